Source: an optimization exercise on an open RTL-to-GDS flow (aim: small area, a short achievable clock period and few clock cycles per item). Production flows keep margins and buffers that such runs may drop. Where RTL was checked, it was by simulation tests only, not by an equivalence proof against the original. Order is by start time. A run may have started before the one above it ended, and the first run may already hold edits. The series may have gaps, and a smaller design here may also do less where the tests do not look. The RTL of runs 2 and 3 was laid out without a check of its function. Power and IR drop assume default switching activity.

[flow/design.v]
typedef enum logic[3:0] {
    ADD     = 4'b0000,
    SLL     = 4'b0001, 
    SLT     = 4'b0010, 
    SLTU    = 4'b0011, 
    XOR     = 4'b0100, 
    SRL     = 4'b0101,
    OR      = 4'b0110, 
    AND     = 4'b0111, 
    SRA     = 4'b1101,
    NOP     = 4'b1000,
    SUB     = 4'b1001
} alu_op_t;
typedef struct packed {
    logic LOAD;
    logic LOAD_FP;
    logic MISC_MEM;
    logic OP_IMM;
    logic AUIPC;
    logic OP_IMM_32;
    logic STORE;
    logic STORE_FP;
    logic AMO;
    logic OP;
    logic LUI;
    logic OP_32;
    logic MADD;
    logic MSUB;
    logic NMSUB;
    logic NMADD;
    logic OP_FP;
    logic BRANCH;
    logic JALR;
    logic JAL;
    logic SYSTEM;
} opcode_map;
typedef struct packed {
    logic [6:0] funct7;
    logic [2:0] funct3;
    logic [4:0] rs2;
    logic [4:0] rs1;
    logic [4:0] rd;
    logic [6:0] opcode;
    logic [11:0] imm_i;
    logic [11:0] imm_s;
    logic [11:0] imm_b;
    logic [19:0] imm_u;
    logic [19:0] imm_j;
} instr_field;
typedef struct packed {
    logic [31:0] rs1_val;
    logic [31:0] rs2_val;
} regval_t;
typedef struct packed {  
    logic ADDI;
    logic SLTI;
    logic SLTIU;
    logic XORI;
    logic ORI;
    logic ANDI;
    logic SLLI;
    logic SRLI;
    logic SRAI;
    logic LUI;
    logic AUIPC;
    logic JAL;
    logic JALR;
    logic ADD;
    logic SUB;
    logic SLL;
    logic SLT;
    logic SLTU;
    logic XOR;
    logic SRL;
    logic SRA;
    logic OR;
    logic AND;
    logic BEQ;
    logic BNE;
    logic BLT;
    logic BGE;
    logic BLTU;
    logic BGEU;
    logic LB;
    logic LH;
    logic LW;
    logic LBU;
    logic LHU;
    logic SB;
    logic SH;
    logic SW;
} instruction_decode_t;
module alu (
    input logic [32-1:0] a,
    input logic [32-1:0] b,
    input alu_op_t op,
    output logic [32-1:0] result,
    output logic EQ,
    output logic NE,
    output logic LT,
    output logic LTU,
    output logic GE,
    output logic GEU
);
    logic [32-2:0] zeros;
    logic cmp_EQ, cmp_NE, cmp_LT, cmp_LTU, cmp_GE, cmp_GEU;  
    assign zeros = 0;
    always_comb begin : result_mux
        case (op)
            AND : result = a & b;
            OR  : result = a | b;
            XOR : result = a ^ b;
            SLT : result = {zeros, cmp_LT};
            SLTU : result = {zeros, cmp_LTU};
            SLL : result = a << b[4:0]; 
            SRA : result = $signed(a) >>> b[4:0];
            SRL : result = a >> b[4:0];
            ADD : result = a + b;
            SUB : result = a - b;
            NOP: result = 0; 
            default : result = 0;
        endcase
    end
    always_comb begin : compare
        cmp_EQ = a == b;
        cmp_NE = ~cmp_EQ;
        cmp_LT = $signed(a) < $signed(b);
        cmp_LTU = a < b;
        cmp_GE = ~cmp_LT;
        cmp_GEU = ~cmp_LTU;
    end
    assign EQ = cmp_EQ;
    assign NE = cmp_NE;
    assign LT = cmp_LT;
    assign LTU = cmp_LTU;
    assign GE = cmp_GE;
    assign GEU = cmp_GEU;
endmodule
module decoder
(
    input logic [31:0] i,  
    output instr_field i_field_pkt,
    output opcode_map op_decode_pkt,
    output instruction_decode_t instruction_decode_pkt,
    output logic illegal_instruction 
);
    logic _0_0_x;
    logic _0_1_x;
    logic _1_0_x;
    logic _1_1_x;
    logic x_0_0_0;
    logic x_0_0_1;
    logic x_0_1_0;
    logic x_0_1_1;
    logic x_1_0_0;
    logic x_1_0_1;
    logic x_1_1_0;
    logic x_1_1_1;
    assign i_field_pkt.funct7 = i[31:25];
    assign i_field_pkt.funct3 = i[14:12];
    assign i_field_pkt.rs2 = i[24:20];
    assign i_field_pkt.rs1 = i[19:15];
    assign i_field_pkt.rd = i[11:7];
    assign i_field_pkt.opcode = i[6:0];
    assign i_field_pkt.imm_i = i[31:20];
    assign i_field_pkt.imm_s = { i[31:25], i[11:7]};
    assign i_field_pkt.imm_b = { i[31], i[7], i[30:25], i[11:8]};
    assign i_field_pkt.imm_u = i[31:12];
    assign i_field_pkt.imm_j = {i[31], i[19:12], i[20], i[30:21]};
    assign _0_0_x = !i[6] & !i[5];
    assign _0_1_x = !i[6] & i[5];
    assign _1_0_x = i[6] & !i[5];
    assign _1_1_x = i[6] & i[5];
    assign x_0_0_0 = !i[4] & !i[3] & !i[2];
    assign x_0_0_1 = !i[4] & !i[3] & i[2];
    assign x_0_1_0 = !i[4] & i[3] & !i[2];
    assign x_0_1_1 = !i[4] & i[3] & i[2];
    assign x_1_0_0 = i[4] & !i[3] & !i[2];
    assign x_1_0_1 = i[4] & !i[3] & i[2];
    assign x_1_1_0 = i[4] & i[3] & !i[2];
    assign x_1_1_1 = i[4] & i[3] & i[2];
    assign op_decode_pkt.LOAD = _0_0_x & x_0_0_0;
    assign op_decode_pkt.STORE = _0_1_x & x_0_0_0;
    assign op_decode_pkt.MADD = _1_0_x & x_0_0_0;
    assign op_decode_pkt.BRANCH = _1_1_x & x_0_0_0;
    assign op_decode_pkt.LOAD_FP = _0_0_x & x_0_0_1;
    assign op_decode_pkt.STORE_FP = _0_1_x & x_0_0_1;
    assign op_decode_pkt.MSUB = _1_0_x & x_0_0_1;
    assign op_decode_pkt.JALR = _1_1_x & x_0_0_1;
    assign op_decode_pkt.NMSUB = _1_0_x & x_0_1_0;
    assign op_decode_pkt.MISC_MEM = _0_0_x & x_0_1_1;
    assign op_decode_pkt.AMO = _0_1_x & x_0_1_1;
    assign op_decode_pkt.NMADD = _1_0_x & x_0_1_1;
    assign op_decode_pkt.JAL = _1_1_x & x_0_1_1;
    assign op_decode_pkt.OP_IMM = _0_0_x & x_1_0_0;
    assign op_decode_pkt.OP = _0_1_x & x_1_0_0;
    assign op_decode_pkt.OP_FP = _1_0_x & x_1_0_0;
    assign op_decode_pkt.SYSTEM = _1_1_x & x_1_0_0;
    assign op_decode_pkt.AUIPC = _0_0_x & x_1_0_1;
    assign op_decode_pkt.LUI = _0_1_x & x_1_0_1;
    assign op_decode_pkt.OP_IMM_32 = _0_0_x & x_1_1_1;
    assign op_decode_pkt.OP_32 = _0_1_x & x_1_1_1;
    assign instruction_decode_pkt.ADDI = op_decode_pkt.OP_IMM & (i_field_pkt.funct3 == 3'b000);
    assign instruction_decode_pkt.SLTI = op_decode_pkt.OP_IMM & (i_field_pkt.funct3 == 3'b010);
    assign instruction_decode_pkt.SLTIU = op_decode_pkt.OP_IMM & (i_field_pkt.funct3 == 3'b011);
    assign instruction_decode_pkt.XORI = op_decode_pkt.OP_IMM & (i_field_pkt.funct3 == 3'b100);
    assign instruction_decode_pkt.ORI = op_decode_pkt.OP_IMM & (i_field_pkt.funct3 == 3'b110);
    assign instruction_decode_pkt.ANDI = op_decode_pkt.OP_IMM & (i_field_pkt.funct3 == 3'b111);
    assign instruction_decode_pkt.SLLI = op_decode_pkt.OP_IMM & (i_field_pkt.funct3 == 3'b001) & i_field_pkt.imm_i[11:5] == 7'b0000000;
    assign instruction_decode_pkt.SRLI = op_decode_pkt.OP_IMM & (i_field_pkt.funct3 == 3'b101) & i_field_pkt.imm_i[11:5] == 7'b0000000;
    assign instruction_decode_pkt.SRAI = op_decode_pkt.OP_IMM & (i_field_pkt.funct3 == 3'b101) & i_field_pkt.imm_i[11:5] == 7'b0100000;
    assign instruction_decode_pkt.LUI = op_decode_pkt.LUI;
    assign instruction_decode_pkt.AUIPC = op_decode_pkt.AUIPC;
    assign instruction_decode_pkt.JAL = op_decode_pkt.JAL;
    assign instruction_decode_pkt.JALR = op_decode_pkt.JALR;
    assign instruction_decode_pkt.ADD = op_decode_pkt.OP & (i_field_pkt.funct3 == 3'b000) & (i_field_pkt.funct7 == 7'b0000000);
    assign instruction_decode_pkt.SUB = op_decode_pkt.OP & (i_field_pkt.funct3 == 3'b000) & (i_field_pkt.funct7 == 7'b0100000);
    assign instruction_decode_pkt.SLL = op_decode_pkt.OP & (i_field_pkt.funct3 == 3'b001) & (i_field_pkt.funct7 == 7'b0000000);
    assign instruction_decode_pkt.SLT = op_decode_pkt.OP & (i_field_pkt.funct3 == 3'b010) & (i_field_pkt.funct7 == 7'b0000000);
    assign instruction_decode_pkt.SLTU = op_decode_pkt.OP & (i_field_pkt.funct3 == 3'b011) & (i_field_pkt.funct7 == 7'b0000000);
    assign instruction_decode_pkt.XOR = op_decode_pkt.OP & (i_field_pkt.funct3 == 3'b100) & (i_field_pkt.funct7 == 7'b0000000);
    assign instruction_decode_pkt.SRL = op_decode_pkt.OP & (i_field_pkt.funct3 == 3'b101) & (i_field_pkt.funct7 == 7'b0000000);
    assign instruction_decode_pkt.SRA = op_decode_pkt.OP & (i_field_pkt.funct3 == 3'b101) & (i_field_pkt.funct7 == 7'b0100000);
    assign instruction_decode_pkt.OR = op_decode_pkt.OP & (i_field_pkt.funct3 == 3'b110) & (i_field_pkt.funct7 == 7'b0000000);
    assign instruction_decode_pkt.AND = op_decode_pkt.OP & (i_field_pkt.funct3 == 3'b111) & (i_field_pkt.funct7 == 7'b0000000);
    assign instruction_decode_pkt.BEQ = op_decode_pkt.BRANCH & (i_field_pkt.funct3 == 3'b000);
    assign instruction_decode_pkt.BNE = op_decode_pkt.BRANCH & (i_field_pkt.funct3 == 3'b001);
    assign instruction_decode_pkt.BLT = op_decode_pkt.BRANCH & (i_field_pkt.funct3 == 3'b100);
    assign instruction_decode_pkt.BGE = op_decode_pkt.BRANCH & (i_field_pkt.funct3 == 3'b101);
    assign instruction_decode_pkt.BLTU = op_decode_pkt.BRANCH & (i_field_pkt.funct3 == 3'b110);
    assign instruction_decode_pkt.BGEU = op_decode_pkt.BRANCH & (i_field_pkt.funct3 == 3'b111);
    assign instruction_decode_pkt.LB = op_decode_pkt.LOAD & (i_field_pkt.funct3 == 3'b000);
    assign instruction_decode_pkt.LH = op_decode_pkt.LOAD & (i_field_pkt.funct3 == 3'b001);
    assign instruction_decode_pkt.LW = op_decode_pkt.LOAD & (i_field_pkt.funct3 == 3'b010);
    assign instruction_decode_pkt.LBU = op_decode_pkt.LOAD & (i_field_pkt.funct3 == 3'b100);
    assign instruction_decode_pkt.LHU = op_decode_pkt.LOAD & (i_field_pkt.funct3 == 3'b101);
    assign instruction_decode_pkt.SB = op_decode_pkt.STORE & (i_field_pkt.funct3 == 3'b000);
    assign instruction_decode_pkt.SH = op_decode_pkt.STORE & (i_field_pkt.funct3 == 3'b001);
    assign instruction_decode_pkt.SW = op_decode_pkt.STORE & (i_field_pkt.funct3 == 3'b010);
    assign illegal_instruction = instruction_decode_pkt == 0;
endmodule
module regfile_32b(
    input logic [4:0] r0addr,
    input logic [4:0] r1addr,
    output logic [31:0] r0data,
    output logic [31:0] r1data,
    input logic [4:0] waddr,
    input logic [31:0] wdata,
    input logic wren,
    input logic clk
);
    logic [31:0]regs[1:31];
    assign r0data = (r0addr == 0) ? 0 : regs[r0addr];
    assign r1data = (r1addr == 0) ? 0 : regs[r1addr];
    always_ff @(posedge clk) begin
            if (wren && (waddr != 0)) begin
                regs[waddr] <= wdata;
            end
    end
endmodule
module core
(
    input logic clk,
    input logic cpu_rstn,
    output logic [32-1:0] instr_rd_addr,
    output logic [32-1:0] instr_wr_addr,
    output logic [32-1:0] instr_wr_data,
    input logic [32-1:0] instr_rd_data,
    output logic [3:0] instr_wr_strobe,
    output logic [32-1:0] data_rd_addr,
    output logic [32-1:0] data_wr_addr,
    output logic [32-1:0] data_wr_data,
    input logic [32-1:0] data_rd_data,
    output logic [3:0] data_wr_strobe
);
    logic [32-1:0] fetch_addr;
    logic fetch_addr_misaligned;
    logic next_pc_sel;
    logic [32-1:0] current_pc;
    logic [32-1:0] next_pc;
    logic [32-1:0] pc_plus_4;
    logic [32-1:0] instruction;
    logic [32-1:0] target_address;
    instr_field i_field_pkt;
    opcode_map op_decode_pkt;
    instruction_decode_t instruction_decode_pkt;
    logic is_illegal_instruction;
    logic [$bits(i_field_pkt.imm_i)-1:0] offset_i;
    logic [$bits(i_field_pkt.imm_j)-1:0] offset_j;
    logic [$bits(i_field_pkt.imm_s)-1:0] offset_s;
    logic [$bits(i_field_pkt.imm_b)-1:0] offset_b;
    logic [32-1:0] regfile_wr_data;
    logic [32-1:0] alu_a;
    logic [32-1:0] alu_b;
    logic [32-1:0] alu_result;
    alu_op_t alu_op;
    regval_t regval;
    logic alu_eq;
    logic alu_ne;
    logic alu_lt;
    logic alu_ltu;
    logic alu_ge;
    logic alu_geu;
    logic [32-1:0] return_address;
    logic [32-1:0] address_generate;
    logic [32-1:0] link_address;
    logic [32-1:0] load_val_mux_out;
    localparam offset_i_nbits = $bits(offset_i);
    localparam offset_j_nbits = $bits(offset_j);
    localparam offset_s_nbits = $bits(offset_s);
    localparam offset_b_nbits = $bits(offset_b);
    localparam sign_extend_i_nbits = $bits(alu_b) - offset_i_nbits;
    localparam sign_extend_j_nbits = $bits(alu_b) - offset_j_nbits;
    localparam sign_extend_s_nbits = $bits(alu_b) - offset_s_nbits;
    localparam sign_extend_b_nbits = $bits(alu_b) - offset_b_nbits;
    logic alu_b_use_imm_i;
    logic alu_b_use_imm_s;
    logic next_pc_jump; 
    logic regfile_use_imm_u;
    logic regfile_use_link_address;
    logic regfile_use_alu_result;
    logic regfile_use_load_val;
    logic use_aligned_address_generate;
    logic use_raw_address_generate;
    logic adder_use_imm_u;
    logic adder_use_offset_j;
    logic adder_use_offset_i;
    logic adder_use_offset_b;
    logic regfile_wr_en;
    logic dmem_write_req;
    logic target_address_sel;
    assign target_address_sel = use_aligned_address_generate;
    assign target_address = target_address_sel ? (alu_result & 32'hFFFF_FFFE) : address_generate;
    always_comb begin : address_gen
        logic [3:0] address_generate_sel;
        address_generate_sel = {adder_use_imm_u, adder_use_offset_b, adder_use_offset_i, adder_use_offset_j};       
        case (address_generate_sel)
            4'b1000: address_generate = current_pc + {i_field_pkt.imm_u, 12'h000};
            4'b0100: address_generate = current_pc + {{(sign_extend_b_nbits-1){offset_b[offset_b_nbits-1]}}, offset_b, 1'b0};
            4'b0010: address_generate = current_pc + {{sign_extend_i_nbits{offset_i[offset_i_nbits-1]}}, offset_i};
            4'b0001: address_generate = current_pc + {{(sign_extend_j_nbits-1){offset_j[offset_j_nbits-1]}}, offset_j, 1'b0};
            default : address_generate = current_pc + {i_field_pkt.imm_u, 12'h000};
        endcase
    end
    assign pc_plus_4 = current_pc + 4; 
    assign fetch_addr = current_pc;
    assign next_pc = next_pc_sel ? target_address : pc_plus_4;
    assign fetch_addr_misaligned = fetch_addr[0] | fetch_addr[1];
    assign next_pc_sel = next_pc_jump;
    assign instr_rd_addr = current_pc[31:2];
    assign instr_wr_addr = 0;
    assign instr_wr_data = 0; 
    assign instr_wr_strobe = 0; 
    assign instruction = instr_rd_data;
  always_ff @(posedge (clk) or negedge (cpu_rstn)) begin                           
    if (!cpu_rstn) begin                                                             
      current_pc <= (0);                                                        
    end else begin                                                                   
      current_pc <= (next_pc);                                                                  
    end                                                                              
  end;
    assign offset_i = i_field_pkt.imm_i;
    assign offset_j = i_field_pkt.imm_j;
    assign offset_s = i_field_pkt.imm_s;
    assign offset_b = i_field_pkt.imm_b;
    assign alu_a = regval.rs1_val;
    always_comb begin: controls
        alu_b_use_imm_i = instruction_decode_pkt.ADDI
                            | instruction_decode_pkt.SLTI
                            | instruction_decode_pkt.SLTIU
                            | instruction_decode_pkt.XORI
                            | instruction_decode_pkt.ORI
                            | instruction_decode_pkt.ANDI
                            | instruction_decode_pkt.SLLI
                            | instruction_decode_pkt.SRLI
                            | instruction_decode_pkt.SRAI
                            | instruction_decode_pkt.LB
                            | instruction_decode_pkt.LH
                            | instruction_decode_pkt.LW
                            | instruction_decode_pkt.LBU
                            | instruction_decode_pkt.LHU
                            | instruction_decode_pkt.JALR;
        alu_b_use_imm_s = instruction_decode_pkt.SB
                        | instruction_decode_pkt.SH
                        | instruction_decode_pkt.SW;
        next_pc_jump = instruction_decode_pkt.JAL | instruction_decode_pkt.JALR 
                            | (instruction_decode_pkt.BEQ & alu_eq)
                            | (instruction_decode_pkt.BNE & alu_ne)
                            | (instruction_decode_pkt.BLT & alu_lt)
                            | (instruction_decode_pkt.BGE & alu_ge)
                            | (instruction_decode_pkt.BLTU & alu_ltu)
                            | (instruction_decode_pkt.BGEU & alu_geu);
        regfile_use_imm_u = instruction_decode_pkt.LUI;
        regfile_use_link_address = instruction_decode_pkt.JAL 
                                | instruction_decode_pkt.JALR ;
        regfile_use_alu_result = op_decode_pkt.OP | op_decode_pkt.OP_IMM;
        regfile_use_load_val = instruction_decode_pkt.LB
                                | instruction_decode_pkt.LH
                                | instruction_decode_pkt.LW
                                | instruction_decode_pkt.LBU
                                | instruction_decode_pkt.LHU;
        use_aligned_address_generate = instruction_decode_pkt.JALR;
        use_raw_address_generate = ~use_aligned_address_generate;
        adder_use_imm_u = instruction_decode_pkt.AUIPC;
        adder_use_offset_j = instruction_decode_pkt.JAL;
        adder_use_offset_i = instruction_decode_pkt.JALR;
        adder_use_offset_b = op_decode_pkt.BRANCH;
        regfile_wr_en = ~is_illegal_instruction 
                        & (instruction_decode_pkt.LUI 
                        | instruction_decode_pkt.AUIPC 
                        | instruction_decode_pkt.JAL 
                        | instruction_decode_pkt.JALR
                        | op_decode_pkt.LOAD
                        | op_decode_pkt.OP
                        | op_decode_pkt.OP_IMM);
        dmem_write_req = ~is_illegal_instruction & op_decode_pkt.STORE;
    end
    always_comb begin: alu_rs2_sel_mux
        if (alu_b_use_imm_i) alu_b = {{sign_extend_i_nbits{offset_i[offset_i_nbits-1]}}, offset_i};
        else if (alu_b_use_imm_s) alu_b = {{sign_extend_s_nbits{offset_s[offset_s_nbits-1]}}, offset_s};
        else alu_b = regval.rs2_val;
    end
    always_comb begin : alu_op_decode
        logic alu_use_qualifier;
        logic alu_op_and;
        logic alu_op_or;
        logic alu_op_xor;
        logic alu_op_slt;
        logic alu_op_sltu;
        logic alu_op_sll;
        logic alu_op_srl;
        logic alu_op_sra;
        logic alu_op_add;
        logic alu_op_sub;
        alu_use_qualifier = op_decode_pkt.OP | op_decode_pkt.OP_IMM 
                            | op_decode_pkt.LOAD | op_decode_pkt.STORE
                            | op_decode_pkt.JALR;
        alu_op_add = instruction_decode_pkt.ADD | instruction_decode_pkt.ADDI
                   | op_decode_pkt.LOAD | op_decode_pkt.STORE | op_decode_pkt.JALR;
        alu_op_sub = instruction_decode_pkt.SUB;
        alu_op_or = instruction_decode_pkt.OR | instruction_decode_pkt.ORI;
        alu_op_xor = instruction_decode_pkt.XOR | instruction_decode_pkt.XORI;
        alu_op_and = instruction_decode_pkt.AND | instruction_decode_pkt.ANDI;
        alu_op_slt = instruction_decode_pkt.SLT | instruction_decode_pkt.SLTI;
        alu_op_sltu = instruction_decode_pkt.SLTU | instruction_decode_pkt.SLTIU;
        alu_op_sll = instruction_decode_pkt.SLL | instruction_decode_pkt.SLLI;
        alu_op_srl = instruction_decode_pkt.SRL | instruction_decode_pkt.SRLI;
        alu_op_sra = instruction_decode_pkt.SRA | instruction_decode_pkt.SRAI;
        if (alu_use_qualifier) begin
            case (1'b1)
                alu_op_add : alu_op = ADD;
                alu_op_sub : alu_op = SUB;
                alu_op_or : alu_op = OR;
                alu_op_xor : alu_op = XOR;
                alu_op_and : alu_op = AND;
                alu_op_slt : alu_op = SLT;
                alu_op_sltu : alu_op = SLTU;
                alu_op_sll : alu_op = SLL;
                alu_op_srl : alu_op = SRL;
                alu_op_sra : alu_op = SRA;
                default : alu_op = NOP;
            endcase 
        end else begin
            alu_op = NOP;
        end
    end
    always_comb begin : regfile_wr_data_mux
        link_address = pc_plus_4;
        if (regfile_use_imm_u) regfile_wr_data = {i_field_pkt.imm_u, 12'b0};
        else if (regfile_use_link_address) regfile_wr_data = link_address;
        else if (regfile_use_alu_result) regfile_wr_data = alu_result;
        else if (regfile_use_load_val) regfile_wr_data = load_val_mux_out;
        else regfile_wr_data = address_generate;  
    end
    assign data_rd_addr = alu_result[31:2];
    assign data_wr_addr = alu_result[31:2];
    logic data_addr_misaligned;
    logic data_wren;
    assign data_addr_misaligned = data_wren & (alu_result[1] | alu_result[0]); 
    assign data_wren = dmem_write_req;
    always_comb begin : store_wr_strobe_logic
        if (instruction_decode_pkt.SB & data_wren) begin
            data_wr_strobe = 4'b0001 << alu_result[1:0];
            data_wr_data = {4{regval.rs2_val[7:0]}};
        end else if (instruction_decode_pkt.SH & data_wren) begin
            data_wr_strobe = alu_result[1] ? 4'b1100 : 4'b0011;
            data_wr_data = {2{regval.rs2_val[15:0]}};
        end else if (instruction_decode_pkt.SW & data_wren) begin
            data_wr_strobe = 4'b1111;
            data_wr_data = regval.rs2_val;
        end else begin
            data_wr_strobe = '0;
            data_wr_data = regval.rs2_val;
        end
    end
    always_comb begin : load_transform_mux
        logic [32-1:0] load_raw;
        logic [32-1:0] load_val_byte;
        logic [32-1:0] load_val_byte_unsigned;
        logic [32-1:0] load_val_word;
        logic [32-1:0] load_val_halfword;
        logic [32-1:0] load_val_halfword_unsigned;
        load_raw = data_rd_data >> {alu_result[1:0], 3'b000};
        load_val_byte = {{24{load_raw[7]}}, load_raw[7:0]};
        load_val_byte_unsigned = {24'b0, load_raw[7:0]};
        load_val_word = load_raw;
        load_val_halfword = {{16{load_raw[15]}}, load_raw[15:0]};
        load_val_halfword_unsigned = {16'b0, load_raw[15:0]};
        if (instruction_decode_pkt.LB) load_val_mux_out = load_val_byte;
        else if (instruction_decode_pkt.LH) load_val_mux_out = load_val_halfword;
        else if (instruction_decode_pkt.LW) load_val_mux_out = load_val_word;
        else if (instruction_decode_pkt.LBU) load_val_mux_out = load_val_byte_unsigned;
        else if (instruction_decode_pkt.LHU) load_val_mux_out = load_val_halfword_unsigned;
        else load_val_mux_out = '0;
    end
    decoder decode(
        .i(instruction),
        .i_field_pkt(i_field_pkt),
        .op_decode_pkt(op_decode_pkt),
        .instruction_decode_pkt(instruction_decode_pkt),
        .illegal_instruction(is_illegal_instruction)
    );
    alu alu(
        .a(alu_a),
        .b(alu_b),
        .op(alu_op),
        .result(alu_result),
        .EQ(alu_eq),
        .NE(alu_ne),
        .LT(alu_lt),
        .LTU(alu_ltu),
        .GE(alu_ge),
        .GEU(alu_geu)
    );
    regfile_32b regfile(
        .r0addr(i_field_pkt.rs1),
        .r1addr(i_field_pkt.rs2),
        .r0data(regval.rs1_val),
        .r1data(regval.rs2_val),
        .waddr(i_field_pkt.rd),
        .wdata(regfile_wr_data),
        .wren(regfile_wr_en),
        .clk(clk)
    );
endmodule
[flow/constraint.sdc]
create_clock -name core_clock -period 13.0 [get_ports {clk}]
set_input_delay 2.6000 -clock core_clock [delete_from_list [all_inputs] [get_ports {clk}]]
set_output_delay 2.6000 -clock core_clock [all_outputs]
set_load 0.01 [all_outputs]
[flow/run.sh]
#!/bin/bash
# synth_recipe.tcl (not shown) runs the flow's synth.tcl, then flattens the netlist and writes it again
# the make line also repeats each setting of config.mk as NAME=value (left out here)
make -C /OpenROAD-flow-scripts/flow DESIGN_CONFIG=/design/flow/config.mk WORK_HOME=/design/flow/orfs CLKGATE_MAP_FILE= SYNTH_SCRIPT=/design/flow/synth_recipe.tcl finish
[flow/config.mk]
export PLATFORM = sky130hd
export DESIGN_NAME = core
export DESIGN_NICKNAME = core
export VERILOG_FILES = /design/flow/design.v
export SDC_FILE = /design/flow/constraint.sdc
export NUM_CORES = 4
export LEC_CHECK = 0
export CAP_MARGIN = 20
export CORE_MARGIN = 2
export CORE_UTILIZATION = 40
export SLEW_MARGIN = 20
==> impl_metrics.csv, run 1 <==
group,metric,value,unit
power_and_ir_drop,p_leak,25.4,nW
critical_path,startpoint,"instr_rd_data[6]",
cts,clkTransAtPathRegs,0.07,ns
critical_path,critPathMaxFanout,10,
drt,drc,0,
timing,relSlewSlack,0.186,
synth,synth_compound_area_frac,0.133,
critical_path,reg2reg_slack,4.28,ns
grt,grt_use_total,0.309,
drt,wl_per_cell,33.8,µm
synth,ys_types,119,
grt,grt_antenna_before_repair,18,
floorplan,die_h,407,µm
timing,setup_viol,0,
synth,yosysTopAreaCellShare,0.459,
drt,vias_per_cell,6.60,
power_and_ir_drop,ir_worst_vdd,0.111,mV
finish,n_fill_cell,14400,
synth,synth_simple_gate_area_share,0.0960,
finish,nets,5684,
floorplan,ios,266,
floorplan,die_w,407,µm
synth,synth_top_family_by_area,"multiplexers",
worst_hold_path,hp-class,"reg -> reg",
timing,tns,0,ns
timing,maxSlewViolCount,0,
critical_path,critical_path_class,"in -> out",
floorplan,core-area,0.161,mm²
outcome,run_status,"finished clean",
grt,grt_overflow_total,0,
critical_path,crit_required,10.40,ns
grt,grt_max_degree,71,
critical_path,r2r_start,"regfile.regs[3][0]",
finish,seq_area,0.0306,mm²
worst_hold_path,min_to,"current_pc[0]",
cts,cts_setup_buffers,0,
cts,cts_made_buffers,108,
synth,ys.flop_type,"edfxtp_1",
timing,min_period,12.72,ns
drt,num_vias,50900,
synth,yosys.area.top_type,"edfxtp_1",
cts,clockBufferDepth,3,
job,cap_violations,0,
synth,synth.most_common_cell,"edfxtp_1",
timing,finalCritPeriodShare,0.979,
synth,yosysSeqAreaShare,0.471,
grt,grt_pass1_wl,362000,µm
timing,tightest_slew,1.22,ns
floorplan,dieArea,0.166,mm²
synth,ys_ff_latch,1024,
synth,synth-xor-area-share,0.0124,
critical_path,r2r-end,"regfile.regs[21][16]",
timing,skew,0.0786,ns
drt,wl,260000,µm
critical_path,r2r_cells,24,
grt,grt_pass1_vias,48200,
finish,fin_util,0.454,
finish,area_growth,12.5,%
critical_path,critPathArrivalTime,10.12,ns
drt,dr.pass1.iters,7,
cts,insertion_delay,0.77,ns
drt,drt_iter0_drc,7195,
critical_path,setup.worst_path.start_class,"input port",
power_and_ir_drop,p_per_area,163,mW/mm²
worst_hold_path,holdPathStages,2,
finish,multi_input_area,0.0315,mm²
floorplan,rows,147,
synth,syn_area_per_cell,12.2,µm²
synth,synthAdderAreaFrac,0.0326,
finish,drive_above_1_share,0.206,
critical_path,worstSetupEndpointType,"primary output",
cts,cts_tree,"yes",
synth,ys_warn_count,3,
placed_design,dp_hpwl,170000,µm
cts,clock_sinks,1024,
synth,synthMuxAreaShare,0.200,
synth,synth_common_cells,"edfxtp_1 (992), nand2_1 (467), mux4_2 (442)",
cts,hold_buffers,0,
synth,synth_area_leaders,"edfxtp_1 (46%), mux4_2 (15%), mux2i_1 (3.2%)",
timing,hold_viol_final,0,
cts,htreeDepth,3,
floorplan,initial_utilization,0.404,
timing,fmax,0.0786,GHz
placed_design,gp_congestion,1.02,
placed_design,portBuffers,189,
cts,ctsResizeCount,0,
cts,root_buffer,"clkbuf_16",
timing,hold_slack,0.546,ns
synth,synthArstFlopShare,0.0313,
drt,drtAntennaViolNets,0,
worst_hold_path,hp-start,"current_pc[0]",
synth,netlist_area,0.0650,mm²
synth,netlist_instances,5319,
timing,rsz0062_at_grt,"false",
synth,synth_edf_count,992,
[stage by stage]
step / worst slack, ns / cell area, µm² / instances / power [mW]
final: 0.279 / 73100 / 7709 / 11.9
after global routing: 0.182 / 73100 / 7703 / 12.3
after CTS: 0.550 / 73100 / 7702 / 11.8
after detailed placement: 0.556 / 69600 / 7502 / 8.77
after global placement: 0.599 / 69600 / 7502 / 8.72
after floorplan: 0.884 / 65200 / 5392 / 7.07
[layout by cell type, fill, tap and decap left out, types with 19 or more instances in the layout]
| master | n |
|---|---|
| xnor2_1 | 55 |
| nand3_1 | 70 |
| o22ai_1 | 42 |
| nand2_1 | 466 |
| a221oi_1 | 30 |
| o211ai_1 | 49 |
| mux2i_1 | 210 |
| buf_12 | 19 |
| mux4_2 | 442 |
| and2_1 | 48 |
| and3_1 | 23 |
| a221o_1 | 26 |
| ha_1 | 161 |
| or3_1 | 27 |
| edfxtp_1 | 992 |
| conb_1 | 74 |
| dfrtp_1 | 32 |
| o21ai_0 | 242 |
| o2111ai_1 | 23 |
| buf_4 | 270 |
| clkdlybuf4s50_1 | 177 |
| o21bai_1 | 32 |
| clkinv_1 | 26 |
| a22oi_1 | 61 |
| a21o_1 | 59 |
| a21oi_1 | 372 |
| mux2_2 | 79 |
| nor2_4 | 33 |
| inv_1 | 137 |
| nand2b_1 | 30 |
| a31oi_1 | 25 |
| o221ai_1 | 43 |
| xor2_1 | 37 |
| a211oi_1 | 108 |
| clkbuf_16 | 109 |
| nor3_1 | 145 |
| nor2_1 | 339 |
| clkbuf_1 | 26 |
| nor3_2 | 21 |
[layer usage]
| layer | vias up | global-route usage | routed length [µm] |
|---|---|---|---|
| met5 | - | 0 | 71 |
| li1 | 21000 | - | - |
| met3 | 720 | 0.0620 | 28300 |
| met1 | 25800 | 0.401 | 96700 |
| met2 | 3388 | 0.480 | 117000 |
| met4 | 10 | 0.185 | 17900 |
[flip-flops by register name, indices dropped and copies added, names as in the netlist]
| signal | cells |
|---|---|
| regfile.regs | 992 |
| current_pc | 32 |
[kinds of logic after synthesis]
logic type / Yosys count
adders and majority gates: 166
muxes: 734
AOI/OAI and AO/OA: 1303
xor gates and xnor gates: 92
and+or+nand+nor: 1334
other: 1
buffers and inverters: 665
DFF: 1024
[worst max path at each step]
stage | to | slack (ns) | cells after the start
finish | data_wr_strobe[2] | 0.28 | 22
global route | data_wr_strobe[3] | 0.18 | 21
CTS | data_wr_strobe[3] | 0.55 | 21
detailed placement | data_wr_strobe[3] | 0.56 | 21
global placement | data_wr_strobe[3] | 0.60 | 21
floorplan | data_wr_strobe[1] | 0.88 | 29
[critical path: stages]
cell,delay (ns)
clkdlybuf4s50_1,0.72
or4b_1,0.35
nor4_4,0.08
buf_4,0.17
a2111oi_2,0.64
nand2_2,0.30
o211a_4,0.36
fa_1,0.44
a21o_1,0.17
a21o_1,0.21
a21oi_1,0.15
o21bai_1,0.11
a2111o_1,0.49
a311oi_2,0.50
nor2_1,0.13
or4_1,0.48
xnor2_1,0.78
o31ai_1,0.29
nor3_4,0.27
a21oi_1,0.11
o21ai_0,0.18
clkdlybuf4s50_1,0.57
[area by class of cell]
cell class	count	share of cell area
inverters	142	0.00733
flip-flops and latches	1024	0.418
clock buffers	135	0.0386
repair buffers	473	0.0582
clock inverters	65	0.00893
multi-input cells	3703	0.431
well taps	2160	0.0370
diodes	7	0.000240
[where the power goes]
group	total (mW)	internal, mW	leakage [nW]	switching [mW]
sequential	4.50	4.35	9.23	0.149
combinational	4.32	1.42	14.5	2.90
clock	3.07	1.72	1.68	1.35
Testbench counts, summed over its fixed seeds: cycles 132,254, instructions 132,254.
==> run 2: changes to the inputs <==
==> flow/design.v (replaced) <==
module core
(
    input  logic        clk,
    input  logic        cpu_rstn,
    output logic [31:0] instr_rd_addr,
    output logic [31:0] instr_wr_addr,
    output logic [31:0] instr_wr_data,
    input  logic [31:0] instr_rd_data,
    output logic [3:0]  instr_wr_strobe,
    output logic [31:0] data_rd_addr,
    output logic [31:0] data_wr_addr,
    output logic [31:0] data_wr_data,
    input  logic [31:0] data_rd_data,
    output logic [3:0]  data_wr_strobe
);
    logic [29:0] pc_f;           
    logic        v_d;
    logic [31:0] ir_d;
    logic [29:0] pc_d;
    logic        v_x;
    logic [31:0] a_x, b_x, s_x;   
    logic [29:0] alt_x;           
    logic [4:0]  rd_x;
    logic        wen_x, ld_x, st_x, br_x, jalr_x, link_x, pred_x;
    logic [2:0]  f3_x;
    logic        sub_x, sra_x;
    logic [3:0]  sel_x;           
    logic        fa_m_x, fa_w_x, fb_m_x, fb_w_x, fs_m_x, fs_w_x;
    logic        wen_m, ld_m;
    logic [4:0]  rd_m;
    logic [2:0]  f3_m;
    logic [31:0] res_m, sd_m;
    logic [3:0]  stb_m;
    logic        wen_w;
    logic [4:0]  rd_w;
    logic [31:0] res_w;
    logic [31:0] rf [1:31];
    assign instr_rd_addr   = {2'b00, pc_f};
    assign instr_wr_addr   = '0;
    assign instr_wr_data   = '0;
    assign instr_wr_strobe = '0;
    logic [6:0] opc;
    logic [4:0] rs1, rs2, rd;
    logic [2:0] f3;
    assign opc = ir_d[6:0];
    assign rs1 = ir_d[19:15];
    assign rs2 = ir_d[24:20];
    assign rd  = ir_d[11:7];
    assign f3  = ir_d[14:12];
    logic is_lui, is_auipc, is_jal, is_jalr, is_br, is_ld, is_st, is_opi, is_op;
    assign is_lui   = opc[6:2] == 5'b01101;
    assign is_auipc = opc[6:2] == 5'b00101;
    assign is_jal   = opc[6:2] == 5'b11011;
    assign is_jalr  = opc[6:2] == 5'b11001;
    assign is_br    = opc[6:2] == 5'b11000;
    assign is_ld    = opc[6:2] == 5'b00000;
    assign is_st    = opc[6:2] == 5'b01000;
    assign is_opi   = opc[6:2] == 5'b00100;
    assign is_op    = opc[6:2] == 5'b01100;
    logic use_rs1, use_rs2, wen_d;
    assign use_rs1 = is_jalr | is_br | is_ld | is_st | is_opi | is_op;
    assign use_rs2 = is_br | is_st | is_op;
    assign wen_d   = (is_lui | is_auipc | is_jal | is_jalr | is_ld | is_opi | is_op) & (rd != 5'd0);
    logic [31:0] imm_i, imm_s, imm_b, imm_u, imm_j;
    assign imm_i = {{20{ir_d[31]}}, ir_d[31:20]};
    assign imm_s = {{20{ir_d[31]}}, ir_d[31:25], ir_d[11:7]};
    assign imm_b = {{19{ir_d[31]}}, ir_d[31], ir_d[7], ir_d[30:25], ir_d[11:8], 1'b0};
    assign imm_u = {ir_d[31:12], 12'b0};
    assign imm_j = {{11{ir_d[31]}}, ir_d[31], ir_d[19:12], ir_d[20], ir_d[30:21], 1'b0};
    logic [31:0] r1, r2;
    always_comb begin
        if (wen_w && rd_w == rs1) r1 = res_w;
        else if (rs1 == 5'd0)     r1 = '0;
        else                      r1 = rf[rs1];
        if (wen_w && rd_w == rs2) r2 = res_w;
        else if (rs2 == 5'd0)     r2 = '0;
        else                      r2 = rf[rs2];
    end
    logic h1x, h2x, h1m, h2m, stall;
    assign h1x = v_x & wen_x & (rd_x == rs1);
    assign h2x = v_x & wen_x & (rd_x == rs2);
    assign h1m = wen_m & (rd_m == rs1);
    assign h2m = wen_m & (rd_m == rs2);
    assign stall = v_d & ld_x & ((use_rs1 & h1x) | (use_rs2 & h2x));
    logic        pred_d;
    logic [29:0] tgt_d, pc1_d;
    assign pc1_d  = pc_d + 30'd1;
    assign tgt_d  = pc_d + (is_jal ? imm_j[31:2] : imm_b[31:2]);
    assign pred_d = is_jal | (is_br & ir_d[31]);
    logic [31:0] a_d, b_d;
    always_comb begin
        if (is_auipc)    a_d = {pc_d, 2'b00};
        else if (is_lui) a_d = '0;
        else             a_d = r1;
        if (is_op | is_br)           b_d = r2;
        else if (is_st)              b_d = imm_s;
        else if (is_lui | is_auipc)  b_d = imm_u;
        else                         b_d = imm_i;
    end
    logic [3:0] sel_d;
    assign sel_d = (is_op | is_opi) ? {1'b0, f3} : 4'd0;
    logic [31:0] a, b, s;
    assign a = fa_m_x ? res_m : fa_w_x ? res_w : a_x;
    assign b = fb_m_x ? res_m : fb_w_x ? res_w : b_x;
    assign s = fs_m_x ? res_m : fs_w_x ? res_w : s_x;
    logic [31:0] sum;
    assign sum = sub_x ? a - b : a + b;
    logic eq, lt, ltu;
    assign eq  = a == b;
    assign ltu = a < b;
    assign lt  = $signed(a) < $signed(b);
    logic [31:0] sra_r, srl_r;
    assign sra_r = $signed(a) >>> b[4:0];
    assign srl_r = a >> b[4:0];
    logic [31:0] alu;
    always_comb begin
        case (sel_x[2:0])
            3'd0: alu = sum;
            3'd1: alu = a << b[4:0];
            3'd2: alu = {31'b0, lt};
            3'd3: alu = {31'b0, ltu};
            3'd4: alu = a ^ b;
            3'd5: alu = sra_x ? sra_r : srl_r;
            3'd6: alu = a | b;
            default: alu = a & b;
        endcase
    end
    logic taken, redir_x;
    logic [29:0] tgt_x;
    always_comb begin
        case (f3_x)
            3'b000: taken = eq;
            3'b001: taken = ~eq;
            3'b100: taken = lt;
            3'b101: taken = ~lt;
            3'b110: taken = ltu;
            default: taken = ~ltu;
        endcase
    end
    assign redir_x = v_x & (jalr_x | (br_x & (taken ^ pred_x)));
    assign tgt_x   = jalr_x ? sum[31:2] : alt_x;
    logic [3:0]  stb_x;
    logic [31:0] sd_x;
    always_comb begin
        case (f3_x[1:0])
            2'b00:   begin stb_x = 4'b0001 << sum[1:0];           sd_x = {4{s[7:0]}}; end
            2'b01:   begin stb_x = sum[1] ? 4'b1100 : 4'b0011;    sd_x = {2{s[15:0]}}; end
            default: begin stb_x = 4'b1111;                        sd_x = s; end
        endcase
    end
    assign data_rd_addr   = {2'b00, res_m[31:2]};
    assign data_wr_addr   = {2'b00, res_m[31:2]};
    assign data_wr_data   = sd_m;
    assign data_wr_strobe = stb_m;
    logic [31:0] ldw, ldv;
    assign ldw = data_rd_data >> {res_m[1:0], 3'b000};
    always_comb begin
        case (f3_m)
            3'b000:  ldv = {{24{ldw[7]}}, ldw[7:0]};
            3'b001:  ldv = {{16{ldw[15]}}, ldw[15:0]};
            3'b100:  ldv = {24'b0, ldw[7:0]};
            3'b101:  ldv = {16'b0, ldw[15:0]};
            default: ldv = ldw;
        endcase
    end
    logic redir_d;
    assign redir_d = v_d & pred_d & ~stall & ~redir_x;
    always_ff @(posedge clk or negedge cpu_rstn) begin
        if (!cpu_rstn) begin
            pc_f  <= '0;
            v_d   <= 1'b0;
            v_x   <= 1'b0;
            wen_x <= 1'b0;
            ld_x  <= 1'b0;
            st_x  <= 1'b0;
            br_x  <= 1'b0;
            jalr_x <= 1'b0;
            wen_m <= 1'b0;
            stb_m <= '0;
            wen_w <= 1'b0;
        end else begin
            if (redir_x)      pc_f <= tgt_x;
            else if (stall)   pc_f <= pc_f;
            else if (redir_d) pc_f <= tgt_d;
            else              pc_f <= pc_f + 30'd1;
            if (redir_x | redir_d) v_d <= 1'b0;
            else if (!stall)       v_d <= 1'b1;
            if (redir_x | stall | ~v_d) begin
                v_x <= 1'b0; wen_x <= 1'b0; ld_x <= 1'b0; st_x <= 1'b0; br_x <= 1'b0; jalr_x <= 1'b0;
            end else begin
                v_x <= 1'b1; wen_x <= wen_d; ld_x <= is_ld; st_x <= is_st; br_x <= is_br; jalr_x <= is_jalr;
            end
            wen_m <= wen_x;
            stb_m <= (v_x & st_x) ? stb_x : 4'b0000;
            wen_w <= wen_m;
        end
    end
    always_ff @(posedge clk) begin
        if (!stall) begin
            ir_d <= instr_rd_data;
            pc_d <= pc_f;
        end
        a_x    <= a_d;
        b_x    <= b_d;
        s_x    <= r2;
        alt_x  <= (is_br & ~ir_d[31]) ? tgt_d : pc1_d;
        rd_x   <= rd;
        link_x <= is_jal | is_jalr;
        pred_x <= ir_d[31];
        f3_x   <= f3;
        sub_x  <= is_op & ir_d[30] & (f3 == 3'b000);
        sra_x  <= ir_d[30];
        sel_x  <= sel_d;
        fa_m_x <= use_rs1 & h1x;
        fa_w_x <= use_rs1 & h1m;
        fb_m_x <= (is_op | is_br) & h2x;
        fb_w_x <= (is_op | is_br) & h2m;
        fs_m_x <= h2x;
        fs_w_x <= h2m;
        rd_m  <= rd_x;
        ld_m  <= ld_x;
        f3_m  <= f3_x;
        res_m <= link_x ? {alt_x, 2'b00} : alu;
        sd_m  <= sd_x;
        rd_w  <= rd_m;
        res_w <= ld_m ? ldv : res_m;
        if (wen_w) rf[rd_w] <= res_w;
    end
endmodule
==> impl_metrics.csv, run 2 <==
group,metric,value,unit
outcome,run_status,"finished clean",
cts,root_buffer,"clkbuf_16",
grt,grt_use_total,0.283,
placed_design,dp.cells,7988,
cts,clock_sinks,1362,
critical_path,r2r_start,"fb_w_x",
timing,finalCritPeriodShare,0.478,
floorplan,rows,157,
drt,num_vias,52000,
drt,vias_per_cell,6.29,
cts,cts_setup_buffers,0,
finish,layoutNonFillerInstCount,8268,
timing,tightest_slew,1.19,ns
critical_path,cp.depth,16,
critical_path,crit_path_end,"pc_f[29]",
placed_design,gp_congestion,1.01,
grt,grt_antenna_before_repair,17,
grt,grt_pass1_vias,49800,
cts,ctsResizeCount,0,
synth,synth_common_cells,"edfxtp_1 (1052), mux4_2 (553), nor2_1 (478)",
critical_path,critPathTopFamily,"compound AO/OA/AOI/OAI gates",
drt,dr.pass1.iters,6,
synth,ys_types,98,
synth,synthArstFlopShare,0.0316,
timing,skew,0.0732,ns
timing,relSlewSlack,0.184,
placed_design,dp_hpwl,179000,µm
placed_design,place_worst_setup_slack,6.68,ns
critical_path,critPathMaxFanout,32,
cts,clockBufferDepth,3,
timing,post-route-worst-setup-slack,6.79,ns
synth,netlist_instances,5649,
drt,wl,269000,µm
power_and_ir_drop,ir_worst_vdd,0.121,mV
cts,cts_made_buffers,148,
cts,htreeDepth,4,
critical_path,cp_slowest_stage_delay,0.73,ns
grt,grt_max_degree,117,
critical_path,cpMaxStageDelayCell,"clkinv_1",
synth,synth_edf_count,1052,
finish,drive_above_1_share,0.185,
finish,final_cell_mix,"edfxtp_1 (1052), mux4_2 (553), nor2_1 (445), mux2i_1 (421), a21oi_1 (395)",
floorplan,dieArea,0.187,mm²
timing,maxSlewViolCount,0,
synth,synth_area_leaders,"edfxtp_1 (43%), mux4_2 (17%), dfxtp_1 (7.3%)",
critical_path,r2r-end,"pc_f[29]",
synth,syn_area_per_cell,13.0,µm²
finish,final_common_cell,"edfxtp_1",
finish,nets,5871,
power_and_ir_drop,p_per_area,166,mW/mm²
synth,yosys.area.top_type,"edfxtp_1",
worst_hold_path,holdPathStages,0,
floorplan,die_w,433,µm
critical_path,startpoint,"fb_w_x",
finish,largest_register,"rf",
synth,ys_ff_latch,1362,
timing,hold_viol_final,0,
timing,rsz0062_at_grt,"false",
critical_path,path_cells,"buf_4 > mux2i_1 > o21a_2 > clkinv_1 > buf_4 > ha_1 > a21oi_1 > o31a_1 > a21o_1 > o211ai_1 > o211ai_1 > a2111oi_0 > o41a_1 > a222oi_1 > o311ai_0 > mux2_1",
drt,wl_per_cell,32.6,µm
grt,grt_pass1_wl,376000,µm
synth,ys_warn_count,1,
cts,insertion_delay,0.84,ns
synth,yosysTopAreaCellShare,0.429,
timing,tns,0,ns
drt,drt_iter0_drc,7015,
cts,cts_tree,"yes",
job,cap_violations,0,
finish,area_growth,12.3,%
placed_design,portBuffers,189,
cts,clkTransAtPathRegs,0.06,ns
critical_path,critPathArrivalTime,6.90,ns
floorplan,core-area,0.183,mm²
critical_path,cp_num_buf_inv,3,
critical_path,setup.worst_path.start_class,"register",
synth,yosysSeqAreaShare,0.516,
floorplan,ios,266,
critical_path,worstSetupEndpointType,"register",
synth,synth.most_common_cell,"edfxtp_1",
cts,hold_buffers,0,
grt,grt_overflow_total,0,
finish,largest_register_ffs,992,
timing,setup_viol,0,
worst_hold_path,hp-class,"reg -> reg",
timing,fmax,0.161,GHz
floorplan,die_h,433,µm
drt,drtAntennaViolNets,0,
worst_hold_path,hp-start,"rd_m[0]",
critical_path,r2r_cells,16,
synth,netlist_area,0.0736,mm²
critical_path,reg2reg_slack,6.79,ns
power_and_ir_drop,finalPower,13.7,mW
floorplan,initial_utilization,0.402,
drt,drc,0,
power_and_ir_drop,p_leak,28.3,nW
critical_path,critical_path_class,"reg -> reg",
synth,ys.flop_type,"edfxtp_1",
critical_path,crit_required,13.69,ns
timing,min_period,6.21,ns
==> run 2: power by group <==
| part | total (mW) | switching [mW] | internal (mW) |
|---|---|---|---|
| clock network | 4.23 | 1.88 | 2.35 |
| registers | 5.98 | 0.562 | 5.42 |
| logic | 3.53 | 2.25 | 1.28 |
==> run 2: per-layer routing <==
metal / vias to the layer above / routed length, µm / GRT usage
met4: 12 / 16300 / 0.154
met1: 26700 / 105000 / 0.375
met2: 2947 / 122000 / 0.434
met5: - / 83 / 0
li1: 21800 / - / -
met3: 566 / 25400 / 0.0587
==> run 2: worst min-delay path by stage <==
stage and endpoint:
6_report rd_w[0], 5_1_grt rd_m[2], 4_1_cts rd_w[0], 3_5_place_dp rd_w[4], 3_3_place_gp rd_m[4], 2_1_floorplan f3_m[0]
==> run 2: layout make-up <==
class | instances | area, µm²
fill | 16300 | 100000
sequential | 1362 | 38100
multi-input combinational | 3671 | 33000
clock buffer | 191 | 3940
timing repair buffer | 357 | 3200
tap | 2464 | 3080
clock inverter | 81 | 892
inverter | 134 | 504
antenna | 8 | 20.0
==> run 2: cell families after synthesis <==
logic type / Yosys count / synth area share
DFF: 1362 / 0.516
AOI/OAI and AO/OA: 1169 / 0.0986
and+or+nand+nor: 1160 / 0.0716
muxes: 1018 / 0.233
buffers and inverters: 689 / 0.0433
adders and majority gates: 131 / 0.0226
xor gates and xnor gates: 119 / 0.0142
other: 1 / 0.0000510
==> run 2: stage by stage <==
stage / utilization / hold WS [ns] / instance area, µm²
after floorplan: - / 0.329 / 73900
after global placement: 0.425 / 0.391 / 77800
after detailed placement: 0.425 / 0.387 / 77800
after CTS: 0.452 / 0.397 / 82600
after global routing: 0.452 / 0.407 / 82600
final: 0.452 / 0.397 / 82700
==> run 3: changes to the inputs <==
==> flow/flow/run.sh (new file) <==
#!/bin/bash
# Standard ORFS layout, with the resizer asked for extra setup slack so that it
# optimises the paths well below the 13 ns constraint.
set -euo pipefail
bash standard.sh SETUP_SLACK_MARGIN=9 finish > flow_std.log 2>&1
==> flow/standard.sh (new file) <==
#!/bin/bash
# synth_recipe.tcl (not shown) runs the flow's synth.tcl, then flattens the netlist and writes it again
# the make line also repeats each setting of config.mk as NAME=value (left out here)
make -C /OpenROAD-flow-scripts/flow DESIGN_CONFIG=/design/flow/config.mk WORK_HOME=/design/flow/orfs CLKGATE_MAP_FILE= SYNTH_SCRIPT=/design/flow/synth_recipe.tcl "${@:-finish}"
--- a/flow/config.mk
+++ b/flow/config.mk
@@ -6,4 +6,5 @@
 export NUM_CORES = 4
 export LEC_CHECK = 0
+export ABC_CLOCK_PERIOD_IN_PS = 4000
 export CAP_MARGIN = 20
 export CORE_MARGIN = 2
removed: flow/run.sh
==> impl_metrics.csv, run 3 <==
group,metric,value,unit
grt,grt_max_degree,119,
drt,vias_per_cell,6.34,
cts,cts_tree,"yes",
worst_hold_path,holdPathStages,0,
drt,drt_iter0_drc,7479,
power_and_ir_drop,internal_power,9.59,mW
floorplan,dieArea,0.187,mm²
finish,final_cell_mix,"edfxtp_1 (1052), mux4_2 (553), nor2_1 (436), mux2i_1 (397), a21oi_1 (370)",
placed_design,dp.cells,7963,
timing,hold_viol_final,0,
drt,wl_per_cell,33.8,µm
critical_path,path_cells,"buf_16 > buf_4 > mux2i_1 > o21a_1 > inv_1 > ha_1 > a21o_1 > a21oi_1 > o41a_1 > o21bai_1 > a21oi_1 > a2111oi_1 > o41a_1 > buf_4 > a222oi_1 > o311ai_1 > mux2_4",
drt,dr.pass1.iters,7,
critical_path,critPathArrivalTime,5.19,ns
drt,wl,289000,µm
floorplan,ios,266,
critical_path,cpMaxStageDelayCell,"dfxtp_4",
finish,layoutNonFillerInstCount,8560,
drt,num_vias,54200,
critical_path,worstSetupEndpointType,"register",
floorplan,rows,157,
critical_path,critPathTopFamily,"compound AO/OA/AOI/OAI gates",
timing,maxSlewViolCount,0,
synth,yosysSeqAreaShare,0.516,
worst_hold_path,hp-class,"reg -> reg",
synth,netlist_instances,5649,
cts,cts_made_buffers,148,
critical_path,r2r_cells,17,
power_and_ir_drop,swShare,0.348,
floorplan,die_h,433,µm
synth,synth.most_common_cell,"edfxtp_1",
timing,rsz0062_at_grt,"true",
cts,clockBufferDepth,3,
placed_design,portBuffers,189,
finish,n_fill_cell,15900,
power_and_ir_drop,p_per_area,167,mW/mm²
timing,skew,0.0511,ns
timing,hold_slack,0.387,ns
timing,tns,0,ns
finish,largest_register,"rf",
power_and_ir_drop,clockPowerShare,0.283,
worst_hold_path,min_to,"rd_m[1]",
synth,synth_edf_count,1052,
floorplan,core-area,0.183,mm²
synth,synth_area_leaders,"edfxtp_1 (43%), mux4_2 (17%), dfxtp_1 (7.3%)",
drt,drc,0,
finish,largest_register_ffs,992,
timing,tightest_slew,1.25,ns
synth,ys_types,98,
synth,synth_common_cells,"edfxtp_1 (1052), mux4_2 (553), nor2_1 (478)",
synth,synthArstFlopShare,0.0316,
cts,insertion_delay,0.82,ns
synth,yosysTopAreaCellShare,0.429,
critical_path,r2r-end,"pc_f[29]",
grt,grt_antenna_before_repair,14,
placed_design,gp_congestion,1.02,
synth,ys_ff_latch,1362,
power_and_ir_drop,seqPwrFrac,0.410,
cts,clock_sinks,1362,
finish,nets,6168,
synth,netlist_area,0.0736,mm²
finish,drive_above_1_share,0.299,
critical_path,cp_slowest_stage_delay,0.44,ns
timing,finalCritPeriodShare,0.346,
power_and_ir_drop,p_leak,30.7,nW
grt,grt_use_total,0.301,
worst_hold_path,hp-start,"rd_x[1]",
synth,ys.flop_type,"edfxtp_1",
timing,fmax,0.223,GHz
cts,root_buffer,"clkbuf_16",
power_and_ir_drop,combPwrFrac,0.307,
synth,syn_area_per_cell,13.0,µm²
placed_design,placed_area,0.0777,mm²
grt,grt_overflow_total,0,
critical_path,critical_path_class,"reg -> reg",
drt,drtAntennaViolNets,0,
timing,min_period,4.49,ns
critical_path,setup.worst_path.start_class,"register",
finish,final_common_cell,"edfxtp_1",
placed_design,dp_hpwl,180000,µm
cts,clkTransAtPathRegs,0.06,ns
synth,ys_warn_count,1,
timing,setup_viol,0,
synth,yosys.area.top_type,"edfxtp_1",
finish,area_growth,19.6,%
power_and_ir_drop,ir_worst_vdd,0.139,mV
floorplan,die_w,433,µm
critical_path,critPathMaxFanout,7,
cts,htreeDepth,4,
critical_path,r2r_start,"fa_w_x",
outcome,run_status,"finished clean",
power_and_ir_drop,p_sw,5.11,mW
job,cap_violations,0,
grt,grt_pass1_vias,51800,
critical_path,crit_required,13.70,ns
finish,final_area,0.0880,mm²
floorplan,initial_utilization,0.402,
critical_path,reg2reg_slack,8.51,ns
critical_path,cp_num_buf_inv,4,
timing,relSlewSlack,0.145,
grt,grt_pass1_wl,397000,µm
[run 3: cells by family after synthesis]
family	share of synthesized area
multiplexers	0.233
buffers and inverters	0.0433
other	0.0000510
XOR/XNOR	0.0142
flip-flops	0.516
AND/OR/NAND/NOR	0.0716
AO/OA/AOI/OAI	0.0986
adder cells (fa/ha/maj)	0.0226
[run 3: worst max path at each step]
stage,slack [ns],cells after the start,startpoint,to
6_report,8.51,17,fa_w_x,pc_f[29]
5_1_grt,8.49,18,fb_w_x,pc_f[7]
4_1_cts,8.55,16,fa_w_x,pc_f[24]
3_5_place_dp,6.97,20,fb_m_x,pc_f[0]
3_3_place_gp,7.00,16,fa_w_x,pc_f[0]
2_1_floorplan,8.88,18,fa_w_x,pc_f[29]
[run 3: stage by stage]
step	worst slack [ns]	util	power (mW)
after floorplan	8.88	-	7.94
after global placement	7.00	0.425	9.47
after detailed placement	6.97	0.425	9.50
after CTS	8.55	0.471	14.3
after global routing	8.49	0.481	15.1
final	8.51	0.481	14.7
[run 3: timing repair]
item	4_1_cts	5_1_grt
pin swaps	73	131
cloned	17	5
buffers inserted	195	105
setup endpoints to repair	328	154
hold buffers	0	0
resized for setup	948	208
[run 3: layout make-up]
class	instances	area [µm²]	area share
clock inverter	77	763	0.00867
inverter	134	548	0.00623
tap	2464	3080	0.0350
sequential	1362	38300	0.435
antenna	5	12.5	0.000142
clock buffer	193	3980	0.0452
timing repair buffer	653	6550	0.0744
multi-input combinational	3672	34800	0.396
[run 3: power by group through the flow]
stage | combinational, mW | clock [mW] | sequential (mW)
finish | 4.51 | 4.16 | 6.02
global route | 4.69 | 4.38 | 6.03
CTS | 4.07 | 4.20 | 6.02
global placement | 3.24 | 0 | 6.23
detailed placement | 3.26 | 0 | 6.24
floorplan | 1.97 | 0 | 5.97
[run 3: metal layers]
metal	vias up	global-route usage	part of all wire
li1	22400	-	-
met1	27800	0.394	0.39
met4	14	0.162	0.061
met3	700	0.0699	0.10
met5	-	0	0.00036
met2	3312	0.463	0.45
[run 3: worst reg2reg max path: cells and delay by family (launching register included)]
family	cells	cell delay [ns]
buf+inv	4	0.72
mux	2	0.49
fa+ha+maj	1	0.33
flops	1	0.44
compound gates	10	2.43
==> run 4: changes to the inputs <==
--- a/flow/design.v
+++ b/flow/design.v
@@ -15,12 +15,16 @@
 );
     logic [29:0] pc_f;           
+    logic        btb_v;          
+    logic [29:0] btb_pc;         
+    logic [29:0] btb_tgt;
     logic        v_d;
+    logic        bp_d;           
     logic [31:0] ir_d;
     logic [29:0] pc_d;
-    logic        v_x;
     logic [31:0] a_x, b_x, s_x;   
     logic [29:0] alt_x;           
     logic [4:0]  rd_x;
-    logic        wen_x, ld_x, st_x, br_x, jalr_x, link_x, pred_x;
+    logic        wen_x, ld_x, st_x, jalr_x, link_x;
+    logic [5:0]  mc_x;
     logic [2:0]  f3_x;
     logic        sub_x, sra_x;
@@ -78,6 +82,6 @@
     end
     logic h1x, h2x, h1m, h2m, stall;
-    assign h1x = v_x & wen_x & (rd_x == rs1);
-    assign h2x = v_x & wen_x & (rd_x == rs2);
+    assign h1x = wen_x & (rd_x == rs1);
+    assign h2x = wen_x & (rd_x == rs2);
     assign h1m = wen_m & (rd_m == rs1);
     assign h2m = wen_m & (rd_m == rs2);
@@ -98,4 +102,19 @@
         else                         b_d = imm_i;
     end
+    logic [5:0] mc_d;
+    always_comb begin
+        mc_d = '0;
+        if (is_br) begin
+            case (f3)
+                3'b000: mc_d[ir_d[31] ? 1 : 0] = 1'b1;
+                3'b001: mc_d[ir_d[31] ? 0 : 1] = 1'b1;
+                3'b100: mc_d[ir_d[31] ? 3 : 2] = 1'b1;
+                3'b101: mc_d[ir_d[31] ? 2 : 3] = 1'b1;
+                3'b110: mc_d[ir_d[31] ? 5 : 4] = 1'b1;
+                3'b111: mc_d[ir_d[31] ? 4 : 5] = 1'b1;
+                default: ;
+            endcase
+        end
+    end
     logic [3:0] sel_d;
     assign sel_d = (is_op | is_opi) ? {1'b0, f3} : 4'd0;
@@ -104,39 +123,39 @@
     assign b = fb_m_x ? res_m : fb_w_x ? res_w : b_x;
     assign s = fs_m_x ? res_m : fs_w_x ? res_w : s_x;
+    logic [33:0] addo;
     logic [31:0] sum;
-    assign sum = sub_x ? a - b : a + b;
-    logic eq, lt, ltu;
-    assign eq  = a == b;
-    assign ltu = a < b;
-    assign lt  = $signed(a) < $signed(b);
-    logic [31:0] sra_r, srl_r;
-    assign sra_r = $signed(a) >>> b[4:0];
-    assign srl_r = a >> b[4:0];
+    logic        eq, lt, ltu;
+    assign addo = {1'b0, a, 1'b1} + {1'b0, b ^ {32{sub_x}}, sub_x};
+    assign sum  = addo[32:1];
+    assign eq   = a == b;
+    assign ltu  = ~addo[33];
+    assign lt   = (a[31] ^ b[31]) ? a[31] : sum[31];
+    logic [31:0] sh_in, sh_out, sh_rev;
+    logic        sh_fill;
+    always_comb begin
+        for (int k = 0; k < 32; k++) sh_in[k] = sel_x[2] ? a[k] : a[31-k];
+    end
+    assign sh_fill = sra_x & sel_x[2] & a[31];
+    assign sh_out  = $signed({sh_fill, sh_in}) >>> b[4:0];
+    always_comb begin
+        for (int k = 0; k < 32; k++) sh_rev[k] = sh_out[31-k];
+    end
     logic [31:0] alu;
     always_comb begin
         case (sel_x[2:0])
             3'd0: alu = sum;
-            3'd1: alu = a << b[4:0];
+            3'd1: alu = sh_rev;
             3'd2: alu = {31'b0, lt};
             3'd3: alu = {31'b0, ltu};
             3'd4: alu = a ^ b;
-            3'd5: alu = sra_x ? sra_r : srl_r;
+            3'd5: alu = sh_out;
             3'd6: alu = a | b;
             default: alu = a & b;
         endcase
     end
-    logic taken, redir_x;
+    logic redir_x;
     logic [29:0] tgt_x;
-    always_comb begin
-        case (f3_x)
-            3'b000: taken = eq;
-            3'b001: taken = ~eq;
-            3'b100: taken = lt;
-            3'b101: taken = ~lt;
-            3'b110: taken = ltu;
-            default: taken = ~ltu;
-        endcase
-    end
-    assign redir_x = v_x & (jalr_x | (br_x & (taken ^ pred_x)));
+    assign redir_x = jalr_x | (mc_x[0] & eq) | (mc_x[1] & ~eq) | (mc_x[2] & lt)
+                   | (mc_x[3] & ~lt) | (mc_x[4] & ltu) | (mc_x[5] & ~ltu);
     assign tgt_x   = jalr_x ? sum[31:2] : alt_x;
     logic [3:0]  stb_x;
@@ -165,14 +184,16 @@
     end
     logic redir_d;
-    assign redir_d = v_d & pred_d & ~stall & ~redir_x;
+    assign redir_d = v_d & pred_d & ~bp_d & ~stall & ~redir_x;
+    logic hit_f;
+    assign hit_f = btb_v & (pc_f == btb_pc);
     always_ff @(posedge clk or negedge cpu_rstn) begin
         if (!cpu_rstn) begin
             pc_f  <= '0;
+            btb_v <= 1'b0;
             v_d   <= 1'b0;
-            v_x   <= 1'b0;
             wen_x <= 1'b0;
             ld_x  <= 1'b0;
             st_x  <= 1'b0;
-            br_x  <= 1'b0;
+            mc_x  <= '0;
             jalr_x <= 1'b0;
             wen_m <= 1'b0;
@@ -183,14 +204,16 @@
             else if (stall)   pc_f <= pc_f;
             else if (redir_d) pc_f <= tgt_d;
+            else if (hit_f)   pc_f <= btb_tgt;
             else              pc_f <= pc_f + 30'd1;
+            if (redir_d & is_br) btb_v <= 1'b1;
             if (redir_x | redir_d) v_d <= 1'b0;
             else if (!stall)       v_d <= 1'b1;
             if (redir_x | stall | ~v_d) begin
-                v_x <= 1'b0; wen_x <= 1'b0; ld_x <= 1'b0; st_x <= 1'b0; br_x <= 1'b0; jalr_x <= 1'b0;
+                wen_x <= 1'b0; ld_x <= 1'b0; st_x <= 1'b0; mc_x <= '0; jalr_x <= 1'b0;
             end else begin
-                v_x <= 1'b1; wen_x <= wen_d; ld_x <= is_ld; st_x <= is_st; br_x <= is_br; jalr_x <= is_jalr;
+                wen_x <= wen_d; ld_x <= is_ld; st_x <= is_st; mc_x <= mc_d; jalr_x <= is_jalr;
             end
             wen_m <= wen_x;
-            stb_m <= (v_x & st_x) ? stb_x : 4'b0000;
+            stb_m <= st_x ? stb_x : 4'b0000;
             wen_w <= wen_m;
         end
@@ -200,4 +223,9 @@
             ir_d <= instr_rd_data;
             pc_d <= pc_f;
+            bp_d <= hit_f;
+        end
+        if (redir_d & is_br) begin
+            btb_pc  <= pc_d;
+            btb_tgt <= tgt_d;
         end
         a_x    <= a_d;
@@ -207,7 +235,6 @@
         rd_x   <= rd;
         link_x <= is_jal | is_jalr;
-        pred_x <= ir_d[31];
         f3_x   <= f3;
-        sub_x  <= is_op & ir_d[30] & (f3 == 3'b000);
+        sub_x  <= (is_op & ir_d[30] & (f3 == 3'b000)) | ((is_op | is_opi) & (f3[2:1] == 2'b01)) | is_br;
         sra_x  <= ir_d[30];
         sel_x  <= sel_d;
==> impl_metrics.csv, run 4 <==
group,metric,value,unit
floorplan,initial_utilization,0.401,
timing,hold_viol_final,0,
grt,grt_pass1_wl,403000,µm
synth,ys.flop_type,"edfxtp_1",
timing,min_period,4.74,ns
outcome,run_status,"finished clean",
finish,nets,6107,
grt,grt_max_degree,113,
finish,n_fill_cell,16100,
cts,htreeDepth,4,
drt,wl,292000,µm
timing,maxSlewViolCount,0,
finish,largest_register,"rf",
finish,largest_register_ffs,992,
synth,yosys.area.top_type,"edfxtp_1",
cts,clock_sinks,1427,
finish,final_cell_mix,"edfxtp_1 (1113), mux4_2 (573), nor2_1 (390), nand2_1 (330), mux2i_1 (319)",
synth,syn_area_per_cell,13.5,µm²
synth,ys_types,91,
job,cap_violations,0,
timing,hold_slack,0.347,ns
cts,cts_made_buffers,153,
drt,drc,0,
placed_design,dp_hpwl,181000,µm
worst_hold_path,holdPathStages,0,
critical_path,r2r-end,"pc_f[29]",
synth,yosysSeqAreaShare,0.532,
critical_path,crit_required,13.65,ns
floorplan,die_w,437,µm
critical_path,crit_path_end,"pc_f[29]",
drt,vias_per_cell,6.39,
cts,insertion_delay,0.83,ns
synth,ys_ff_latch,1427,
critical_path,startpoint,"fb_w_x",
cts,clkTransAtPathRegs,0.06,ns
timing,relSlewSlack,0.192,
critical_path,critPathMaxFanout,8,
cts,cts_tree,"yes",
power_and_ir_drop,ir_worst_vdd,0.144,mV
grt,grt_antenna_before_repair,13,
drt,wl_per_cell,34.2,µm
synth,netlist_instances,5569,
grt,grt_overflow_total,0,
synth,synth_edf_count,1113,
synth,synth.most_common_cell,"edfxtp_1",
critical_path,reg2reg_slack,8.26,ns
drt,dr.pass1.iters,6,
floorplan,rows,159,
timing,tightest_slew,1.21,ns
cts,root_buffer,"clkbuf_16",
synth,synth_area_leaders,"edfxtp_1 (44%), mux4_2 (17%), dfxtp_1 (7.1%)",
timing,tns,0,ns
synth,yosysTopAreaCellShare,0.445,
critical_path,setup.worst_path.start_class,"register",
floorplan,ios,266,
timing,setup_viol,0,
power_and_ir_drop,p_per_area,175,mW/mm²
floorplan,core-area,0.187,mm²
drt,drt_iter0_drc,7943,
drt,drtAntennaViolNets,0,
grt,grt_pass1_vias,51900,
critical_path,critical_path_class,"reg -> reg",
timing,skew,0.0698,ns
critical_path,r2r_start,"fb_w_x",
finish,area_growth,20.6,%
synth,synth_common_cells,"edfxtp_1 (1113), mux4_2 (573), nor2_1 (435)",
placed_design,gp_congestion,1.00,
placed_design,portBuffers,189,
floorplan,dieArea,0.191,mm²
power_and_ir_drop,p_leak,31.6,nW
synth,synthArstFlopShare,0.0336,
floorplan,die_h,437,µm
finish,drive_above_1_share,0.318,
critical_path,r2r_cells,22,
grt,grt_use_total,0.298,
timing,rsz0062_at_grt,"true",
drt,num_vias,54600,
timing,finalCritPeriodShare,0.365,
worst_hold_path,hp-class,"reg -> reg",
cts,clockBufferDepth,3,
synth,ys_warn_count,1,
timing,fmax,0.211,GHz
cts,hold_buffers,0,
synth,netlist_area,0.0751,mm²
critical_path,critPathArrivalTime,5.39,ns
critical_path,worstSetupEndpointType,"register",
finish,final_common_cell,"edfxtp_1",
## run 4: changes by cell type after synthesis, sizes merged, moves of 17 or more
| cell | previous run | this run |
|---|---|---|
| a211oi | 113 | 133 |
| a21oi | 395 | 335 |
| edfxtp | 1052 | 1113 |
| inv | 128 | 102 |
| mux2i | 422 | 339 |
| mux4 | 553 | 573 |
| nand2 | 312 | 337 |
| nor2 | 478 | 435 |
| o21a | 61 | 35 |
| o21ai | 278 | 237 |
| o22ai | 27 | 10 |
| xnor2 | 56 | 125 |
## run 4: area by class of cell
cell class                 instances  area (µm²)  area share
inverter                         104         408     0.00450
clock buffer                     198        4160      0.0459
tap                             2495        3120      0.0344
sequential                      1427       40200       0.444
multi-input combinational       3571       35000       0.386
timing repair buffer             655        6810      0.0752
antenna                            4        10.0    0.000110
clock inverter                    87         941      0.0104
## run 4: power breakdown
group	leakage (nW)	switching, mW	internal (mW)	total (mW)
Clock	2.48	1.94	2.51	4.45
Combinational	16.1	2.99	1.94	4.93
Sequential	13.0	0.663	5.80	6.47
Total	31.6	5.59	10.3	15.8
## run 4: what timing repair did
action                                  CTS  global route
pin swaps                                82            70
buffers inserted                        228            75
setup endpoints to repair               376           232
cloned                                   27             4
resized for setup                      1065           181
endpoints found under the hold margin     0             0
## run 4: per-layer routing
metal / vias to the layer above / share of wire / global-route usage
li1: 22300 / - / -
met1: 28000 / 0.38 / 0.396
met2: 3578 / 0.45 / 0.452
met3: 768 / 0.10 / 0.0614
met4: 8 / 0.072 / 0.174
met5: - / 0.00020 / 0
## run 4: stage by stage
stage | util | cells | power (mW) | worst slack (ns) | area (µm²)
floorplan | - | 5642 | 8.43 | 7.64 | 75800
global placement | 0.424 | 7918 | 10.2 | 6.26 | 79400
detailed placement | 0.424 | 7918 | 10.3 | 6.20 | 79400
CTS | 0.476 | 8458 | 15.4 | 8.40 | 89100
global route | 0.484 | 8539 | 16.2 | 8.19 | 90600
finish | 0.484 | 8541 | 15.8 | 8.26 | 90600
## run 4: cells by family (layout without fill, tap and decap cells)
kind of cell,after synthesis,after routing,synth area share
flip-flops,1427,1427,0.532
AND/OR/NAND/NOR,1147,1150,0.0697
AO/OA/AOI/OAI,1057,1059,0.0895
multiplexers,955,955,0.224
buffers and inverters,649,1044,0.0400
XOR/XNOR,204,204,0.0238
adder cells (fa/ha/maj),129,129,0.0216
other,1,78,0.0000499
## run 4: worst min path at each step
stage,from,end,slack [ns]
after detailed placement,f3_x[2],f3_m[2],0.33
after floorplan,f3_x[2],f3_m[2],0.31
after global placement,f3_x[2],f3_m[2],0.32
after global routing,f3_x[2],f3_m[2],0.35
final,f3_x[2],f3_m[2],0.35
after CTS,f3_x[2],f3_m[2],0.34
## run 4: worst max-delay path, cell delays in order (launching register included)
cell,delay (ns)
dfxtp_4,0.41
buf_4,0.15
buf_16,0.15
mux2i_2,0.24
nor2_2,0.07
a21oi_4,0.27
xnor2_1,0.11
ha_2,0.43
nand2_2,0.08
nor4_4,0.31
and3_4,0.25
nor2_1,0.04
a31o_2,0.24
a311oi_4,0.33
mux2i_2,0.37
a2111oi_4,0.10
buf_4,0.17
buf_6,0.11
buf_6,0.11
buf_12,0.13
buf_16,0.16
a211oi_4,0.27
a21oi_2,0.06
Testbench counts for the RTL of run 4, summed over its fixed seeds: cycles 149,464, instructions 132,254.
==> run 5: changes to the inputs <==
==> flow/design.v (replaced) <==
module core
(
    input  logic        clk,
    input  logic        cpu_rstn,
    output logic [31:0] instr_rd_addr,
    output logic [31:0] instr_wr_addr,
    output logic [31:0] instr_wr_data,
    input  logic [31:0] instr_rd_data,
    output logic [3:0]  instr_wr_strobe,
    output logic [31:0] data_rd_addr,
    output logic [31:0] data_wr_addr,
    output logic [31:0] data_wr_data,
    input  logic [31:0] data_rd_data,
    output logic [3:0]  data_wr_strobe
);
    logic [29:0] pc_f;            
    logic        v_d;
    logic        fr_d;            
    logic [31:0] ir_d;
    logic [29:0] pc_d;
    logic [31:0] a_x, b_x;        
    logic [29:0] alt_x;           
    logic [4:0]  rd_x;
    logic        wen_x, ld_x, st_x, jalr_x, ar_x;
    logic        kill_x;          
    logic [5:0]  mc_x;            
    logic [2:0]  f3_x;
    logic        sub_x, sra_x;
    logic [2:0]  sel_x;           
    logic        fa_x, fb_x;      
    logic        wen_m, ld_m;
    logic [4:0]  rd_m;
    logic [2:0]  f3_m;
    logic [31:0] res_m, sd_m;
    logic [3:0]  stb_m;
    logic [31:0] rf [1:31];
    assign instr_rd_addr   = {2'b00, pc_f};
    assign instr_wr_addr   = '0;
    assign instr_wr_data   = '0;
    assign instr_wr_strobe = '0;
    assign data_rd_addr   = {2'b00, res_m[31:2]};
    assign data_wr_addr   = {2'b00, res_m[31:2]};
    assign data_wr_data   = sd_m;
    assign data_wr_strobe = stb_m;
    logic [31:0] ldw, ldv, wdata;
    assign ldw = data_rd_data >> {res_m[1:0], 3'b000};
    always_comb begin
        case (f3_m)
            3'b000:  ldv = {{24{ldw[7]}}, ldw[7:0]};
            3'b001:  ldv = {{16{ldw[15]}}, ldw[15:0]};
            3'b100:  ldv = {24'b0, ldw[7:0]};
            3'b101:  ldv = {16'b0, ldw[15:0]};
            default: ldv = ldw;
        endcase
    end
    assign wdata = ld_m ? ldv : res_m;
    localparam int SK = 8;
    logic [31:0] ins, imm_f;
    logic        take_f, near_f;
    logic [SK:0] lo_f;
    assign ins    = instr_rd_data;
    assign take_f = (ins[6:2] == 5'b11011) | ((ins[6:2] == 5'b11000) & ins[31]);
    assign imm_f  = ins[2] ? {{11{ins[31]}}, ins[31], ins[19:12], ins[20], ins[30:21], 1'b0}
                           : {{19{ins[31]}}, ins[31], ins[7], ins[30:25], ins[11:8], 1'b0};
    assign lo_f   = {1'b0, pc_f[SK-1:0]} + {1'b0, imm_f[SK+1:2]};
    assign near_f = (((imm_f[31:SK+2] == '0) & ~lo_f[SK]) | ((imm_f[31:SK+2] == '1) & lo_f[SK]))
                  & ~(&pc_f[SK-1:0]);
    logic [6:0] opc;
    logic [4:0] rs1, rs2, rd;
    logic [2:0] f3;
    assign opc = ir_d[6:0];
    assign rs1 = ir_d[19:15];
    assign rs2 = ir_d[24:20];
    assign rd  = ir_d[11:7];
    assign f3  = ir_d[14:12];
    logic is_lui, is_auipc, is_jal, is_jalr, is_br, is_ld, is_st, is_opi, is_op;
    assign is_lui   = opc[6:2] == 5'b01101;
    assign is_auipc = opc[6:2] == 5'b00101;
    assign is_jal   = opc[6:2] == 5'b11011;
    assign is_jalr  = opc[6:2] == 5'b11001;
    assign is_br    = opc[6:2] == 5'b11000;
    assign is_ld    = opc[6:2] == 5'b00000;
    assign is_st    = opc[6:2] == 5'b01000;
    assign is_opi   = opc[6:2] == 5'b00100;
    assign is_op    = opc[6:2] == 5'b01100;
    logic use_rs1, use_rs2, wen_d;
    assign use_rs1 = is_jalr | is_br | is_ld | is_st | is_opi | is_op;
    assign use_rs2 = is_br | is_st | is_op;
    assign wen_d   = (is_lui | is_auipc | is_jal | is_jalr | is_ld | is_opi | is_op) & (rd != 5'd0);
    logic [31:0] imm_i, imm_s, imm_b, imm_u, imm_j;
    assign imm_j = {{11{ir_d[31]}}, ir_d[31], ir_d[19:12], ir_d[20], ir_d[30:21], 1'b0};
    assign imm_i = {{20{ir_d[31]}}, ir_d[31:20]};
    assign imm_s = {{20{ir_d[31]}}, ir_d[31:25], ir_d[11:7]};
    assign imm_b = {{19{ir_d[31]}}, ir_d[31], ir_d[7], ir_d[30:25], ir_d[11:8], 1'b0};
    assign imm_u = {ir_d[31:12], 12'b0};
    logic [31:1] rs1_oh, rs2_oh;
    logic [31:0] q1, q2, r1, r2;
    always_comb begin
        for (int k = 1; k < 32; k++) begin
            rs1_oh[k] = rs1 == k[4:0];
            rs2_oh[k] = rs2 == k[4:0];
        end
        q1 = '0;
        q2 = '0;
        for (int k = 1; k < 32; k++) begin
            q1 = q1 | (rf[k] & {32{rs1_oh[k]}});
            q2 = q2 | (rf[k] & {32{rs2_oh[k]}});
        end
        if (wen_m && rd_m == rs1) r1 = wdata;
        else                      r1 = q1;
        if (wen_m && rd_m == rs2) r2 = wdata;
        else                      r2 = q2;
    end
    logic h1x, h2x, stall;
    assign h1x   = wen_x & ~kill_x & (rd_x == rs1);
    assign h2x   = wen_x & ~kill_x & (rd_x == rs2);
    assign stall = v_d & ld_x & ((use_rs1 & h1x) | (use_rs2 & h2x));
    logic [29:0] add_d, pc1_d, alt_d;
    logic        redir_d;
    assign pc1_d = pc_d + 30'd1;
    assign add_d = pc_d + (is_br ? imm_b[31:2] : is_jal ? imm_j[31:2] : imm_u[31:2]);
    assign redir_d = v_d & ~fr_d & (is_jal | (is_br & ir_d[31])) & ~stall;
    always_comb begin
        if ((is_br & ~ir_d[31]) | is_auipc) alt_d = add_d;
        else if (is_lui)                    alt_d = imm_u[31:2];
        else if (is_st)                     alt_d = imm_s[29:0];
        else                                alt_d = pc1_d;
    end
    logic [5:0] mc_d;
    always_comb begin
        mc_d = '0;
        if (is_br) begin
            case (f3)
                3'b000: mc_d[ir_d[31] ? 1 : 0] = 1'b1;
                3'b001: mc_d[ir_d[31] ? 0 : 1] = 1'b1;
                3'b100: mc_d[ir_d[31] ? 3 : 2] = 1'b1;
                3'b101: mc_d[ir_d[31] ? 2 : 3] = 1'b1;
                3'b110: mc_d[ir_d[31] ? 5 : 4] = 1'b1;
                3'b111: mc_d[ir_d[31] ? 4 : 5] = 1'b1;
                default: ;
            endcase
        end
    end
    logic [31:0] a, b, bs;
    assign a  = fa_x ? res_m : a_x;
    assign bs = fb_x ? res_m : b_x;                        
    assign b  = st_x ? {{2{alt_x[29]}}, alt_x} : bs;       
    logic [32:0] addo;
    logic [31:0] sum;
    assign addo = {a, 1'b1} + {b ^ {32{sub_x}}, sub_x};
    assign sum  = addo[32:1];
    logic eq, lt, ltu;
    assign eq  = a == bs;
    assign ltu = a < bs;
    assign lt  = (a[31] ^ bs[31]) ? a[31] : ltu;
    logic [31:0] sh_in, sh_out, sh_rev;
    logic        sh_fill;
    always_comb begin
        for (int k = 0; k < 32; k++) sh_in[k] = sel_x[2] ? a[k] : a[31-k];
    end
    assign sh_fill = sra_x & sel_x[2] & a[31];
    assign sh_out  = $signed({sh_fill, sh_in}) >>> b[4:0];
    always_comb begin
        for (int k = 0; k < 32; k++) sh_rev[k] = sh_out[31-k];
    end
    logic [31:0] alu;
    always_comb begin
        case (sel_x)
            3'd0: alu = sum;
            3'd1: alu = sh_rev;
            3'd2: alu = {31'b0, lt};
            3'd3: alu = {31'b0, ltu};
            3'd4: alu = a ^ b;
            3'd5: alu = sh_out;
            3'd6: alu = a | b;
            default: alu = a & b;
        endcase
    end
    logic        redir_x;
    logic [29:0] tgt_x;
    logic [5:0] mc;
    logic       jalr;
    assign mc      = mc_x & {6{~kill_x}};
    assign jalr    = jalr_x & ~kill_x;
    assign redir_x = jalr | (mc[0] & eq) | (mc[1] & ~eq) | (mc[2] & lt)
                   | (mc[3] & ~lt) | (mc[4] & ltu) | (mc[5] & ~ltu);
    assign tgt_x   = jalr ? sum[31:2] : alt_x;
    logic [3:0]  stb_x;
    logic [31:0] sd_x;
    always_comb begin
        case (f3_x[1:0])
            2'b00:   begin stb_x = 4'b0001 << sum[1:0];           sd_x = {4{bs[7:0]}}; end
            2'b01:   begin stb_x = sum[1] ? 4'b1100 : 4'b0011;    sd_x = {2{bs[15:0]}}; end
            default: begin stb_x = 4'b1111;                        sd_x = bs; end
        endcase
    end
    always_ff @(posedge clk or negedge cpu_rstn) begin
        if (!cpu_rstn) begin
            pc_f   <= '0;
            v_d    <= 1'b0;
            wen_x  <= 1'b0;
            ld_x   <= 1'b0;
            st_x   <= 1'b0;
            mc_x   <= '0;
            jalr_x <= 1'b0;
            kill_x <= 1'b0;
            wen_m  <= 1'b0;
            stb_m  <= '0;
        end else begin
            if (redir_x)      pc_f <= tgt_x;
            else if (stall)   pc_f <= pc_f;
            else if (redir_d) pc_f <= add_d;
            else begin
                pc_f[29:SK]   <= pc_f[29:SK] + {{(29-SK){1'b0}}, &pc_f[SK-1:0]};
                pc_f[SK-1:0]  <= (take_f & near_f) ? lo_f[SK-1:0] : pc_f[SK-1:0] + 1'b1;
            end
            if (redir_x | redir_d) v_d <= 1'b0;
            else if (!stall)  v_d <= 1'b1;
            kill_x <= redir_x;
            if (stall | ~v_d) begin
                wen_x <= 1'b0; ld_x <= 1'b0; st_x <= 1'b0; mc_x <= '0; jalr_x <= 1'b0;
            end else begin
                wen_x <= wen_d; ld_x <= is_ld; st_x <= is_st; mc_x <= mc_d; jalr_x <= is_jalr;
            end
            wen_m <= wen_x & ~kill_x;
            stb_m <= (st_x & ~kill_x) ? stb_x : 4'b0000;
        end
    end
    always_ff @(posedge clk) begin
        if (!stall) begin
            ir_d <= instr_rd_data;
            pc_d <= pc_f;
            fr_d <= near_f;
        end
        a_x   <= r1;
        b_x   <= (is_op | is_br | is_st) ? r2 : imm_i;
        alt_x <= alt_d;
        rd_x  <= rd;
        ar_x  <= is_jal | is_jalr | is_lui | is_auipc;
        f3_x  <= f3;
        sub_x <= is_op & ir_d[30] & (f3 == 3'b000);
        sra_x <= ir_d[30];
        sel_x <= (is_op | is_opi) ? f3 : 3'd0;
        fa_x  <= use_rs1 & h1x;
        fb_x  <= use_rs2 & h2x;
        rd_m  <= rd_x;
        ld_m  <= ld_x;
        f3_m  <= f3_x;
        res_m <= ar_x ? {alt_x, 2'b00} : alu;
        sd_m  <= sd_x;
        for (int k = 1; k < 32; k++)
            if (wen_m && rd_m == k[4:0]) rf[k] <= wdata;
    end
endmodule
==> impl_metrics.csv, run 5 <==
group,metric,value,unit
critical_path,crit_required,13.70,ns
floorplan,die_w,408,µm
critical_path,critPathArrivalTime,5.07,ns
cts,insertion_delay,0.84,ns
synth,ys_warn_count,2,
finish,fin_util,0.501,
job,cap_violations,0,
drt,vias_per_cell,7.40,
timing,tightest_slew,1.35,ns
grt,grt_overflow_total,0,
power_and_ir_drop,p_sw,5.13,mW
synth,ys_types,93,
critical_path,worstSetupEndpointType,"register",
critical_path,critPathMaxFanout,4,
floorplan,dieArea,0.167,mm²
timing,rsz0062_at_grt,"true",
timing,min_period,4.37,ns
floorplan,rows,148,
drt,num_vias,61300,
power_and_ir_drop,p_per_area,175,mW/mm²
synth,yosysTopAreaCellShare,0.483,
drt,drtAntennaViolNets,0,
timing,post-route-worst-setup-slack,8.63,ns
timing,setup_viol,0,
synth,ys_ff_latch,1283,
timing,fmax,0.229,GHz
timing,relSlewSlack,0.0933,
timing,skew,0.0741,ns
placed_design,dp_hpwl,199000,µm
power_and_ir_drop,swShare,0.361,
power_and_ir_drop,seqPwrFrac,0.393,
cts,hold_buffers,0,
drt,routed-wl-met3,62200,µm
finish,area_growth,24.6,%
finish,nets,6217,
timing,maxSlewViolCount,0,
critical_path,cpMaxStageDelayCell,"clkdlybuf4s50_1",
finish,largest_register,"rf",
floorplan,core-area,0.163,mm²
timing,tns,0,ns
drt,dr.pass1.iters,13,
synth,ys.flop_type,"edfxtp_1",
floorplan,initial_utilization,0.402,
synth,netlist_instances,5554,
cts,cts_made_buffers,139,
synth,synth_area_leaders,"edfxtp_1 (48%), dfxtp_1 (5.6%), a22oi_1 (4.3%)",
drt,wl_per_cell,42.4,µm
floorplan,die_h,408,µm
critical_path,setup.worst_path.start_class,"input port",
drt,top_layer_used,"met5",
drt,met2_wirelength,140000,µm
timing,hold_viol_final,0,
synth,synth.most_common_cell,"edfxtp_1",
critical_path,cp_slowest_stage_delay,0.45,ns
power_and_ir_drop,p_leak,28.7,nW
cts,clockBufferDepth,3,
finish,final_common_cell,"edfxtp_1",
cts,cts_tree,"yes",
critical_path,critical_path_class,"in -> reg",
drt,wl,351000,µm
critical_path,path_cells,"clkdlybuf4s50_1 > nor4_1 > nand3_1 > a2111o_1 > a21o_1 > a21oi_4 > nand2_4 > buf_12 > mux2i_4 > o211ai_1 > a22oi_1",
placed_design,place_worst_setup_slack,6.88,ns
power_and_ir_drop,internal_power,9.10,mW
synth,synth_edf_count,1053,
outcome,run_status,"finished clean",
synth,yosys.area.top_type,"edfxtp_1",
power_and_ir_drop,combPwrFrac,0.317,
power_and_ir_drop,clockPowerShare,0.290,
cts,clkTransAtPathRegs,0.06,ns
floorplan,ios,266,
finish,largest_register_ffs,992,
drt,drc,0,
placed_design,portBuffers,189,
drt,met1_length,114000,µm
grt,grt_pass1_wl,460000,µm
synth,syn_area_per_cell,11.8,µm²
finish,drive_above_1_share,0.247,
grt,grt_max_degree,77,
cts,htreeDepth,4,
timing,hold_slack,0.404,ns
cts,root_buffer,"clkbuf_16",
synth,synth_common_cells,"edfxtp_1 (1053), nor2_1 (390), a22oi_1 (378)",
grt,grt_use_total,0.397,
synth,netlist_area,0.0654,mm²
cts,clock_sinks,1283,
timing,finalCritPeriodShare,0.336,
worst_hold_path,hp-class,"reg -> reg",
placed_design,gp_congestion,1.01,
grt,grt_pass1_vias,56000,
synth,yosysSeqAreaShare,0.557,
drt,drt_iter0_drc,14700,
power_and_ir_drop,ir_worst_vdd,0.136,mV
synth,synthArstFlopShare,0.0366,
finish,final_cell_mix,"edfxtp_1 (1053), buf_4 (405), a22oi_1 (378), nor2_1 (279), a221oi_1 (278)",
grt,grt_antenna_before_repair,21,
[run 5: metrics by stage]
stage                     power [mW]  std cells  instance area (µm²)
after floorplan                 7.38       5627                66100
after global placement          8.79       7647                70200
after detailed placement        8.81       7647                70200
after CTS                       13.6       8142                79200
after global routing            14.4       8275                81500
final                           14.2       8282                81500
[run 5: cells by family after synthesis]
logic type / after synthesis / share of synthesized area
muxes: 235 / 0.0438
DFF: 1283 / 0.557
buffers and inverters: 647 / 0.0467
adders and majority gates: 170 / 0.0327
other: 1 / 0.0000573
AOI/OAI and AO/OA: 1850 / 0.210
and+or+nand+nor: 1222 / 0.0893
xor gates and xnor gates: 146 / 0.0196
[run 5: final timing paths]
kind | start | endpoint | slack [ns] | cells past startpoint
worst min register to register | rd_x[2] | rd_m[2] | 0.40 | 0
worst min-delay path | rd_x[2] | rd_m[2] | 0.40 | 0
worst max register to register | fb_x | res_m[26] | 8.72 | 18
worst max-delay path | instr_rd_data[16] | pc_f[6] | 8.63 | 11
min in group asynchronous | cpu_rstn | pc_f[26] | 1.92 | 2
max in group asynchronous | cpu_rstn | pc_f[0] | 10.49 | 2
[run 5: cell type report]
type                    instances  area [µm²]
fillers                     14100       81100
flip-flops and latches       1283       36600
multi-input cells            3717       30000
repair buffers                714        6910
clock buffers                 172        3710
well taps                    2175        2720
clock inverters                85         990
inverters                     126         507
diodes                         10        25.0
[run 5: timing repair]
| action | CTS | global route |
|---|---|---|
| pin swaps | 102 | 115 |
| setup endpoints to repair | 1000 | 575 |
| cloned | 34 | 6 |
| setup buffers | 204 | 124 |
| resized for setup | 1008 | 229 |
[run 5: power groups by stage]
| stage | Sequential [mW] | Clock, mW | Combinational [mW] |
|---|---|---|---|
| floorplan | 5.43 | 0 | 1.95 |
| global placement | 5.75 | 0 | 3.04 |
| detailed placement | 5.75 | 0 | 3.06 |
| CTS | 5.57 | 4.10 | 3.92 |
| global route | 5.59 | 4.26 | 4.60 |
| finish | 5.59 | 4.13 | 4.51 |
[run 5: critical path: cells and delay by family]
family	cells	cell delay, ns
AND/OR/NAND/NOR	3	0.57
AO/OA/AOI/OAI	5	1.10
buffers and inverters	2	0.62
multiplexers	1	0.17
[run 5: layer usage]
| layer | GRT usage | vias to the layer above |
|---|---|---|
| li1 | - | 23000 |
| met1 | 0.471 | 29500 |
| met2 | 0.556 | 6780 |
| met3 | 0.191 | 1997 |
| met4 | 0.284 | 41 |
| met5 | 0.0365 | - |
Testbench counts for the RTL of run 5, summed over its fixed seeds: cycles 145,876, instructions 132,254.
==> run 6: changes to the inputs <==
--- a/flow/design.v
+++ b/flow/design.v
@@ -29,4 +29,5 @@
     logic [2:0]  sel_x;           
     logic        fa_x, fb_x;      
+    logic        bm_x, bx_x, bi_x;  
     logic        wen_m, ld_m;
     logic [4:0]  rd_m;
@@ -145,5 +146,6 @@
     assign a  = fa_x ? res_m : a_x;
     assign bs = fb_x ? res_m : b_x;                        
-    assign b  = st_x ? {{2{alt_x[29]}}, alt_x} : bs;       
+    assign b  = ({32{bm_x}} & res_m) | ({32{bx_x}} & b_x)   
+              | ({32{bi_x}} & {{2{alt_x[29]}}, alt_x});
     logic [32:0] addo;
     logic [31:0] sum;
@@ -244,4 +246,7 @@
         fa_x  <= use_rs1 & h1x;
         fb_x  <= use_rs2 & h2x;
+        bm_x  <= use_rs2 & h2x & ~is_st;
+        bx_x  <= ~(use_rs2 & h2x) & ~is_st;
+        bi_x  <= is_st;
         rd_m  <= rd_x;
         ld_m  <= ld_x;
==> flow/flow/run.sh (replaced) <==
#!/bin/bash
# Standard ORFS layout, with the resizer asked for extra setup slack so that it
# optimises the paths well below the 13 ns constraint, and the ports buffered
# with plain buffers.
set -euo pipefail
bash standard.sh SETUP_SLACK_MARGIN=9 "BUFFER_PORTS_ARGS=-buffer_cell sky130_fd_sc_hd__buf_4" finish > flow_std.log 2>&1
==> impl_metrics.csv, run 6 <==
group,metric,value,unit
outcome,run_status,"finished clean",
timing,relSlewSlack,0.212,
timing,tightest_slew,1.18,ns
grt,grt_use_total,0.387,
synth,ys.flop_type,"edfxtp_1",
finish,n_fill_cell,14300,
job,cap_violations,0,
drt,drt_iter0_drc,13400,
critical_path,crit_required,13.71,ns
floorplan,die_h,408,µm
synth,ys_ff_latch,1286,
grt,grt_pass1_wl,450000,µm
floorplan,core-area,0.163,mm²
cts,htreeDepth,4,
critical_path,worstSetupEndpointType,"register",
timing,finalCritPeriodShare,0.347,
cts,clockBufferDepth,3,
cts,clkTransAtPathRegs,0.06,ns
power_and_ir_drop,ir_worst_vdd,0.134,mV
drt,vias_per_cell,7.44,
drt,drc,0,
placed_design,dp.cells,7617,
cts,cts_tree,"yes",
synth,yosysSeqAreaShare,0.558,
finish,nets,6079,
timing,tns,0,ns
drt,num_vias,60700,
finish,fin_util,0.487,
synth,synth_area_leaders,"edfxtp_1 (48%), dfxtp_1 (5.7%), a22oi_1 (4.4%)",
critical_path,critPathArrivalTime,5.23,ns
synth,ys_types,95,
critical_path,critPathMaxFanout,4,
synth,syn_area_per_cell,11.8,µm²
grt,grt_overflow_total,0,
finish,drive_above_1_share,0.226,
timing,rsz0062_at_grt,"true",
finish,layoutNonFillerInstCount,8152,
placed_design,gp_congestion,1.02,
drt,wl,341000,µm
placed_design,portBuffers,189,
finish,final_common_cell,"edfxtp_1",
synth,netlist_instances,5542,
placed_design,dp_hpwl,192000,µm
power_and_ir_drop,p_per_area,176,mW/mm²
synth,synthArstFlopShare,0.0365,
timing,post-route-worst-setup-slack,8.49,ns
timing,skew,0.0947,ns
synth,netlist_area,0.0654,mm²
drt,drtAntennaViolNets,0,
power_and_ir_drop,finalPower,13.9,mW
drt,dr.pass1.iters,13,
floorplan,initial_utilization,0.403,
cts,hold_buffers,0,
drt,wl_per_cell,41.8,µm
timing,hold_slack,0.363,ns
floorplan,rows,148,
synth,synth_common_cells,"edfxtp_1 (1053), nor2_1 (381), a22oi_1 (380)",
synth,ys_warn_count,2,
finish,largest_register_ffs,992,
timing,fmax,0.222,GHz
cts,insertion_delay,0.85,ns
floorplan,ios,266,
timing,maxSlewViolCount,0,
grt,grt_max_degree,65,
placed_design,placed_area,0.0696,mm²
cts,clock_sinks,1286,
finish,largest_register,"rf",
timing,min_period,4.51,ns
finish,final_area,0.0791,mm²
cts,cts_made_buffers,140,
worst_hold_path,hp-class,"reg -> reg",
grt,grt_pass1_vias,55300,
finish,area_growth,20.9,%
grt,grt_antenna_before_repair,11,
placed_design,place_worst_setup_slack,6.95,ns
synth,yosysTopAreaCellShare,0.483,
floorplan,dieArea,0.167,mm²
timing,setup_viol,0,
synth,yosys.area.top_type,"edfxtp_1",
power_and_ir_drop,p_leak,27.8,nW
critical_path,critical_path_class,"in -> reg",
synth,synth.most_common_cell,"edfxtp_1",
cts,root_buffer,"clkbuf_16",
finish,final_cell_mix,"edfxtp_1 (1053), buf_4 (486), a22oi_1 (378), nor2_1 (283), a221oi_1 (277)",
floorplan,die_w,408,µm
critical_path,setup.worst_path.start_class,"input port",
timing,hold_viol_final,0,
synth,synth_edf_count,1053,
run 6: changes by cell type after synthesis, moves of 10 or more:
cell / delta
a21oi_1: +18
nor2b_1: -14
nor3_1: +11
o211ai_1: -12
nand2b_1: -16
clkbuf_1: -17
a222oi_1: +28
a21o_1: -10
buf_2: +15
mux2i_1: +18
run 6: power breakdown:
part           internal (mW)  switching (mW)
Combinational           1.47            2.61
Sequential              5.15           0.528
Clock                   2.30            1.89
run 6: repair_timing:
action                     in CTS  in global routing
gates resized for setup       318                215
pin swaps                      58                 77
setup endpoints to repair     455                453
gates cloned                   25                 10
buffers inserted              131                 92
run 6: worst max-delay path, cell delays in order:
cell	delay [ns]
buf_12	0.10
mux2_4	0.20
ha_4	0.12
inv_2	0.04
fa_2	0.36
nor2b_1	0.12
o21ai_1	0.08
a21boi_1	0.13
o21ai_1	0.09
a211o_1	0.36
mux2i_4	0.25
buf_12	0.15
buf_8	0.12
mux2i_2	0.21
a211oi_1	0.10
a31oi_1	0.19
run 6: layer usage:
layer	vias to the layer above	routed length [µm]	track usage
li1	22800	-	-
met1	29200	110000	0.446
met2	6635	137000	0.549
met3	2019	59800	0.197
met4	20	33700	0.282
met5	-	465	0.00230
run 6: final timing paths:
check                                      start  endpoint  slack [ns]  depth (start not counted)
max in group asynchronous               cpu_rstn   pc_f[0]       10.62                          1
worst min-delay path                     rd_x[3]   rd_m[3]        0.36                          0
min in group asynchronous               cpu_rstn  pc_f[28]        1.79                          1
worst min register to register           rd_x[3]   rd_m[3]        0.36                          0
worst max register to register              fb_x   pc_f[3]        8.76                         15
worst max-delay path            instr_rd_data[2]   pc_f[6]        8.49                         16
run 6: area by class of cell:
class | count | area (µm²) | area share
Tap cell | 2175 | 2720 | 0.0344
Inverter | 120 | 485 | 0.00613
Antenna cell | 15 | 37.5 | 0.000474
Timing Repair Buffer | 586 | 5350 | 0.0675
Clock buffer | 173 | 3770 | 0.0477
Multi-Input combinational cell | 3705 | 29000 | 0.366
Sequential cell | 1286 | 36700 | 0.464
Timing Repair inverter | 4 | 63.8 | 0.000806
Clock inverter | 88 | 1040 | 0.0131
run 6: kinds of logic (layout without fill, tap and decap cells):
kind of cell,Yosys count,in the layout,share of synthesized area
buffers and inverters,641,971,0.0461
adder cells (fa/ha/maj),170,170,0.0327
multiplexers,243,243,0.0441
flip-flops,1286,1286,0.558
AND/OR/NAND/NOR,1188,1188,0.0871
XOR/XNOR,146,146,0.0195
AO/OA/AOI/OAI,1867,1884,0.212
other,1,89,0.0000573
Testbench counts for the RTL of run 6, summed over its fixed seeds: cycles 145,876, instructions 132,254.
==> run 7: changes to the inputs <==
--- a/flow/design.v
+++ b/flow/design.v
@@ -57,14 +57,18 @@
     assign wdata = ld_m ? ldv : res_m;
     localparam int SK = 8;
-    logic [31:0] ins, imm_f;
-    logic        take_f, near_f;
-    logic [SK:0] lo_f;
+    logic [31:0] ins, imm_jf, imm_bf;
+    logic        jal_f, bb_f, near_j, near_b, last_f, near_f;
+    logic [SK:0] lo_j, lo_b;
     assign ins    = instr_rd_data;
-    assign take_f = (ins[6:2] == 5'b11011) | ((ins[6:2] == 5'b11000) & ins[31]);
-    assign imm_f  = ins[2] ? {{11{ins[31]}}, ins[31], ins[19:12], ins[20], ins[30:21], 1'b0}
-                           : {{19{ins[31]}}, ins[31], ins[7], ins[30:25], ins[11:8], 1'b0};
-    assign lo_f   = {1'b0, pc_f[SK-1:0]} + {1'b0, imm_f[SK+1:2]};
-    assign near_f = (((imm_f[31:SK+2] == '0) & ~lo_f[SK]) | ((imm_f[31:SK+2] == '1) & lo_f[SK]))
-                  & ~(&pc_f[SK-1:0]);
+    assign jal_f  = ins[6:2] == 5'b11011;
+    assign bb_f   = (ins[6:2] == 5'b11000) & ins[31];
+    assign imm_jf = {{11{ins[31]}}, ins[31], ins[19:12], ins[20], ins[30:21], 1'b0};
+    assign imm_bf = {{19{ins[31]}}, ins[31], ins[7], ins[30:25], ins[11:8], 1'b0};
+    assign lo_j   = {1'b0, pc_f[SK-1:0]} + {1'b0, imm_jf[SK+1:2]};
+    assign lo_b   = {1'b0, pc_f[SK-1:0]} + {1'b0, imm_bf[SK+1:2]};
+    assign last_f = &pc_f[SK-1:0];
+    assign near_j = (((imm_jf[31:SK+2] == '0) & ~lo_j[SK]) | ((imm_jf[31:SK+2] == '1) & lo_j[SK])) & ~last_f;
+    assign near_b = (imm_bf[31:SK+2] == '1) & lo_b[SK] & ~last_f;
+    assign near_f = ins[2] ? near_j : near_b;
     logic [6:0] opc;
     logic [4:0] rs1, rs2, rd;
@@ -131,5 +135,5 @@
     always_comb begin
         mc_d = '0;
-        if (is_br) begin
+        if (is_br & (imm_b[31:2] != 30'd1)) begin
             case (f3)
                 3'b000: mc_d[ir_d[31] ? 1 : 0] = 1'b1;
@@ -197,4 +201,13 @@
         endcase
     end
+    logic        en_f;
+    logic [SK-1:0] lo_o;
+    assign en_f = ~(redir_x | stall | redir_d);
+    always_comb begin
+        if (redir_x)      lo_o = tgt_x[SK-1:0];
+        else if (stall)   lo_o = pc_d[SK-1:0];
+        else if (redir_d) lo_o = add_d[SK-1:0];
+        else              lo_o = pc_f[SK-1:0] + 1'b1;
+    end
     always_ff @(posedge clk or negedge cpu_rstn) begin
         if (!cpu_rstn) begin
@@ -210,13 +223,12 @@
             stb_m  <= '0;
         end else begin
-            if (redir_x)      pc_f <= tgt_x;
-            else if (stall)   pc_f <= pc_f;
-            else if (redir_d) pc_f <= add_d;
-            else begin
-                pc_f[29:SK]   <= pc_f[29:SK] + {{(29-SK){1'b0}}, &pc_f[SK-1:0]};
-                pc_f[SK-1:0]  <= (take_f & near_f) ? lo_f[SK-1:0] : pc_f[SK-1:0] + 1'b1;
-            end
-            if (redir_x | redir_d) v_d <= 1'b0;
-            else if (!stall)  v_d <= 1'b1;
+            if (redir_x)      pc_f[29:SK] <= tgt_x[29:SK];
+            else if (stall)   pc_f[29:SK] <= pc_d[29:SK];
+            else if (redir_d) pc_f[29:SK] <= add_d[29:SK];
+            else              pc_f[29:SK] <= pc_f[29:SK] + {{(29-SK){1'b0}}, last_f};
+            pc_f[SK-1:0] <= ({SK{jal_f & near_j & en_f}} & lo_j[SK-1:0])
+                          | ({SK{bb_f & near_b & en_f}} & lo_b[SK-1:0])
+                          | ({SK{~(((jal_f & near_j) | (bb_f & near_b)) & en_f)}} & lo_o);
+            v_d <= ~(redir_x | redir_d | stall);
             kill_x <= redir_x;
             if (stall | ~v_d) begin
@@ -230,9 +242,7 @@
     end
     always_ff @(posedge clk) begin
-        if (!stall) begin
-            ir_d <= instr_rd_data;
-            pc_d <= pc_f;
-            fr_d <= near_f;
-        end
+        ir_d <= instr_rd_data;
+        pc_d <= pc_f;
+        fr_d <= near_f;
         a_x   <= r1;
         b_x   <= (is_op | is_br | is_st) ? r2 : imm_i;
==> impl_metrics.csv, run 7 <==
group,metric,value,unit
drt,wl,350000,µm
critical_path,r2r-end,"pc_f[7]",
finish,nets,6129,
cts,htreeDepth,4,
floorplan,rows,148,
cts,cts_tree,"yes",
cts,hold_buffers,0,
timing,finalCritPeriodShare,0.342,
critical_path,r2r_start,"fa_x",
synth,synth.most_common_cell,"edfxtp_1",
synth,synth_edf_count,992,
floorplan,die_w,407,µm
grt,grt_util_met1,0.473,
timing,hold_slack,0.338,ns
grt,grt_antenna_before_repair,18,
grt,grt_pass1_wl,459000,µm
synth,ys_types,100,
outcome,run_status,"finished clean",
grt,grt_pass1_vias,55400,
synth,ys.flop_type,"edfxtp_1",
synth,synthArstFlopShare,0.0365,
grt,busiest_layer,"met2",
timing,hold_viol_final,0,
drt,drc,0,
placed_design,portBuffers,189,
critical_path,startpoint,"instr_rd_data[22]",
job,cap_violations,0,
synth,netlist_area,0.0651,mm²
timing,setup_viol,0,
finish,area_growth,21.2,%
critical_path,crit_required,13.68,ns
timing,rsz0062_at_grt,"true",
timing,fmax,0.225,GHz
floorplan,die_h,407,µm
finish,final_common_cell,"edfxtp_1",
synth,synth_common_cells,"edfxtp_1 (992), a22oi_1 (412), nor2_1 (395)",
critical_path,crit_path_end,"pc_f[7]",
synth,yosys.area.top_type,"edfxtp_1",
cts,clkTransAtPathRegs,0.06,ns
drt,num_vias,60800,
finish,final_cell_mix,"edfxtp_1 (992), buf_4 (514), a22oi_1 (410), nor2_1 (284), a221oi_1 (278)",
finish,largest_register,"rf",
synth,yosysTopAreaCellShare,0.458,
timing,skew,0.0525,ns
critical_path,critPathArrivalTime,5.13,ns
grt,met2_usage,0.556,
floorplan,dieArea,0.166,mm²
cts,clock_sinks,1286,
synth,netlist_instances,5566,
cts,insertion_delay,0.82,ns
drt,vias_per_cell,7.43,
cts,cts_made_buffers,139,
synth,syn_area_per_cell,11.7,µm²
floorplan,ios,266,
critical_path,reg2reg_slack,8.79,ns
critical_path,critPathMaxFanout,4,
timing,min_period,4.44,ns
critical_path,worstSetupEndpointType,"register",
cts,clockBufferDepth,3,
worst_hold_path,hp-class,"reg -> reg",
timing,maxSlewViolCount,0,
grt,use_met3,0.187,
synth,synth_area_leaders,"edfxtp_1 (46%), dfxtp_1 (7.6%), a22oi_1 (4.8%)",
power_and_ir_drop,p_per_area,178,mW/mm²
power_and_ir_drop,ir_worst_vdd,0.118,mV
critical_path,r2r_cells,17,
power_and_ir_drop,finalPower,14.0,mW
finish,drive_above_1_share,0.224,
floorplan,core-area,0.162,mm²
timing,tightest_slew,1.43,ns
timing,relSlewSlack,0.0430,
grt,grt_overflow_total,0,
synth,ys_ff_latch,1286,
placed_design,dp_hpwl,200000,µm
finish,largest_register_ffs,992,
floorplan,initial_utilization,0.401,
placed_design,gp_congestion,0.990,
drt,drtAntennaViolNets,0,
critical_path,critical_path_class,"in -> reg",
synth,yosysSeqAreaShare,0.552,
grt,grt_max_degree,65,
timing,tns,0,ns
power_and_ir_drop,p_leak,27.5,nW
critical_path,setup.worst_path.start_class,"input port",
cts,root_buffer,"clkbuf_16",
grt,grt_use_total,0.396,
drt,wl_per_cell,42.8,µm
drt,dr.pass1.iters,15,
drt,drt_iter0_drc,14400,
synth,ys_warn_count,2,
[run 7: worst min path at each step]
stage | start | endpoint | slack [ns] | cells past startpoint
finish | f3_x[2] | f3_m[2] | 0.34 | 0
global route | f3_x[2] | f3_m[2] | 0.36 | 0
detailed placement | f3_x[2] | f3_m[2] | 0.31 | 0
floorplan | f3_x[2] | f3_m[2] | 0.31 | 0
CTS | f3_x[2] | f3_m[2] | 0.34 | 0
global placement | f3_x[2] | f3_m[2] | 0.32 | 0
[run 7: final cells by class]
| type | count | area (µm²) |
|---|---|---|
| fill | 14300 | 83300 |
| sequential | 1286 | 36100 |
| multi-input combinational | 3739 | 29400 |
| timing repair buffer | 606 | 5570 |
| clock buffer | 168 | 3650 |
| tap | 2175 | 2720 |
| clock inverter | 85 | 1030 |
| inverter | 117 | 483 |
| antenna | 6 | 15.0 |
[run 7: metrics by stage]
stage               setup slack (ns)  cell area, µm²  instances   util
floorplan                       8.01           65700       5639      -
global placement                6.80           69300       7658  0.427
detailed placement              6.82           69300       7658  0.427
CTS                             8.57           77100       8065  0.475
global route                    8.44           78900       8179  0.486
finish                          8.56           78900       8182  0.486
[run 7: kinds of logic (layout without fill, tap and decap cells)]
logic type      after synthesis  after routing  share of synthesized area
buf+inv                     635            976                     0.0464
compound gates             1886           1899                      0.217
simple gates               1220           1228                     0.0899
fa+ha+maj                   174            174                     0.0338
flops                      1286           1286                      0.552
other cells                   1             80                  0.0000576
mux                         200            200                     0.0390
xor+xnor                    164            164                     0.0221
[run 7: repair_timing]
item,4_1_cts,5_1_grt
gates cloned,21,16
pin swaps,60,59
gates resized for setup,356,133
setup buffers,133,94
hold endpoints to repair,0,0
endpoints found under the setup margin,723,318
[run 7: per-layer routing]
layer	vias up	routed length [µm]
met2	6689	139000
met1	29300	116000
met4	34	32900
met3	1845	61700
li1	22900	-
met5	-	600
[run 7: critical path, stage by stage]
cell and delay, ns:
buf_8 0.10, ha_4 0.15, fa_2 0.34, a21o_1 0.19
a21o_1 0.18, a221oi_2 0.25, mux2i_1 0.15, nor3b_2 0.25
nand2_2 0.13, a221oi_4 0.34, buf_6 0.16, a211oi_2 0.03
a211o_1 0.24
[run 7: report_power, final]
part	switching (mW)	total, mW	internal (mW)
clock	1.82	4.11	2.29
combinational	2.77	4.27	1.51
sequential	0.510	5.64	5.13
total	5.10	14.0	8.92
Testbench counts for the RTL of run 7, summed over its fixed seeds: cycles 144,211, instructions 132,254.
==> run 8: changes to the inputs <==
--- a/flow/design.v
+++ b/flow/design.v
@@ -56,5 +56,5 @@
     end
     assign wdata = ld_m ? ldv : res_m;
-    localparam int SK = 8;
+    localparam int SK = 6;
     logic [31:0] ins, imm_jf, imm_bf;
     logic        jal_f, bb_f, near_j, near_b, last_f, near_f;
==> impl_metrics.csv, run 8 <==
group,metric,value,unit
synth,synth_area_leaders,"edfxtp_1 (46%), dfxtp_1 (7.6%), a22oi_1 (4.7%)",
timing,finalCritPeriodShare,0.331,
cts,clkTransAtPathRegs,0.06,ns
critical_path,setup.worst_path.start_class,"register",
critical_path,critical_path_class,"reg -> reg",
power_and_ir_drop,finalPower,14.2,mW
timing,hold_slack,0.331,ns
floorplan,die_w,408,µm
cts,cts_made_buffers,143,
timing,min_period,4.31,ns
finish,area_growth,22.1,%
finish,drive_above_1_share,0.238,
synth,netlist_area,0.0651,mm²
grt,grt_max_degree,64,
worst_hold_path,hp-class,"reg -> reg",
finish,final_cell_mix,"edfxtp_1 (992), buf_4 (537), a22oi_1 (400), nor2_1 (317), a221oi_1 (265)",
critical_path,worstSetupEndpointType,"register",
grt,grt_pass1_wl,461000,µm
synth,synthArstFlopShare,0.0365,
finish,multi_input_area,0.0294,mm²
timing,rsz0062_at_grt,"true",
job,cap_violations,0,
synth,ys_warn_count,2,
timing,tightest_slew,1.22,ns
synth,syn_area_per_cell,11.6,µm²
timing,relSlewSlack,0.182,
synth,synth_edf_count,992,
floorplan,die_h,408,µm
finish,nets,6209,
cts,cts_tree,"yes",
grt,grt_use_total,0.398,
floorplan,core-area,0.162,mm²
critical_path,critPathArrivalTime,5.04,ns
grt,grt_antenna_before_repair,27,
synth,synth.most_common_cell,"edfxtp_1",
drt,drc,0,
drt,dr.pass1.iters,17,
timing,maxSlewViolCount,0,
floorplan,ios,266,
finish,final_common_cell,"edfxtp_1",
finish,n_fill_cell,14300,
drt,drt_iter0_drc,13800,
placed_design,portBuffers,189,
placed_design,dp_hpwl,199000,µm
critical_path,crit_required,13.74,ns
synth,synth_common_cells,"edfxtp_1 (992), nor2_1 (424), a22oi_1 (405)",
synth,ys.flop_type,"edfxtp_1",
power_and_ir_drop,p_leak,27.9,nW
grt,grt_overflow_total,0,
grt,grt_pass1_vias,55900,
timing,fmax,0.232,GHz
timing,post-route-worst-setup-slack,8.69,ns
outcome,run_status,"finished clean",
synth,yosys.area.top_type,"edfxtp_1",
synth,ys_types,91,
placed_design,place_worst_setup_slack,7.11,ns
finish,largest_register_ffs,992,
timing,setup_viol,0,
cts,insertion_delay,0.84,ns
critical_path,critPathMaxFanout,10,
critical_path,reg2reg_slack,8.69,ns
drt,wl,351000,µm
timing,hold_viol_final,0,
cts,clockBufferDepth,3,
synth,yosysSeqAreaShare,0.551,
drt,drtAntennaViolNets,0,
floorplan,rows,148,
finish,largest_register,"rf",
synth,yosysTopAreaCellShare,0.457,
synth,netlist_instances,5622,
power_and_ir_drop,p_per_area,178,mW/mm²
finish,seq_area,0.0361,mm²
power_and_ir_drop,ir_worst_vdd,0.149,mV
drt,num_vias,61300,
timing,tns,0,ns
cts,root_buffer,"clkbuf_16",
floorplan,dieArea,0.166,mm²
cts,htreeDepth,4,
drt,vias_per_cell,7.41,
floorplan,initial_utilization,0.401,
timing,skew,0.0595,ns
placed_design,gp_congestion,1.05,
synth,ys_ff_latch,1286,
cts,clock_sinks,1286,
drt,wl_per_cell,42.4,µm
-- run 8: worst paths after layout --
kind | from | cells past startpoint | end
min in group asynchronous | cpu_rstn | 1 | stb_m[0]
min | f3_x[2] | 0 | f3_m[2]
min reg2reg | f3_x[2] | 0 | f3_m[2]
max reg2reg | res_m[0] | 22 | res_m[1]
max | res_m[0] | 22 | res_m[1]
max in group asynchronous | cpu_rstn | 1 | pc_f[14]
-- run 8: logic make-up after synthesis --
| kind of cell | Yosys count | share of synthesized area |
|---|---|---|
| AO/OA/AOI/OAI | 1852 | 0.212 |
| XOR/XNOR | 160 | 0.0215 |
| adder cells (fa/ha/maj) | 172 | 0.0334 |
| buffers and inverters | 651 | 0.0469 |
| flip-flops | 1286 | 0.551 |
| multiplexers | 228 | 0.0420 |
| other | 1 | 0.0000576 |
| AND/OR/NAND/NOR | 1272 | 0.0928 |
-- run 8: cell type report --
class	instances	share of cell area
Sequential cell	1286	0.454
Multi-Input combinational cell	3775	0.370
Inverter	125	0.00603
Tap cell	2175	0.0342
Timing Repair Buffer	640	0.0727
Antenna cell	15	0.000472
Clock buffer	176	0.0494
Clock inverter	86	0.0133
-- run 8: metrics by stage --
stage | util | area (µm²) | cells
2_1_floorplan | - | 65800 | 5695
3_3_place_gp | 0.428 | 69500 | 7718
3_5_place_dp | 0.428 | 69500 | 7718
4_1_cts | 0.474 | 77000 | 8130
5_1_grt | 0.490 | 79500 | 8266
6_report | 0.490 | 79500 | 8278
-- run 8: per-layer routing --
metal	global-route usage	share of wire
met5	0.00977	0.0019
met4	0.292	0.10
met3	0.206	0.18
met2	0.564	0.40
met1	0.458	0.32
-- run 8: repair_timing --
item,CTS,global route
setup endpoints to repair,763,325
hold buffers,0,0
cloned,20,15
resized for setup,308,239
pin swaps,44,91
buffers inserted,130,117
-- run 8: critical path, stage by stage, from the launching register on --
cell        delay (ns)
dfxtp_4           0.35
buf_12            0.14
a222oi_1          0.46
buf_4             0.19
buf_4             0.09
buf_4             0.09
buf_4             0.09
buf_4             0.09
buf_4             0.09
buf_4             0.09
buf_4             0.09
buf_4             0.10
buf_8             0.17
buf_12            0.15
buf_4             0.12
clkinvlp_4        0.26
mux2i_1           0.22
a211oi_1          0.28
a211oi_1          0.07
a311oi_1          0.42
a21oi_2           0.14
o21ai_0           0.23
o211a_1           0.26
-- run 8: where the power goes --
group	leakage [nW]	internal (mW)	switching [mW]	total, mW
sequential	11.6	5.11	0.535	5.65
combinational	13.9	1.52	2.69	4.21
clock	2.43	2.47	1.86	4.33
Testbench counts for the RTL of run 8, summed over its fixed seeds: cycles 144,976, instructions 132,254.
==> run 9: changes to the inputs <==
==> flow/flow/run.sh (replaced) <==
#!/bin/bash
# Standard ORFS layout, with the resizer asked for extra setup slack so that it
# optimises the paths well below the 13 ns constraint, and the ports buffered
# with plain buffers.
set -euo pipefail
bash standard.sh SETUP_SLACK_MARGIN=9 "BUFFER_PORTS_ARGS=-buffer_cell sky130_fd_sc_hd__buf_2" finish > flow_std.log 2>&1
==> impl_metrics.csv, run 9 <==
group,metric,value,unit
critical_path,setup.worst_path.start_class,"input port",
timing,rsz0062_at_grt,"true",
synth,ys_types,91,
timing,maxSlewViolCount,0,
finish,drive_above_1_share,0.240,
finish,final_cell_mix,"edfxtp_1 (992), buf_4 (413), a22oi_1 (403), nor2_1 (320), a221oi_1 (265)",
synth,ys.flop_type,"edfxtp_1",
drt,num_vias,61900,
finish,largest_register,"rf",
cts,cts_tree,"yes",
placed_design,dp.cells,7713,
synth,yosysTopAreaCellShare,0.457,
synth,synth_area_leaders,"edfxtp_1 (46%), dfxtp_1 (7.6%), a22oi_1 (4.7%)",
drt,drtAntennaViolNets,0,
floorplan,die_h,408,µm
drt,wl,358000,µm
critical_path,critPathMaxFanout,4,
grt,grt_antenna_before_repair,29,
power_and_ir_drop,p_sw,5.13,mW
synth,synth_common_cells,"edfxtp_1 (992), nor2_1 (424), a22oi_1 (405)",
synth,yosys.area.top_type,"edfxtp_1",
synth,netlist_area,0.0651,mm²
timing,relSlewSlack,0.127,
synth,ys_warn_count,2,
floorplan,ios,266,
critical_path,cp_common_cell,"a21oi_2",
cts,cts_made_buffers,139,
critical_path,cp_num_buf_inv,1,
drt,wl_per_cell,43.0,µm
critical_path,critical_path_class,"in -> reg",
critical_path,cpMaxStageDelayCell,"o221a_2",
timing,skew,0.0664,ns
cts,hold_buffers,0,
drt,drt_iter0_drc,13900,
drt,vias_per_cell,7.43,
floorplan,initial_utilization,0.401,
synth,synthArstFlopShare,0.0365,
critical_path,critPathTopFamily,"compound AO/OA/AOI/OAI gates",
floorplan,core-area,0.162,mm²
power_and_ir_drop,internal_power,8.96,mW
finish,area_growth,22.2,%
power_and_ir_drop,clockPowerShare,0.290,
cts,root_buffer,"clkbuf_16",
critical_path,critPathArrivalTime,5.06,ns
outcome,run_status,"finished clean",
timing,min_period,4.35,ns
finish,largest_register_ffs,992,
grt,grt_max_degree,64,
power_and_ir_drop,swShare,0.364,
floorplan,dieArea,0.166,mm²
cts,clock_sinks,1286,
drt,drc,0,
timing,fmax,0.230,GHz
placed_design,gp_congestion,1.04,
drt,dr.pass1.iters,12,
critical_path,crit_required,13.70,ns
timing,tns,0,ns
synth,synth.most_common_cell,"edfxtp_1",
cts,insertion_delay,0.84,ns
floorplan,rows,148,
timing,finalCritPeriodShare,0.335,
grt,grt_pass1_vias,56100,
synth,yosysSeqAreaShare,0.551,
cts,clkTransAtPathRegs,0.06,ns
placed_design,portBuffers,189,
cts,htreeDepth,4,
floorplan,die_w,408,µm
power_and_ir_drop,p_per_area,177,mW/mm²
placed_design,dp_hpwl,201000,µm
critical_path,path_cells,"buf_8 > ha_4 > fa_2 > a21o_1 > a21oi_2 > o21ai_2 > mux2i_2 > nor4_2 > nand3_2 > o221a_2 > o221a_4 > a21oi_2",
synth,synth_edf_count,992,
job,cap_violations,0,
critical_path,worstSetupEndpointType,"register",
critical_path,cp_slowest_stage_delay,0.35,ns
grt,grt_use_total,0.403,
synth,ys_ff_latch,1286,
cts,clockBufferDepth,3,
power_and_ir_drop,seqPwrFrac,0.400,
grt,grt_overflow_total,0,
synth,syn_area_per_cell,11.6,µm²
timing,setup_viol,0,
timing,tightest_slew,1.30,ns
power_and_ir_drop,ir_worst_vdd,0.157,mV
finish,nets,6264,
power_and_ir_drop,combPwrFrac,0.309,
grt,grt_pass1_wl,466000,µm
finish,final_common_cell,"edfxtp_1",
timing,hold_viol_final,0,
power_and_ir_drop,p_leak,27.9,nW
worst_hold_path,hp-class,"reg -> reg",
synth,netlist_instances,5622,
finish,layoutNonFillerInstCount,8332,
## run 9: cell types whose count changed in the layout (fill, tap and decap cells not counted), moves of 11 or more
cell and delta:
mux2i_2 -13, clkinv_1 +11, buf_12 +13, clkinv_2 -12, o21ai_1 +12, buf_6 +15, buf_2 +147, mux2i_1 +18
buf_4 -124
## run 9: layout make-up
class                           count  area (µm²)
Tap cell                         2175        2720
Multi-Input combinational cell   3781       29600
Clock inverter                     80         952
Inverter                          125         490
Timing Repair inverter              1        5.00
Fill cell                       14300       82600
Clock buffer                      176        3720
Sequential cell                  1286       36100
Timing Repair Buffer              692        6010
Antenna cell                       16        40.0
## run 9: power groups by stage
stage	sequential [mW]	combinational, mW	clock (mW)
final	5.64	4.36	4.09
after global routing	5.63	4.47	4.24
after detailed placement	5.73	2.97	0
after CTS	5.61	3.64	4.07
after global placement	5.73	2.96	0
after floorplan	5.41	1.97	0
## run 9: through the flow
stage	instance area [µm²]	total power [mW]	setup slack, ns	hold WS, ns	utilization
2_1_floorplan	65800	7.38	8.29	0.310	-
3_3_place_gp	69000	8.69	7.26	0.318	0.425
3_5_place_dp	69000	8.71	7.25	0.322	0.425
4_1_cts	76200	13.3	8.66	0.331	0.470
5_1_grt	79600	14.3	8.58	0.355	0.491
6_report	79600	14.1	8.65	0.328	0.491
## run 9: repair_timing
action                     CTS  global route
gates resized for setup    292           286
buffers inserted           134           168
setup endpoints to repair  910           321
pin swaps                   53           121
gates cloned                22            21
## run 9: cells by family (layout without fill, tap and decap cells)
| logic type | count (synthesis) | in the layout | share of synthesized area |
|---|---|---|---|
| other | 1 | 90 | 0.0000576 |
| buffers and inverters | 651 | 1074 | 0.0469 |
| AOI/OAI and AO/OA | 1852 | 1874 | 0.212 |
| xor gates and xnor gates | 160 | 160 | 0.0215 |
| muxes | 228 | 228 | 0.0420 |
| DFF | 1286 | 1286 | 0.551 |
| adders and majority gates | 172 | 172 | 0.0334 |
| and+or+nand+nor | 1272 | 1273 | 0.0928 |
## run 9: worst register-to-register path, cell delays in order (launching register included)
cell	delay, ns
dfxtp_4	0.45
buf_6	0.15
buf_16	0.16
mux2i_4	0.39
inv_2	0.13
ha_1	0.31
nand4_1	0.15
nor4_2	0.40
buf_4	0.29
a21boi_4	0.29
buf_6	0.14
nor2_4	0.05
mux2i_4	0.19
a31o_4	0.21
clkinvlp_4	0.16
buf_12	0.16
clkbuf_16	0.16
o32a_1	0.35
## run 9: worst paths after layout
check | slack (ns) | to | from | depth (start not counted)
max in group asynchronous | 10.46 | pc_f[2] | cpu_rstn | 2
worst max-delay path | 8.65 | pc_f[4] | instr_rd_data[22] | 12
worst min-delay path | 0.33 | f3_m[2] | f3_x[2] | 0
worst min register to register | 0.33 | f3_m[2] | f3_x[2] | 0
min in group asynchronous | 1.94 | stb_m[3] | cpu_rstn | 2
worst max register to register | 8.73 | pc_f[28] | fa_x | 17
## run 9: layer usage
metal | up-vias | global-route usage | wire [µm]
met4 | 44 | 0.291 | 36600
met5 | - | 0.0201 | 1210
li1 | 23100 | - | -
met1 | 29700 | 0.474 | 116000
met3 | 2182 | 0.194 | 62900
met2 | 6857 | 0.569 | 142000
==> run 10: changes to the inputs <==
--- a/flow/config.mk
+++ b/flow/config.mk
@@ -9,4 +9,4 @@
 export CAP_MARGIN = 20
 export CORE_MARGIN = 2
-export CORE_UTILIZATION = 40
+export CORE_UTILIZATION = 45
 export SLEW_MARGIN = 20
==> impl_metrics.csv, run 10 <==
group,metric,value,unit
power_and_ir_drop,p_leak,27.8,nW
power_and_ir_drop,swShare,0.358,
grt,grt_pass1_vias,55400,
finish,largest_register,"rf",
timing,skew,0.0678,ns
drt,dr.pass1.iters,23,
power_and_ir_drop,ir_worst_vdd,0.135,mV
placed_design,dp_hpwl,197000,µm
grt,grt_overflow_total,0,
grt,grt_antenna_before_repair,21,
drt,drc,0,
timing,tns,0,ns
finish,multi_input_area,0.0294,mm²
power_and_ir_drop,seqPwrFrac,0.398,
synth,ys_types,91,
drt,drtAntennaViolNets,0,
floorplan,core-area,0.144,mm²
synth,ys.flop_type,"edfxtp_1",
critical_path,crit_required,13.70,ns
synth,synth.most_common_cell,"edfxtp_1",
power_and_ir_drop,p_per_area,179,mW/mm²
synth,syn_area_per_cell,11.6,µm²
cts,root_buffer,"clkbuf_16",
drt,num_vias,61700,
timing,maxSlewViolCount,0,
synth,netlist_area,0.0651,mm²
cts,clkTransAtPathRegs,0.06,ns
critical_path,critPathArrivalTime,5.14,ns
finish,fin_util,0.549,
outcome,run_status,"finished clean",
synth,ys_ff_latch,1286,
cts,htreeDepth,4,
power_and_ir_drop,clockPowerShare,0.300,
worst_hold_path,hp-class,"reg -> reg",
drt,vias_per_cell,7.70,
cts,insertion_delay,0.82,ns
finish,final_cell_mix,"edfxtp_1 (992), a22oi_1 (399), buf_4 (398), nor2_1 (320), a221oi_1 (271)",
critical_path,worstSetupEndpointType,"register",
cts,hold_buffers,0,
finish,final_common_cell,"edfxtp_1",
grt,grt_max_degree,64,
cts,clock_sinks,1286,
finish,n_fill_cell,12100,
synth,netlist_instances,5622,
synth,yosysTopAreaCellShare,0.457,
drt,drt_iter0_drc,14300,
cts,clockBufferDepth,3,
timing,hold_viol_final,0,
finish,nets,6227,
synth,synthArstFlopShare,0.0365,
floorplan,initial_utilization,0.453,
drt,wl_per_cell,43.7,µm
finish,largest_register_ffs,992,
grt,grt_pass1_wl,459000,µm
timing,setup_viol,0,
critical_path,critPathMaxFanout,16,
timing,tightest_slew,1.32,ns
cts,cts_made_buffers,138,
synth,ys_warn_count,2,
floorplan,rows,139,
synth,yosysSeqAreaShare,0.551,
finish,drive_above_1_share,0.232,
cts,cts_tree,"yes",
synth,synth_area_leaders,"edfxtp_1 (46%), dfxtp_1 (7.6%), a22oi_1 (4.7%)",
floorplan,ios,266,
power_and_ir_drop,internal_power,9.06,mW
power_and_ir_drop,p_sw,5.04,mW
timing,finalCritPeriodShare,0.341,
critical_path,critical_path_class,"reg -> reg",
floorplan,dieArea,0.148,mm²
grt,grt_use_total,0.452,
synth,synth_edf_count,992,
timing,hold_slack,0.346,ns
synth,yosys.area.top_type,"edfxtp_1",
drt,wl,351000,µm
synth,synth_common_cells,"edfxtp_1 (992), nor2_1 (424), a22oi_1 (405)",
power_and_ir_drop,combPwrFrac,0.302,
placed_design,gp_congestion,1.08,
floorplan,die_w,384,µm
job,cap_violations,0,
finish,seq_area,0.0361,mm²
timing,rsz0062_at_grt,"true",
critical_path,setup.worst_path.start_class,"register",
finish,area_growth,21.1,%
timing,relSlewSlack,0.116,
timing,fmax,0.225,GHz
floorplan,die_h,384,µm
placed_design,portBuffers,189,
timing,min_period,4.44,ns
==> run 10: kinds of logic after synthesis <==
kind of cell,count (synthesis),share of synthesized area
flops,1286,0.551
buf+inv,651,0.0469
other cells,1,0.0000576
compound gates,1852,0.212
xor+xnor,160,0.0215
fa+ha+maj,172,0.0334
simple gates,1272,0.0928
mux,228,0.0420
==> run 10: final timing paths <==
path / startpoint / end / slack (ns) / depth (start not counted)
setup / recovery: bi_x / pc_f[11] / 8.56 / 13
hold / removal: f3_x[2] / f3_m[2] / 0.35 / 0
setup reg to reg: bi_x / pc_f[11] / 8.56 / 13
hold reg to reg: f3_x[2] / f3_m[2] / 0.35 / 0
max in group asynchronous: cpu_rstn / pc_f[8] / 10.40 / 2
min in group asynchronous: cpu_rstn / stb_m[2] / 1.99 / 2
==> run 10: power groups by stage <==
stage / logic, mW / clock network, mW / registers [mW]
after global placement: 3.01 / 0 / 5.71
after CTS: 3.58 / 4.21 / 5.59
after detailed placement: 3.02 / 0 / 5.71
after floorplan: 1.97 / 0 / 5.41
after global routing: 4.37 / 4.38 / 5.60
final: 4.26 / 4.23 / 5.61
==> run 10: routing by layer <==
| layer | GRT usage | up-vias | wire length, µm |
|---|---|---|---|
| met4 | 0.347 | 32 | 36700 |
| met1 | 0.528 | 29600 | 113000 |
| li1 | - | 23100 | - |
| met2 | 0.634 | 6945 | 140000 |
| met3 | 0.220 | 2107 | 60900 |
| met5 | 0.0159 | - | 526 |
==> run 10: cell type report <==
type / count / share of cell area
Clock inverter: 92 / 0.0149
Sequential cell: 1286 / 0.458
Timing Repair Buffer: 664 / 0.0721
Inverter: 125 / 0.00628
Clock buffer: 160 / 0.0461
Antenna cell: 14 / 0.000444
Multi-Input combinational cell: 3774 / 0.372
Tap cell: 1903 / 0.0302
==> run 10: worst max-delay path, stage by stage (launching register included) <==
cell and delay [ns]:
dfxtp_4 0.36, buf_12 0.13, bufbuf_16 0.30, a222oi_1 0.58
xnor2_1 0.14, ha_2 0.45, and4_1 0.25, and3_1 0.23
o21ai_2 0.10, nor3_4 0.25, nor2_1 0.12, nor3_2 0.82
mux2i_1 0.36, o21ai_0 0.24
==> run 10: per-stage QoR <==
step	power, mW	setup slack (ns)	cells	area, µm²
2_1_floorplan	7.38	8.29	5695	65800
3_3_place_gp	8.72	6.74	7436	68600
3_5_place_dp	8.72	6.76	7436	68600
4_1_cts	13.4	8.80	7830	75800
5_1_grt	14.3	8.47	8006	78800
6_report	14.1	8.56	8018	78900
==> run 10: timing repair <==
item	CTS	global route
hold endpoints to repair	0	0
buffers inserted	117	162
pin swaps	52	97
gates resized for setup	291	239
cloned	25	11
endpoints found under the setup margin	694	332
==> run 11: changes to the inputs <==
==> flow/flow/run.sh (replaced) <==
#!/bin/bash
# Standard ORFS layout, with the resizer asked for extra setup slack so that it
# optimises the paths well below the 13 ns constraint, and the ports buffered
# with plain buffers.
set -euo pipefail
bash standard.sh SETUP_SLACK_MARGIN=9.4 "BUFFER_PORTS_ARGS=-buffer_cell sky130_fd_sc_hd__buf_2" finish > flow_std.log 2>&1
--- a/flow/config.mk
+++ b/flow/config.mk
@@ -9,4 +9,4 @@
 export CAP_MARGIN = 20
 export CORE_MARGIN = 2
-export CORE_UTILIZATION = 45
+export CORE_UTILIZATION = 40
 export SLEW_MARGIN = 20
==> impl_metrics.csv, run 11 <==
group,metric,value,unit
drt,num_vias,64100,
drt,drc,0,
worst_hold_path,hp-class,"reg -> reg",
finish,layoutNonFillerInstCount,8498,
finish,area_growth,29.3,%
finish,final_area,0.0842,mm²
worst_hold_path,hp-start,"f3_x[2]",
cts,clkTransAtPathRegs,0.07,ns
power_and_ir_drop,ir_worst_vdd,0.149,mV
cts,htreeDepth,4,
cts,cts_made_buffers,138,
grt,grt_pass1_vias,57200,
worst_hold_path,holdPathStages,0,
timing,setup_viol,0,
cts,cts_tree,"yes",
job,cap_violations,0,
critical_path,worstSetupEndpointType,"register",
timing,hold_slack,0.330,ns
outcome,run_status,"finished clean",
synth,yosysTopAreaCellShare,0.457,
finish,drive_above_1_share,0.298,
grt,grt_overflow_total,0,
drt,dr.pass1.iters,17,
critical_path,setup.worst_path.start_class,"input port",
timing,skew,0.0727,ns
timing,tightest_slew,1.41,ns
drt,wl_per_cell,43.1,µm
finish,n_fill_cell,13600,
finish,final_common_cell,"edfxtp_1",
timing,relSlewSlack,0.0590,
critical_path,r2r_cells,14,
drt,top_layer_used,"met5",
power_and_ir_drop,p_per_area,179,mW/mm²
floorplan,ios,266,
floorplan,core-area,0.162,mm²
drt,met1_length,115000,µm
critical_path,cp_common_cell,"a21oi_2",
timing,min_period,4.24,ns
power_and_ir_drop,p_sw,5.48,mW
power_and_ir_drop,internal_power,9.64,mW
synth,netlist_instances,5622,
critical_path,r2r_start,"fb_x",
power_and_ir_drop,combPwrFrac,0.351,
grt,grt_antenna_before_repair,22,
placed_design,portBuffers,189,
synth,yosysSeqAreaShare,0.551,
power_and_ir_drop,clockPowerShare,0.276,
cts,insertion_delay,0.83,ns
timing,hold_viol_final,0,
critical_path,crit_required,13.68,ns
worst_hold_path,min_to,"f3_m[2]",
synth,netlist_area,0.0651,mm²
critical_path,cp_num_buf_inv,1,
synth,synth.most_common_cell,"edfxtp_1",
critical_path,critPathArrivalTime,4.92,ns
timing,tns,0,ns
timing,rsz0062_at_grt,"true",
critical_path,path_cells,"buf_6 > ha_4 > fa_2 > a21o_1 > a21oi_2 > o21ai_2 > mux2i_1 > nor4_2 > nand3_1 > o221a_2 > o221a_4 > a21oi_2",
synth,synth_edf_count,992,
grt,grt_use_total,0.411,
drt,drtAntennaViolNets,0,
timing,fmax,0.236,GHz
synth,ys_warn_count,2,
synth,yosys.area.top_type,"edfxtp_1",
synth,ys_ff_latch,1286,
finish,final_cell_mix,"edfxtp_1 (992), buf_4 (440), a22oi_1 (402), nor2_1 (284)",
drt,met2_wirelength,142000,µm
placed_design,gp_congestion,1.06,
critical_path,critPathMaxFanout,4,
critical_path,cpMaxStageDelayCell,"o221a_2",
drt,vias_per_cell,7.55,
timing,maxSlewViolCount,0,
synth,synth_area_leaders,"edfxtp_1 (46%), dfxtp_1 (7.6%), a22oi_1 (4.7%)",
drt,drt_iter0_drc,14600,
critical_path,reg2reg_slack,8.82,ns
grt,grt_max_degree,64,
floorplan,rows,148,
cts,clock_sinks,1286,
synth,ys_types,91,
placed_design,place_worst_setup_slack,6.81,ns
cts,root_buffer,"clkbuf_16",
placed_design,dp.cells,7701,
timing,post-route-worst-setup-slack,8.76,ns
finish,largest_register_ffs,992,
power_and_ir_drop,finalPower,15.1,mW
critical_path,r2r-end,"pc_f[29]",
floorplan,die_h,408,µm
synth,synthArstFlopShare,0.0365,
placed_design,dp_hpwl,196000,µm
finish,fin_util,0.519,
power_and_ir_drop,p_leak,29.6,nW
grt,grt_pass1_wl,474000,µm
critical_path,cp_slowest_stage_delay,0.36,ns
power_and_ir_drop,swShare,0.362,
floorplan,die_w,408,µm
cts,clockBufferDepth,3,
synth,synth_common_cells,"edfxtp_1 (992), nor2_1 (424), a22oi_1 (405)",
synth,ys.flop_type,"edfxtp_1",
finish,largest_register,"rf",
placed_design,placed_area,0.0690,mm²
finish,nets,6424,
synth,syn_area_per_cell,11.6,µm²
drt,routed-wl-met3,67700,µm
power_and_ir_drop,seqPwrFrac,0.374,
timing,finalCritPeriodShare,0.326,
critical_path,critical_path_class,"in -> reg",
floorplan,initial_utilization,0.401,
critical_path,critPathTopFamily,"compound AO/OA/AOI/OAI gates",
floorplan,dieArea,0.166,mm²
drt,wl,366000,µm
[run 11: changes by cell type in the layout (fill, tap and decap cells not counted), moves of 36 or more]
cell	change
buf_6	+154
buf_2	-81
buf_4	+42
a21oi_1	-36
nor2_1	-36
mux2i_1	-44
[run 11: cell type report]
type	count	area, µm²	share of cell area
Inverter	125	539	0.00640
Antenna cell	25	62.6	0.000743
Tap cell	2175	2720	0.0323
Clock inverter	77	1010	0.0120
Multi-Input combinational cell	3799	31600	0.375
Timing Repair Buffer	832	8430	0.100
Timing Repair inverter	4	58.8	0.000698
Sequential cell	1286	36100	0.429
Clock buffer	175	3720	0.0441
[run 11: logic make-up after synthesis]
family                     after synthesis  synth area share
and+or+nand+nor                       1272            0.0928
muxes                                  228            0.0420
xor gates and xnor gates               160            0.0215
AOI/OAI and AO/OA                     1852             0.212
DFF                                   1286             0.551
adders and majority gates              172            0.0334
buffers and inverters                  651            0.0469
other                                    1         0.0000576
[run 11: repair_timing]
action | 4_1_cts | 5_1_grt
hold endpoints to repair | 0 | 0
resized for setup | 554 | 594
setup endpoints to repair | 1016 | 1053
cloned | 49 | 28
pin swaps | 76 | 185
buffers inserted | 249 | 193
hold buffers | 0 | 0
[run 11: layer usage]
layer,vias to the layer above,track usage
li1,23500,-
met1,30500,0.475
met5,-,0.00718
met3,2546,0.218
met2,7475,0.570
met4,46,0.313
[run 11: how the worst max path moves through the flow]
stage	to	depth (start not counted)	slack (ns)	from
final	pc_f[4]	12	8.76	instr_rd_data[22]
after global routing	pc_f[4]	12	8.66	instr_rd_data[22]
after CTS	pc_f[4]	12	8.66	instr_rd_data[22]
after detailed placement	pc_f[24]	13	6.81	fa_x
after global placement	pc_f[24]	13	6.83	fa_x
after floorplan	pc_f[3]	12	8.29	instr_rd_data[22]
[run 11: power by group through the flow]
stage	Combinational, mW	Clock (mW)	Sequential, mW
after floorplan	2.00	0	5.41
after global placement	2.97	0	5.72
after detailed placement	2.99	0	5.72
after CTS	4.24	4.14	5.60
after global routing	5.41	4.30	5.63
final	5.30	4.17	5.65

[afterwards: timing with drivers on the ports]
The flow's constraints put no driver on any port. The routed layouts listed below were extracted and timed again, unchanged, in two steps. Step 1 assumes that a clkbuf_16 drives the clock port and a buf_2 every other input. Step 2, shift: input delay + t, output delay - t, t = (earliest + latest rising clock arrival at the registers) / 2. This alone moves slack from input paths to output paths. Slacks: no drivers / after step 1 / after step 2; pairs: no drivers / after step 1.
run | t (ns) | slack for setup (ns) | worst setup path after step 2 | latest minus earliest clock arrival (ns) | worst slew at a driven data input, ns
run 1 | 0.805 | 0.279 / 0.242 / 0.242 | input to output | 0.078 / 0.079 | 0.21
run 2 | 0.883 | 6.791 / 6.791 / 6.791 | register to register | 0.081 / 0.081 | 0.05
run 3 | 0.885 | 8.506 / 8.506 / 8.219 | input to register | 0.051 / 0.051 | 0.09
run 4 | 0.882 | 8.256 / 8.256 / 8.256 | register to register | 0.074 / 0.074 | 0.04
run 5 | 0.882 | 8.628 / 8.684 / 7.802 | input to register | 0.074 / 0.074 | 0.08
run 6 | 0.897 | 8.488 / 8.524 / 7.626 | input to register | 0.108 / 0.109 | 0.10
run 7 | 0.890 | 8.556 / 8.613 / 7.723 | input to register | 0.066 / 0.066 | 0.06
run 8 | 0.885 | 8.694 / 8.694 / 7.900 | input to register | 0.061 / 0.060 | 0.06
run 9 | 0.889 | 8.649 / 8.686 / 7.797 | input to register | 0.070 / 0.070 | 0.07
run 10 | 0.871 | 8.563 / 8.563 / 7.955 | input to register | 0.069 / 0.069 | 0.05
run 11 | 0.876 | 8.758 / 8.784 / 7.908 | input to register | 0.074 / 0.074 | 0.07
After both steps every run listed still meets setup and hold. The setup slack of run 6, which loses most, moves by +0.036 ns with the drivers and by -0.862 ns with both steps.
